This design comes from an exercise in tuning for a short achievable clock period and few clock cycles on the open sky130 flow, not from production work.
Where RTL was checked, it was by simulation tests only, not by an equivalence proof against the original.
Runs are listed by start time; runs that overlapped did not see each other's results, and the first one shown may already differ from the original design.
Some runs may be left out. An edit can pass the tests and still lose a function that they never use.
Only the layout flow was run in run 1; the RTL was not checked for function there.
Power is estimated from default activity; no workload was simulated.

## config.mk

```make
export PLATFORM = sky130hd
export DESIGN_NAME = core_model
export DESIGN_NICKNAME = core_model
export VERILOG_FILES = /design/flow/design.v
export SDC_FILE = /design/flow/constraint.sdc
export NUM_CORES = 4
export LEC_CHECK = 0
export ABC_CLOCK_PERIOD_IN_PS = 4000
export CAP_MARGIN = 20
export CORE_MARGIN = 2
export CORE_UTILIZATION = 40
export SLEW_MARGIN = 20
```

## constraint.sdc

```tcl
create_clock -name core_clock -period 25.0 [get_ports {clk_i}]
set_input_delay 5.0000 -clock core_clock [delete_from_list [all_inputs] [get_ports {clk_i}]]
set_output_delay 5.0000 -clock core_clock [all_outputs]
set_load 0.01 [all_outputs]
```

## design.v

```verilog
`timescale 1ns / 1ps
module core_model (
    input  logic        clk_i,         
    input  logic        rstn_i,        
    output logic [31:0] imem_addr_o,   
    input  logic [31:0] imem_rdata_i,  
    output logic [31:0] dmem_addr_o,   
    output logic [3:0]  dmem_wmask_o,  
    output logic [31:0] dmem_wdata_o,  
    input  logic [31:0] dmem_rdata_i,  
    output logic        wb_valid_o,    
    output logic [4:0]  wb_rd_o,       
    output logic [31:0] wb_data_o      
);
  localparam int R_ADD = 0, R_SLT = 1, R_SLTU = 2, R_XOR = 3, R_OR = 4, R_AND = 5,
                 R_SLL = 6, R_SRL = 7, R_CLZ = 8, R_CTZ = 9, R_CPOP = 10, R_EARLY = 11;
  localparam int NR = 12;
  logic [31:0] pc_f;
  logic        v_d;
  logic [31:0] instr_d, pc_d;
  logic        wen_e, ld_e, st_e, early_e, sub_e, sra_e, bimm_e;
  logic [4:0]  rd_e;
  logic [2:0]  f3_e;
  logic [NR-1:0] rsel_e;
  logic [31:0] a_e, b_e, imm_e, early_val_e;
  logic        fa_m_e, fa_w_e, fb_m_e, fb_w_e;
  logic        wen_m, ld_m;
  logic [4:0]  rd_m;
  logic [2:0]  f3_m;
  logic [1:0]  off_m;
  logic [31:0] res_m, wdata_m;
  logic [3:0]  wmask_m;
  logic        wen_w;
  logic [4:0]  rd_w;
  logic [31:0] res_w;
  logic [31:0] rf [1:31];
  logic [31:1] rf_v;           
  logic [4:0] op_d, rs1_d, rs2_d, rd_d;
  logic [2:0] f3_d;
  logic is_lui, is_auipc, is_jal, is_jalr, is_br, is_ld, is_st, is_opi, is_op;
  assign op_d  = instr_d[6:2];
  assign rs1_d = instr_d[19:15];
  assign rs2_d = instr_d[24:20];
  assign rd_d  = instr_d[11:7];
  assign f3_d  = instr_d[14:12];
  assign is_lui   = (op_d == 5'b01101);
  assign is_auipc = (op_d == 5'b00101);
  assign is_jal   = (op_d == 5'b11011);
  assign is_jalr  = (op_d == 5'b11001);
  assign is_br    = (op_d == 5'b11000);
  assign is_ld    = (op_d == 5'b00000);
  assign is_st    = (op_d == 5'b01000);
  assign is_opi   = (op_d == 5'b00100);
  assign is_op    = (op_d == 5'b01100);
  logic use1_d, use2_d, wen_d, early_d;
  assign use1_d  = is_jalr | is_br | is_ld | is_st | is_opi | is_op;
  assign use2_d  = is_br | is_st | is_op;
  assign wen_d   = (is_lui | is_auipc | is_jal | is_jalr | is_ld | is_opi | is_op) &
                   (rd_d != 5'd0);
  assign early_d = is_lui | is_auipc | is_jal | is_jalr;
  logic [31:0] imm_i, imm_s, imm_b, imm_u, imm_j;
  assign imm_i = {{20{instr_d[31]}}, instr_d[31:20]};
  assign imm_s = {{20{instr_d[31]}}, instr_d[31:25], instr_d[11:7]};
  assign imm_b = {{19{instr_d[31]}}, instr_d[31], instr_d[7], instr_d[30:25], instr_d[11:8], 1'b0};
  assign imm_u = {instr_d[31:12], 12'b0};
  assign imm_j = {{11{instr_d[31]}}, instr_d[31], instr_d[19:12], instr_d[20], instr_d[30:21], 1'b0};
  logic [31:0] early_val_d;
  always_comb begin
    if (is_lui)        early_val_d = imm_u;
    else if (is_auipc) early_val_d = pc_d + imm_u;
    else               early_val_d = pc_d + 32'd4;
  end
  logic [31:0] rf1, rf2;
  assign rf1 = (rs1_d != 5'd0 && rf_v[rs1_d]) ? rf[rs1_d] : 32'd0;
  assign rf2 = (rs2_d != 5'd0 && rf_v[rs2_d]) ? rf[rs2_d] : 32'd0;
  logic fe1, fm1, fw1, fe2, fm2, fw2;
  assign fe1 = wen_e & (rd_e == rs1_d);
  assign fm1 = wen_m & (rd_m == rs1_d);
  assign fw1 = wen_w & (rd_w == rs1_d);
  assign fe2 = wen_e & (rd_e == rs2_d);
  assign fm2 = wen_m & (rd_m == rs2_d);
  assign fw2 = wen_w & (rd_w == rs2_d);
  logic [31:0] a_d, b_d;
  always_comb begin
    if (fe1)      a_d = early_val_e;
    else if (fm1) a_d = res_m;
    else if (fw1) a_d = res_w;
    else          a_d = rf1;
    if (fe2)      b_d = early_val_e;
    else if (fm2) b_d = res_m;
    else if (fw2) b_d = res_w;
    else          b_d = rf2;
  end
  logic needd1, needd2, stall_d;
  assign needd1 = is_jalr | is_br;
  assign needd2 = is_br;
  assign stall_d = v_d & (
      (use1_d & fe1 & ld_e) | (use2_d & fe2 & ld_e) |
      (needd1 & ((fe1 & ~early_e) | (~fe1 & fm1 & ld_m))) |
      (needd2 & ((fe2 & ~early_e) | (~fe2 & fm2 & ld_m))));
  logic eq_d, lt_d, ltu_d, cond_d, taken_d;
  assign eq_d  = (a_d == b_d);
  assign lt_d  = ($signed(a_d) < $signed(b_d));
  assign ltu_d = (a_d < b_d);
  always_comb begin
    case (f3_d[2:1])
      2'b00:   cond_d = eq_d;
      2'b10:   cond_d = lt_d;
      default: cond_d = ltu_d;
    endcase
    cond_d = cond_d ^ f3_d[0];
  end
  assign taken_d = v_d & ~stall_d & (is_jal | is_jalr | (is_br & cond_d));
  logic [31:0] tgt_pc_d, tgt_jalr_d, tgt_d;
  assign tgt_pc_d   = pc_d + (is_jal ? imm_j : imm_b);
  assign tgt_jalr_d = a_d + imm_i;
  assign tgt_d      = is_jalr ? {tgt_jalr_d[31:1], 1'b0} : tgt_pc_d;
  logic [NR-1:0] rsel_d;
  logic sub_d, sra_d, bimm_d;
  always_comb begin
    rsel_d = '0;
    sub_d  = 1'b0;
    sra_d  = instr_d[30];
    bimm_d = ~is_op;
    if (early_d) rsel_d[R_EARLY] = 1'b1;
    else if (is_ld | is_st) rsel_d[R_ADD] = 1'b1;
    else begin
      case (f3_d)
        3'b000: begin rsel_d[R_ADD] = 1'b1; sub_d = is_op & instr_d[30]; end
        3'b001: begin
          if (is_opi & instr_d[29]) begin
            case (instr_d[21:20])
              2'b00:   rsel_d[R_CLZ]  = 1'b1;
              2'b01:   rsel_d[R_CTZ]  = 1'b1;
              default: rsel_d[R_CPOP] = 1'b1;
            endcase
          end else rsel_d[R_SLL] = 1'b1;
        end
        3'b010: begin rsel_d[R_SLT]  = 1'b1; sub_d = 1'b1; end
        3'b011: begin rsel_d[R_SLTU] = 1'b1; sub_d = 1'b1; end
        3'b100: rsel_d[R_XOR] = 1'b1;
        3'b101: rsel_d[R_SRL] = 1'b1;
        3'b110: rsel_d[R_OR]  = 1'b1;
        default: rsel_d[R_AND] = 1'b1;
      endcase
    end
  end
  logic [31:0] pc_next;
  always_comb begin
    if (taken_d)      pc_next = tgt_d;
    else if (stall_d) pc_next = pc_f;
    else              pc_next = pc_f + 32'd4;
  end
  always_ff @(posedge clk_i or negedge rstn_i) begin
    if (!rstn_i) begin
      pc_f <= 32'h8000_0000;
      v_d  <= 1'b0;
    end else begin
      pc_f <= pc_next;
      if (!stall_d) v_d <= ~taken_d;
    end
  end
  always_ff @(posedge clk_i) begin
    if (!stall_d) begin
      instr_d <= imem_rdata_i;
      pc_d    <= pc_f;
    end
  end
  logic go_d;
  assign go_d = v_d & ~stall_d;
  always_ff @(posedge clk_i or negedge rstn_i) begin
    if (!rstn_i) begin
      wen_e <= 1'b0;
      ld_e  <= 1'b0;
      st_e  <= 1'b0;
    end else begin
      wen_e <= go_d & wen_d;
      ld_e  <= go_d & is_ld;
      st_e  <= go_d & is_st;
    end
  end
  always_ff @(posedge clk_i) begin
    early_e     <= early_d;
    rd_e        <= rd_d;
    f3_e        <= f3_d;
    rsel_e      <= rsel_d;
    sub_e       <= sub_d;
    sra_e       <= sra_d;
    bimm_e      <= bimm_d;
    a_e         <= a_d;
    b_e         <= b_d;
    imm_e       <= is_st ? imm_s : imm_i;
    early_val_e <= early_val_d;
    fa_m_e      <= fe1;
    fa_w_e      <= ~fe1 & fm1;
    fb_m_e      <= fe2;
    fb_w_e      <= ~fe2 & fm2;
  end
  logic [31:0] ra, rb, opb;
  assign ra  = fa_m_e ? res_m : fa_w_e ? res_w : a_e;
  assign rb  = fb_m_e ? res_m : fb_w_e ? res_w : b_e;
  assign opb = bimm_e ? imm_e : rb;
  logic [32:0] sum;
  assign sum = {1'b0, ra} + {1'b0, opb ^ {32{sub_e}}} + {32'd0, sub_e};
  logic slt, sltu;
  assign sltu = ~sum[32];
  assign slt  = (ra[31] ^ opb[31]) ? ra[31] : sum[31];
  logic [4:0]  shamt;
  logic [31:0] sll_r, srl_r;
  assign shamt = opb[4:0];
  assign sll_r = ra << shamt;
  assign srl_r = $signed({sra_e & ra[31], ra}) >>> shamt;
  logic [5:0] clz_c, ctz_c, cpop_c;
  always_comb begin
    clz_c = 6'd32;
    for (int k = 0; k < 32; k++) if (ra[k]) clz_c = 6'(31 - k);
  end
  always_comb begin
    ctz_c = 6'd32;
    for (int k = 31; k >= 0; k--) if (ra[k]) ctz_c = 6'(k);
  end
  always_comb begin
    cpop_c = 6'd0;
    for (int k = 0; k < 32; k++) cpop_c = cpop_c + {5'd0, ra[k]};
  end
  logic [31:0] res_e;
  assign res_e = ({32{rsel_e[R_ADD]}}   & sum[31:0]) |
                 ({32{rsel_e[R_SLT]}}   & {31'd0, slt}) |
                 ({32{rsel_e[R_SLTU]}}  & {31'd0, sltu}) |
                 ({32{rsel_e[R_XOR]}}   & (ra ^ opb)) |
                 ({32{rsel_e[R_OR]}}    & (ra | opb)) |
                 ({32{rsel_e[R_AND]}}   & (ra & opb)) |
                 ({32{rsel_e[R_SLL]}}   & sll_r) |
                 ({32{rsel_e[R_SRL]}}   & srl_r) |
                 ({32{rsel_e[R_CLZ]}}   & {26'd0, clz_c}) |
                 ({32{rsel_e[R_CTZ]}}   & {26'd0, ctz_c}) |
                 ({32{rsel_e[R_CPOP]}}  & {26'd0, cpop_c}) |
                 ({32{rsel_e[R_EARLY]}} & early_val_e);
  logic [3:0]  wmask_e;
  logic [31:0] wdata_e;
  always_comb begin
    case (f3_e[1:0])
      2'b00:   begin wmask_e = 4'b0001 << sum[1:0];             wdata_e = {4{rb[7:0]}}; end
      2'b01:   begin wmask_e = sum[1] ? 4'b1100 : 4'b0011;      wdata_e = {2{rb[15:0]}}; end
      default: begin wmask_e = 4'b1111;                          wdata_e = rb; end
    endcase
  end
  always_ff @(posedge clk_i or negedge rstn_i) begin
    if (!rstn_i) begin
      wen_m   <= 1'b0;
      ld_m    <= 1'b0;
      wmask_m <= 4'b0;
    end else begin
      wen_m   <= wen_e;
      ld_m    <= ld_e;
      wmask_m <= st_e ? wmask_e : 4'b0;
    end
  end
  always_ff @(posedge clk_i) begin
    rd_m    <= rd_e;
    f3_m    <= f3_e;
    off_m   <= sum[1:0];
    res_m   <= res_e;
    wdata_m <= wdata_e;
  end
  logic [7:0]  lbyte;
  logic [15:0] lhalf;
  logic [31:0] ldata, res_mw;
  always_comb begin
    case (off_m)
      2'b00:   lbyte = dmem_rdata_i[7:0];
      2'b01:   lbyte = dmem_rdata_i[15:8];
      2'b10:   lbyte = dmem_rdata_i[23:16];
      default: lbyte = dmem_rdata_i[31:24];
    endcase
    lhalf = off_m[1] ? dmem_rdata_i[31:16] : dmem_rdata_i[15:0];
    case (f3_m[1:0])
      2'b00:   ldata = {{24{lbyte[7] & ~f3_m[2]}}, lbyte};
      2'b01:   ldata = {{16{lhalf[15] & ~f3_m[2]}}, lhalf};
      default: ldata = dmem_rdata_i;
    endcase
  end
  assign res_mw = ld_m ? ldata : res_m;
  always_ff @(posedge clk_i or negedge rstn_i) begin
    if (!rstn_i) wen_w <= 1'b0;
    else         wen_w <= wen_m;
  end
  always_ff @(posedge clk_i) begin
    rd_w  <= rd_m;
    res_w <= res_mw;
  end
  always_ff @(posedge clk_i) begin
    if (wen_w) rf[rd_w] <= res_w;
  end
  always_ff @(posedge clk_i or negedge rstn_i) begin
    if (!rstn_i) rf_v <= '0;
    else if (wen_w) rf_v[rd_w] <= 1'b1;
  end
  assign imem_addr_o  = pc_f;
  assign dmem_addr_o  = res_m;
  assign dmem_wmask_o = wmask_m;
  assign dmem_wdata_o = wdata_m;
  assign wb_valid_o   = wen_w;
  assign wb_rd_o      = rd_w;
  assign wb_data_o    = res_w;
endmodule
```

## run.sh

```bash
#!/bin/bash
# synth_recipe.tcl (not shown) runs the flow's synth.tcl, then flattens the netlist and writes it again
# the make line also repeats each setting of config.mk as NAME=value (left out here)
make -C /OpenROAD-flow-scripts/flow DESIGN_CONFIG=/design/flow/config.mk WORK_HOME=/design/flow/orfs CLKGATE_MAP_FILE= SYNTH_SCRIPT=/design/flow/synth_recipe.tcl finish
```

==> summary.md, run 1 <==
| Metric | Value |
|---|---|
| Met1 Use GR | `38.1%` |
| Num CTS Buffers | `148` |
| CP Max Fanout | `64` |
| Mean number of vias per cell | `6.37` |
| CTS tree | `built` |
| Fin crit share | `39.1%` |
| Post-Synthesis Cells | `5930` |
| Crit path arrival time | `roughly 10 ns` |
| Commonest non-fill, non-tap cells in the layout | `edfxtp_1, mux4_2, nand2_1` |
| Multi-input gate area | `about 37000 sq um` |
| DR pass1 iterations | `6` |
| Synth Warn # | `1` |
| Buffers added on ports | `roughly 200` |
| Outcome | `timing/DRC/antenna clean` |
| Min Clock Period, post-route | `a little under 10 ns` |
| Post-CTS Setup Repair Bufs | `0` |
| Root buf cell | `clkbuf_16` |
| Largest delay contributor family on the critical path | `buffers and inverters` |
| Initial antenna violation count | `17` |
| Worst setup SP type | `flip-flop` |
| CTS Buffer Depth | `3` |
| Die width | `444 um` |
| Per-cell routed wire length | `32.7 um` |
| Worst slack at placement | `15.29 ns` |
| Final Max Tran Viols | `0` |
| Clock sink total | `approximately 1400` |
| GRT Util Overall | `roughly 28%` |
| Routed WL | `284000 um` |
| Die ar. | `197000 sq um` |
| Maxcap violations | `0` |
| Reg clk slew, reported paths | `roughly 0.06 ns` |
| Largest net degree at the start of global routing | `between 100 and 150` |
| First-pass GRT wire length | `about 400000 um` |
| Hold Vio Cnt, Final | `0` |
| Antenna Violating Nets Remaining | `0` |
| FMAX | `roughly 100 MHz` |
| Layout cells sized above 1 | `18.9%` |
| Post-route DRC violation count | `0` |
| Cells along the critical path | `buf_4 > buf_4 > buf_4 > mux4_2 > mux4_2 > mux2i_1 > o311ai_0 > o21ai_0 > o21ai_0 > ha_1 > nand3_1 > nor2_1 > nand4_1 > or4_1 > nor2b_1 > and3_1 > o21ai_0 > and3b_4 > buf_4 > nand2_2 > inv_1 > a311oi_1` |
| Slack of the critical path | `15.23 ns` |
| Core Util, Final | `roughly 46%` |
| # rows | `161` |
| EDFF count, synth | `between 1000 and 1500` |
| Crit path kind | `flip-flop to flip-flop` |
| Grt met2 use | `between 40% and 50%` |
| Sequential cell area | `38700 sq um` |
| Post_cts resized | `0` |
| RSZ-0062 raised after global routing | `false` |
| Layout overhead on the synthesized area | `13.1%` |
| Number of hold buffers added after CTS | `0` |
| Synthesized cell area | `between 70000 and 80000 sq um` |
| Worst EP required | `25.63 ns` |
| CP peak stage delay | `0.90 ns` |
| Core area | `193000 sq um` |
| Worst-margin pin slew | `1.36 ns` |
| Max VDD drop | `between 0.05 and 0.06 mV` |
| H-tree levels | `4` |
| P_leak | `30.9 nW` |
| Final RePlAce weighted congestion | `0.982` |
| CP Capture Type | `flip-flop` |
| Slowest-stage cell, CP | `mux2i_1` |
| Yosys cell types | `91` |
| DP HPWL | `between 150000 and 200000 um` |
| Vias in the first global route | `53800` |
| Hold Crit Class | `flip-flop to flip-flop` |
| Fillers | `17100` |
| Setup Viol. Count Final | `0` |
| NumNets Final | `6363` |
| Setup_tns | `0 ns` |
| DR iter-0 viols | `6777` |
| Met3 usage | `5.20%` |
| Hold slack | `0.339 ns` |
| I/O pin count | `~200` |
| Starting Density | `40.2%` |
| Crit path buf inv count | `5` |
| Tot Pwr | `~0.0073 W` |
| Routed vias | `55400` |
| Number of synthesized register bits | `1383` |
| Synthesized area per cell | `13.1 sq um` |
| Post-synth ARST share | `5.35%` |
| Worst skew pair latency | `0.83 ns` |
| P per Cell Area | `83.2 nW/um^2` |
| Height of the die | `444 um` |
| Post-synthesis sequential area ratio | `49.8%` |
| Global routing's busiest layer | `met2` |
| Critical Path Most Common Cell | `buf_4` |
| Dominant synthesized flop cell | `edfxtp_1` |
| Slew HR | `8.15%` |
| Most common cell after layout, fill and taps aside | `edfxtp_1` |
| Grt total ovfl | `0` |
| Skew final | `0.0709 ns` |
sequential cells by signal (all words and copies together) (netlist names), 12 cells and up, named ones only:
name         flops
pc_f            32
early_val_e     32
rf             992
a_e             32
res_w           32
wdata_m         32
pc_d            32
rf_v            31
res_m           32
rsel_e          12
b_e             32
imm_e           12
instr_d         30
cells in the mapped netlist, drive strengths merged (59+ instances only):
master  instances  area share, %
buf           157           0.98
clkbuf        250            1.2
mux4          591             17
inv           162           0.78
edfxtp       1054             41
xor2           65           0.73
a21o           81           0.78
dfrtp          73            2.4
ha            233            3.8
a21oi         379            2.5
o21ai         280            1.8
xnor2         113            1.3
mux2           59           0.87
o211ai         90           0.87
dfxtp         255            6.6
nand3          98           0.63
nor3           67           0.45
o21a           99           0.96
nor2          384            1.9
mux2i         354            4.6
nand2         425            2.1
report_power, final:
part / total, W / switching (W) / internal, W / leakage, nW
Sequential: 0.00304 / 0.000313 / 0.00272 / 12.7
Combinational: 0.00197 / 0.00120 / 0.000769 / 15.7
Clock: 0.00228 / 0.000985 / 0.00129 / 2.45
Total: 0.00729 / 0.00250 / 0.00479 / 30.9
cell families (layout without fill, tap and decap cells):
logic type | Yosys count | in the layout | share of synthesized area [%]
adder cells (fa/ha/maj) | 261 | 261 | 4.48
AO/OA/AOI/OAI | 1309 | 1309 | 10.9
XOR/XNOR | 178 | 178 | 2.01
other | 0 | 7 | 0
buffers and inverters | 575 | 808 | 3.01
multiplexers | 1004 | 1004 | 22.6
AND/OR/NAND/NOR | 1220 | 1220 | 7.15
flip-flops | 1383 | 1383 | 49.8
per-layer routing:
layer | vias to the layer above | wire (um)
met2 | 3023 | 132000
met4 | 6 | 15100
met5 | - | 48
met3 | 575 | 25200
met1 | 28300 | 113000
li1 | 23500 | -
metrics by stage:
step                      cell area [sq um]  std cells
after floorplan                       77500       5930
after global routing                  87600       8691
after global placement                82500       8411
after CTS                             87600       8688
final                                 87600       8696
after detailed placement              82600       8411
layout make-up:
class                           count  share of cell area [%]
Sequential cell                  1383                    44.1
Multi-Input combinational cell   3972                    42.0
Clock buffer                      172                    4.42
Timing Repair Buffer              363                    3.79
Tap cell                         2526                    3.61
Clock inverter                    105                    1.32
Inverter                          168                   0.722
Antenna cell                        7                  0.0200
final timing paths:
check                           slack (ns)  depth (start not counted)       from  endpoint
worst min-delay path                  0.34                          0    f3_e[2]   f3_m[2]
min in group asynchronous             4.22                          1     rstn_i  pc_f[19]
worst max-delay path                 15.23                         22  flip-flop  pc_f[20]
worst max register to register       15.23                         22  flip-flop  pc_f[20]
worst min register to register        0.34                          0    f3_e[2]   f3_m[2]
max in group asynchronous            19.67                          2     rstn_i      ld_m
==> run 2: changes to the inputs <==
--- a/design.v
+++ b/design.v
@@ -17,6 +17,20 @@
   localparam int NR = 12;
-  logic [31:0] pc_f;
+  localparam logic [31:0] RESET_PC = 32'h8000_0000;
+  logic [31:0] pc_f, pcn_f;     
+  logic [31:0] pco_f;
   logic        v_d;
   logic [31:0] instr_d, pc_d;
-  logic        wen_e, ld_e, st_e, early_e, sub_e, sra_e, bimm_e;
+  logic [31:1] s1_d, s2_d;      
+  logic [31:1] s1n_d, s2n_d;    
+  logic        pb_d;            
+  logic        pr_d;            
+  logic        pj_d;            
+  logic [31:0] ras;             
+  logic        ras_ok;          
+  logic is_lui, is_auipc, is_jal, is_jalr, is_br, is_ld, is_st, is_opi, is_op;
+  logic use1_d, use2_d, wen_d, early_d;
+  logic fe1, fm1, fw1, fe2, fm2, fw2;
+  logic        wen_e, ld_e, st_e, early_e, sub_e, sra_e, bimm_e, add_e;
+  logic        br_e, pred_e;     
+  logic [31:0] alt_e;            
   logic [4:0]  rd_e;
@@ -30,13 +44,12 @@
   logic [1:0]  off_m;
-  logic [31:0] res_m, wdata_m;
+  logic [31:0] res_m, resn_m, wdata_m, dao_m;    
   logic [3:0]  wmask_m;
-  logic        wen_w;
-  logic [4:0]  rd_w;
-  logic [31:0] res_w;
+  logic        wen_w, wenn_w, wbv_w;             
+  logic [4:0]  rd_w, rdn_w, wbr_w;               
+  logic [31:0] res_w, resn_w, wbd_w;
   logic [31:0] rf [1:31];
-  logic [31:1] rf_v;           
-  logic [4:0] op_d, rs1_d, rs2_d, rd_d;
+  logic [31:0] ra, rb, opb;    
+  logic        mis_e;          
+  logic [4:0] rs1_d, rs2_d, rd_d;
   logic [2:0] f3_d;
-  logic is_lui, is_auipc, is_jal, is_jalr, is_br, is_ld, is_st, is_opi, is_op;
-  assign op_d  = instr_d[6:2];
   assign rs1_d = instr_d[19:15];
@@ -45,17 +58,2 @@
   assign f3_d  = instr_d[14:12];
-  assign is_lui   = (op_d == 5'b01101);
-  assign is_auipc = (op_d == 5'b00101);
-  assign is_jal   = (op_d == 5'b11011);
-  assign is_jalr  = (op_d == 5'b11001);
-  assign is_br    = (op_d == 5'b11000);
-  assign is_ld    = (op_d == 5'b00000);
-  assign is_st    = (op_d == 5'b01000);
-  assign is_opi   = (op_d == 5'b00100);
-  assign is_op    = (op_d == 5'b01100);
-  logic use1_d, use2_d, wen_d, early_d;
-  assign use1_d  = is_jalr | is_br | is_ld | is_st | is_opi | is_op;
-  assign use2_d  = is_br | is_st | is_op;
-  assign wen_d   = (is_lui | is_auipc | is_jal | is_jalr | is_ld | is_opi | is_op) &
-                   (rd_d != 5'd0);
-  assign early_d = is_lui | is_auipc | is_jal | is_jalr;
   logic [31:0] imm_i, imm_s, imm_b, imm_u, imm_j;
@@ -66,2 +64,5 @@
   assign imm_j = {{11{instr_d[31]}}, instr_d[31], instr_d[19:12], instr_d[20], instr_d[30:21], 1'b0};
+  logic [31:0] p4_d, tgt_pc_d;
+  assign p4_d     = pc_d + 32'd4;
+  assign tgt_pc_d = pc_d + (is_jal ? imm_j : imm_b);
   logic [31:0] early_val_d;
@@ -70,14 +71,13 @@
     else if (is_auipc) early_val_d = pc_d + imm_u;
-    else               early_val_d = pc_d + 32'd4;
+    else               early_val_d = p4_d;
   end
   logic [31:0] rf1, rf2;
-  assign rf1 = (rs1_d != 5'd0 && rf_v[rs1_d]) ? rf[rs1_d] : 32'd0;
-  assign rf2 = (rs2_d != 5'd0 && rf_v[rs2_d]) ? rf[rs2_d] : 32'd0;
-  logic fe1, fm1, fw1, fe2, fm2, fw2;
-  assign fe1 = wen_e & (rd_e == rs1_d);
-  assign fm1 = wen_m & (rd_m == rs1_d);
-  assign fw1 = wen_w & (rd_w == rs1_d);
-  assign fe2 = wen_e & (rd_e == rs2_d);
-  assign fm2 = wen_m & (rd_m == rs2_d);
-  assign fw2 = wen_w & (rd_w == rs2_d);
+  always_comb begin
+    rf1 = 32'd0;
+    rf2 = 32'd0;
+    for (int k = 1; k < 32; k++) begin
+      rf1 = rf1 | ({{16{~s1n_d[k]}}, {16{s1_d[k]}}} & rf[k]);
+      rf2 = rf2 | ({{16{~s2n_d[k]}}, {16{s2_d[k]}}} & rf[k]);
+    end
+  end
   logic [31:0] a_d, b_d;
@@ -93,26 +93,37 @@
   end
-  logic needd1, needd2, stall_d;
-  assign needd1 = is_jalr | is_br;
-  assign needd2 = is_br;
+  logic late1, late2, late_br, stall_d;
+  logic ope1, ope2, lm1, lm2, fast_br, eq_fast;
+  assign ope1    = fe1 & ~early_e;
+  assign ope2    = fe2 & ~early_e;
+  assign lm1     = ~fe1 & fm1 & ld_m;
+  assign lm2     = ~fe2 & fm2 & ld_m;
+  assign late1   = ope1 | lm1;
+  assign late2   = ope2 | lm2;
+  assign fast_br = ~f3_d[2] & add_e &
+                   ((ope1 & ope2) | (ope1 & ~lm2) | (ope2 & ~lm1));
+  assign late_br = is_br & (late1 | late2) & ~fast_br;
   assign stall_d = v_d & (
-      (use1_d & fe1 & ld_e) | (use2_d & fe2 & ld_e) |
-      (needd1 & ((fe1 & ~early_e) | (~fe1 & fm1 & ld_m))) |
-      (needd2 & ((fe2 & ~early_e) | (~fe2 & fm2 & ld_m))));
-  logic eq_d, lt_d, ltu_d, cond_d, taken_d;
-  assign eq_d  = (a_d == b_d);
-  assign lt_d  = ($signed(a_d) < $signed(b_d));
-  assign ltu_d = (a_d < b_d);
-  always_comb begin
-    case (f3_d[2:1])
-      2'b00:   cond_d = eq_d;
-      2'b10:   cond_d = lt_d;
-      default: cond_d = ltu_d;
-    endcase
-    cond_d = cond_d ^ f3_d[0];
-  end
-  assign taken_d = v_d & ~stall_d & (is_jal | is_jalr | (is_br & cond_d));
-  logic [31:0] tgt_pc_d, tgt_jalr_d, tgt_d;
-  assign tgt_pc_d   = pc_d + (is_jal ? imm_j : imm_b);
-  assign tgt_jalr_d = a_d + imm_i;
-  assign tgt_d      = is_jalr ? {tgt_jalr_d[31:1], 1'b0} : tgt_pc_d;
+      (use1_d & fe1 & ld_e) | (use2_d & fe2 & ld_e) | (is_jalr & late1));
+  logic [31:0] fx_a, fx_b, fx_c, fx_carry;
+  assign fx_a     = ra;
+  assign fx_b     = opb ^ {32{sub_e}};
+  assign fx_c     = ope1 ? b_d : a_d;
+  assign fx_carry = {(fx_a[30:0] & fx_b[30:0]) | ((fx_a[30:0] | fx_b[30:0]) & ~fx_c[30:0]), sub_e};
+  assign eq_fast  = (ope1 & ope2) | ((fx_a ^ fx_b ^ fx_c) == fx_carry);
+  logic cond_d, cond_n;
+  br_cond u_cond_d (.a(a_d), .b(b_d), .f3(f3_d), .cond(cond_n));
+  assign cond_d = (ope1 | ope2) ? (eq_fast ^ f3_d[0]) : cond_n;
+  logic ret_ok, redir_d, k_br, k_jr, k_other;
+  assign ret_ok  = pr_d;
+  assign k_br    = is_br & ~late_br;
+  assign k_jr    = is_jalr & ~pj_d;
+  assign k_other = (is_jal & ~pb_d) | (~is_br & ~is_jal & ~is_jalr & pb_d);
+  assign redir_d = (k_br & (cond_d ^ pb_d)) | (k_jr & ~ret_ok) | k_other;
+  logic [31:0] tgt_jalr_d, tgt_pb_d;
+  ks_add #(.W(32)) u_add_jalr (.a(a_d), .b(imm_i), .cin(1'b0), .s(tgt_jalr_d), .cout());
+  assign tgt_pb_d = (pb_d & ~is_jal) ? p4_d : tgt_pc_d;
+  logic sel_de, taken_d, act_d;
+  assign sel_de  = mis_e | stall_d | (v_d & redir_d);
+  assign act_d   = v_d & ~stall_d & ~mis_e;
+  assign taken_d = act_d & redir_d;
   logic [NR-1:0] rsel_d;
@@ -147,15 +158,111 @@
   end
-  logic [31:0] pc_next;
-  always_comb begin
-    if (taken_d)      pc_next = tgt_d;
-    else if (stall_d) pc_next = pc_f;
-    else              pc_next = pc_f + 32'd4;
+  logic [31:0] w;
+  assign w = imem_rdata_i;
+  logic        add_d, zvalid_d, z_d, brz_f, ntz_f;
+  logic [31:0] zb_d;
+  assign add_d    = rsel_d[R_ADD] & ~is_ld & ~is_st;
+  assign zvalid_d = v_d & add_d & wen_d & ~late1 & ~(is_op & late2);
+  assign zb_d     = (is_op ? b_d : imm_i) ^ {32{sub_d}};
+  assign z_d      = ((a_d ^ zb_d) == {(a_d[30:0] | zb_d[30:0]), sub_d});
+  assign brz_f    = (w[6:0] == 7'b1100011) & (w[14:13] == 2'b00) &
+                    (((w[19:15] == rd_d) & (w[24:20] == 5'd0)) |
+                     ((w[24:20] == rd_d) & (w[19:15] == 5'd0)));
+  assign ntz_f    = zvalid_d & brz_f & (w[12] ? z_d : ~z_d);
+  logic ret_f, jal_f, bwd_f, jalr_f, pb_f, pj_f, pr_f, p4_f;
+  assign jal_f  = (w[6:0] == 7'b1101111);
+  assign bwd_f  = (w[6:0] == 7'b1100011) & w[31];
+  assign jalr_f = (w[6:0] == 7'b1100111);
+  assign ret_f  = jalr_f & (w[19:15] == 5'd1) & (w[31:20] == 12'd0);
+  assign pj_f   = jalr_f & v_d & early_d & wen_d & (rd_d == w[19:15]);
+  assign pb_f   = jal_f | (bwd_f & ~ntz_f);
+  assign pr_f   = ret_f & ~pj_f & ras_ok & ~(v_d & wen_d & (rd_d == 5'd1));
+  assign p4_f   = ~(pb_f | pj_f | pr_f);
+  logic [31:0] imm_j_f, imm_b_f;
+  assign imm_j_f = {{11{w[31]}}, w[31], w[19:12], w[20], w[30:21], 1'b0};
+  assign imm_b_f = {{19{w[31]}}, w[31], w[7], w[30:25], w[11:8], 1'b0};
+  logic [20:0] lo_j;
+  logic [12:0] lo_b;
+  logic [11:0] lo_r;
+  logic        cj, cb, cr;
+  ks_add #(.W(21)) u_add_j (.a(pc_f[20:0]), .b(imm_j_f[20:0]), .cin(1'b0), .s(lo_j), .cout(cj));
+  ks_add #(.W(13)) u_add_b (.a(pc_f[12:0]), .b(imm_b_f[12:0]), .cin(1'b0), .s(lo_b), .cout(cb));
+  ks_add #(.W(12)) u_add_r (.a(early_val_d[11:0]), .b(w[31:20]), .cin(1'b0), .s(lo_r), .cout(cr));
+  logic [10:0] hj_p, hj_m;
+  logic [18:0] hb_m;
+  logic [19:0] hr_p, hr_m;
+  assign hj_p = pc_f[31:21] + 11'd1;
+  assign hj_m = pc_f[31:21] - 11'd1;
+  assign hb_m = pc_f[31:13] - 19'd1;              
+  assign hr_p = early_val_d[31:12] + 20'd1;
+  assign hr_m = early_val_d[31:12] - 20'd1;
+  logic [31:0] pc4_f;
+  assign pc4_f = pc_f + 32'd4;
+  logic [31:0] pc_next, pco_next;
+  npc_sel u_npc (
+    .rstn(rstn_i), .sel_de(sel_de), .mis_e(mis_e), .stall_d(stall_d), .jr_d(is_jalr),
+    .alt_e(alt_e), .pc_f(pc_f), .tgt_pb_d(tgt_pb_d), .tgt_jalr_d(tgt_jalr_d),
+    .jal_f(jal_f), .pb_f(pb_f), .pj_f(pj_f), .pr_f(pr_f), .p4_f(p4_f),
+    .sgn(w[31]),
+    .lo_j(lo_j), .cj(cj), .hj(pc_f[31:21]), .hj_p(hj_p), .hj_m(hj_m),
+    .lo_b(lo_b), .cb(cb), .hb(pc_f[31:13]), .hb_m(hb_m),
+    .lo_r(lo_r), .cr(cr), .hr(early_val_d[31:12]), .hr_p(hr_p), .hr_m(hr_m),
+    .ras(ras), .pc4_f(pc4_f),
+    .pc_next(pc_next), .pco_next(pco_next)
+  );
+  always_ff @(posedge clk_i) begin
+    if (act_d & (is_jal | is_jalr) & (rd_d == 5'd1)) ras <= p4_d;
   end
   always_ff @(posedge clk_i or negedge rstn_i) begin
+    if (!rstn_i) ras_ok <= 1'b0;
+    else if (act_d & wen_d & (rd_d == 5'd1)) ras_ok <= is_jal | is_jalr;
+  end
+  assign pc_f = ~pcn_f;
+  always_ff @(posedge clk_i or negedge rstn_i) begin
     if (!rstn_i) begin
-      pc_f <= 32'h8000_0000;
-      v_d  <= 1'b0;
+      pcn_f <= ~RESET_PC;
+      v_d   <= 1'b0;
     end else begin
-      pc_f <= pc_next;
-      if (!stall_d) v_d <= ~taken_d;
+      pcn_f <= ~pc_next;
+      if (mis_e)         v_d <= 1'b0;
+      else if (!stall_d) v_d <= ~taken_d;
+    end
+  end
+  always_ff @(posedge clk_i) pco_f <= pco_next;
+  logic [4:0] op_f;
+  logic c_lui, c_auipc, c_jal, c_jalr, c_br, c_ld, c_st, c_opi, c_op;
+  assign op_f    = w[6:2];
+  assign c_lui   = (op_f == 5'b01101);
+  assign c_auipc = (op_f == 5'b00101);
+  assign c_jal   = (op_f == 5'b11011);
+  assign c_jalr  = (op_f == 5'b11001);
+  assign c_br    = (op_f == 5'b11000);
+  assign c_ld    = (op_f == 5'b00000);
+  assign c_st    = (op_f == 5'b01000);
+  assign c_opi   = (op_f == 5'b00100);
+  assign c_op    = (op_f == 5'b01100);
+  logic [31:1] s1_f, s2_f;
+  always_comb begin
+    for (int k = 1; k < 32; k++) begin
+      s1_f[k] = (w[19:15] == 5'(k));
+      s2_f[k] = (w[24:20] == 5'(k));
+    end
+  end
+  logic [4:0] rs1_f, rs2_f;
+  assign rs1_f = w[19:15];
+  assign rs2_f = w[24:20];
+  always_ff @(posedge clk_i) begin
+    if (stall_d) begin
+      fe1 <= 1'b0;
+      fm1 <= fe1;
+      fw1 <= fm1;
+      fe2 <= 1'b0;
+      fm2 <= fe2;
+      fw2 <= fm2;
+    end else begin
+      fe1 <= v_d & wen_d & (rd_d == rs1_f);
+      fm1 <= wen_e & (rd_e == rs1_f);
+      fw1 <= wen_m & (rd_m == rs1_f);
+      fe2 <= v_d & wen_d & (rd_d == rs2_f);
+      fm2 <= wen_e & (rd_e == rs2_f);
+      fw2 <= wen_m & (rd_m == rs2_f);
     end
@@ -164,4 +271,24 @@
     if (!stall_d) begin
-      instr_d <= imem_rdata_i;
-      pc_d    <= pc_f;
+      instr_d  <= w;
+      pc_d     <= pc_f;
+      s1_d     <= s1_f;
+      s2_d     <= s2_f;
+      s1n_d    <= ~s1_f;
+      s2n_d    <= ~s2_f;
+      pb_d     <= pb_f;
+      pr_d     <= pr_f;
+      pj_d     <= pj_f;
+      is_lui   <= c_lui;
+      is_auipc <= c_auipc;
+      is_jal   <= c_jal;
+      is_jalr  <= c_jalr;
+      is_br    <= c_br;
+      is_ld    <= c_ld;
+      is_st    <= c_st;
+      is_opi   <= c_opi;
+      is_op    <= c_op;
+      use1_d   <= c_jalr | c_br | c_ld | c_st | c_opi | c_op;
+      use2_d   <= c_br | c_st | c_op;
+      wen_d    <= (c_lui | c_auipc | c_jal | c_jalr | c_ld | c_opi | c_op) & (w[11:7] != 5'd0);
+      early_d  <= c_lui | c_auipc | c_jal | c_jalr;
     end
@@ -169,3 +296,3 @@
   logic go_d;
-  assign go_d = v_d & ~stall_d;
+  assign go_d = v_d & ~stall_d & ~mis_e;
   always_ff @(posedge clk_i or negedge rstn_i) begin
@@ -175,2 +302,3 @@
       st_e  <= 1'b0;
+      br_e  <= 1'b0;
     end else begin
@@ -179,2 +307,3 @@
       st_e  <= go_d & is_st;
+      br_e  <= go_d & late_br;
     end
@@ -186,2 +315,3 @@
     rsel_e      <= rsel_d;
+    add_e       <= rsel_d[R_ADD] & ~is_ld;
     sub_e       <= sub_d;
@@ -193,2 +323,4 @@
     early_val_e <= early_val_d;
+    pred_e      <= pb_d;
+    alt_e       <= pb_d ? p4_d : tgt_pc_d;
     fa_m_e      <= fe1;
@@ -198,3 +330,2 @@
   end
-  logic [31:0] ra, rb, opb;
   assign ra  = fa_m_e ? res_m : fa_w_e ? res_w : a_e;
@@ -203,3 +334,3 @@
   logic [32:0] sum;
-  assign sum = {1'b0, ra} + {1'b0, opb ^ {32{sub_e}}} + {32'd0, sub_e};
+  ks_add #(.W(32)) u_add_e (.a(ra), .b(opb ^ {32{sub_e}}), .cin(sub_e), .s(sum[31:0]), .cout(sum[32]));
   logic slt, sltu;
@@ -213,14 +344,10 @@
   logic [5:0] clz_c, ctz_c, cpop_c;
-  always_comb begin
-    clz_c = 6'd32;
-    for (int k = 0; k < 32; k++) if (ra[k]) clz_c = 6'(31 - k);
-  end
-  always_comb begin
-    ctz_c = 6'd32;
-    for (int k = 31; k >= 0; k--) if (ra[k]) ctz_c = 6'(k);
-  end
-  always_comb begin
-    cpop_c = 6'd0;
-    for (int k = 0; k < 32; k++) cpop_c = cpop_c + {5'd0, ra[k]};
-  end
+  logic [31:0] ra_rev;
+  always_comb for (int k = 0; k < 32; k++) ra_rev[k] = ra[31 - k];
+  lzc32 u_clz (.x(ra),     .n(clz_c));
+  lzc32 u_ctz (.x(ra_rev), .n(ctz_c));
+  popc32 u_cpop (.x(ra), .n(cpop_c));
+  logic cond_e;
+  br_cond u_cond_e (.a(ra), .b(rb), .f3(f3_e), .cond(cond_e));
+  assign mis_e = br_e & (cond_e ^ pred_e);
   logic [31:0] res_e;
@@ -262,5 +389,7 @@
     off_m   <= sum[1:0];
-    res_m   <= res_e;
+    resn_m  <= ~res_e;
+    dao_m   <= res_e;
     wdata_m <= wdata_e;
   end
+  assign res_m = ~resn_m;
   logic [7:0]  lbyte;
@@ -284,23 +413,151 @@
   always_ff @(posedge clk_i or negedge rstn_i) begin
-    if (!rstn_i) wen_w <= 1'b0;
-    else         wen_w <= wen_m;
+    if (!rstn_i) begin
+      wenn_w <= 1'b1;
+      wbv_w  <= 1'b0;
+    end else begin
+      wenn_w <= ~wen_m;
+      wbv_w  <= wen_m;
+    end
   end
   always_ff @(posedge clk_i) begin
-    rd_w  <= rd_m;
-    res_w <= res_mw;
-  end
+    rdn_w  <= ~rd_m;
+    resn_w <= ~res_mw;
+    wbr_w  <= rd_m;
+    wbd_w  <= res_mw;
+  end
+  assign wen_w = ~wenn_w;
+  assign rd_w  = ~rdn_w;
+  assign res_w = ~resn_w;
   always_ff @(posedge clk_i) begin
-    if (wen_w) rf[rd_w] <= res_w;
-  end
-  always_ff @(posedge clk_i or negedge rstn_i) begin
-    if (!rstn_i) rf_v <= '0;
-    else if (wen_w) rf_v[rd_w] <= 1'b1;
+    for (int k = 1; k < 32; k++)
+      if (!rstn_i || (wen_w && rd_w == 5'(k))) rf[k] <= rstn_i ? res_w : 32'd0;
   end
-  assign imem_addr_o  = pc_f;
-  assign dmem_addr_o  = res_m;
+  assign imem_addr_o  = pco_f;
+  assign dmem_addr_o  = dao_m;
   assign dmem_wmask_o = wmask_m;
   assign dmem_wdata_o = wdata_m;
-  assign wb_valid_o   = wen_w;
-  assign wb_rd_o      = rd_w;
-  assign wb_data_o    = res_w;
+  assign wb_valid_o   = wbv_w;
+  assign wb_rd_o      = wbr_w;
+  assign wb_data_o    = wbd_w;
+endmodule
+module npc_sel (
+    input  logic        rstn,
+    input  logic        sel_de, mis_e, stall_d, jr_d,
+    input  logic [31:0] alt_e, pc_f, tgt_pb_d, tgt_jalr_d,
+    input  logic        jal_f, pb_f, pj_f, pr_f, p4_f,
+    input  logic        sgn,               
+    input  logic [20:0] lo_j,
+    input  logic        cj,
+    input  logic [10:0] hj, hj_p, hj_m,
+    input  logic [12:0] lo_b,
+    input  logic        cb,
+    input  logic [18:0] hb, hb_m,
+    input  logic [11:0] lo_r,
+    input  logic        cr,
+    input  logic [19:0] hr, hr_p, hr_m,
+    input  logic [31:0] ras, pc4_f,
+    output logic [31:0] pc_next,
+    output logic [31:0] pco_next
+);
+  logic [31:0] pc_de, pc_fp, tj, tb, tr;
+  assign pc_de = mis_e ? alt_e : stall_d ? pc_f : jr_d ? {tgt_jalr_d[31:1], 1'b0} : tgt_pb_d;
+  assign tj    = {(cj ? (sgn ? hj : hj_p) : (sgn ? hj_m : hj)), lo_j};
+  assign tb    = {(cb ? hb : hb_m), lo_b};      
+  assign tr    = {(cr ? (sgn ? hr : hr_p) : (sgn ? hr_m : hr)), lo_r[11:1], 1'b0};
+  assign pc_fp = ({32{pb_f & jal_f}}  & tj) | ({32{pb_f & ~jal_f}} & tb) |
+                 ({32{pj_f}} & tr) | ({32{pr_f}} & ras) | ({32{p4_f}} & pc4_f);
+  assign pc_next  = sel_de ? pc_de : pc_fp;
+  assign pco_next = rstn ? pc_next : 32'h8000_0000;
+endmodule
+module br_cond (
+    input  logic [31:0] a,
+    input  logic [31:0] b,
+    input  logic [2:0]  f3,
+    output logic        cond
+);
+  logic eq, lt, ltu, c;
+  assign eq  = (a == b);
+  assign lt  = ($signed(a) < $signed(b));
+  assign ltu = (a < b);
+  always_comb begin
+    case (f3[2:1])
+      2'b00:   c = eq;
+      2'b10:   c = lt;
+      default: c = ltu;
+    endcase
+  end
+  assign cond = c ^ f3[0];
+endmodule
+module ks_add #(
+    parameter int W = 32
+) (
+    input  logic [W-1:0] a,
+    input  logic [W-1:0] b,
+    input  logic         cin,
+    output logic [W-1:0] s,
+    output logic         cout
+);
+  logic [W-1:0] p, g, gg, pp;
+  always_comb begin
+    p  = a ^ b;
+    g  = a & b;
+    gg = g;
+    pp = p;
+    gg[0] = g[0] | (p[0] & cin);
+    for (int d = 1; d < W; d = d * 2) begin
+      for (int i = W - 1; i >= d; i--) begin
+        gg[i] = gg[i] | (pp[i] & gg[i - d]);
+        pp[i] = pp[i] & pp[i - d];
+      end
+    end
+  end
+  assign s    = p ^ {gg[W-2:0], cin};
+  assign cout = gg[W-1];
+endmodule
+module lzc32 (
+    input  logic [31:0] x,
+    output logic [5:0]  n
+);
+  logic [15:0] v1; logic [15:0][0:0] c1;
+  logic [7:0]  v2; logic [7:0][1:0]  c2;
+  logic [3:0]  v3; logic [3:0][2:0]  c3;
+  logic [1:0]  v4; logic [1:0][3:0]  c4;
+  logic        v5; logic [4:0]       c5;
+  always_comb begin
+    for (int i = 0; i < 16; i++) begin
+      v1[i] = x[2*i+1] | x[2*i];
+      c1[i] = ~x[2*i+1];
+    end
+    for (int i = 0; i < 8; i++) begin
+      v2[i] = v1[2*i+1] | v1[2*i];
+      c2[i] = v1[2*i+1] ? {1'b0, c1[2*i+1]} : {1'b1, c1[2*i]};
+    end
+    for (int i = 0; i < 4; i++) begin
+      v3[i] = v2[2*i+1] | v2[2*i];
+      c3[i] = v2[2*i+1] ? {1'b0, c2[2*i+1]} : {1'b1, c2[2*i]};
+    end
+    for (int i = 0; i < 2; i++) begin
+      v4[i] = v3[2*i+1] | v3[2*i];
+      c4[i] = v3[2*i+1] ? {1'b0, c3[2*i+1]} : {1'b1, c3[2*i]};
+    end
+    v5 = v4[1] | v4[0];
+    c5 = v4[1] ? {1'b0, c4[1]} : {1'b1, c4[0]};
+    n  = v5 ? {1'b0, c5} : 6'd32;
+  end
+endmodule
+module popc32 (
+    input  logic [31:0] x,
+    output logic [5:0]  n
+);
+  logic [15:0][1:0] s1;
+  logic [7:0][2:0]  s2;
+  logic [3:0][3:0]  s3;
+  logic [1:0][4:0]  s4;
+  always_comb begin
+    for (int i = 0; i < 16; i++) s1[i] = {1'b0, x[2*i]} + {1'b0, x[2*i+1]};
+    for (int i = 0; i < 8; i++)  s2[i] = {1'b0, s1[2*i]} + {1'b0, s1[2*i+1]};
+    for (int i = 0; i < 4; i++)  s3[i] = {1'b0, s2[2*i]} + {1'b0, s2[2*i+1]};
+    for (int i = 0; i < 2; i++)  s4[i] = {1'b0, s3[2*i]} + {1'b0, s3[2*i+1]};
+    n = {1'b0, s4[0]} + {1'b0, s4[1]};
+  end
 endmodule
==> flow/run.sh (new file) <==
#!/bin/bash
# The standard ORFS layout (standard.sh), tuned for speed:
#  - gates may be resized to any footprint,
#  - no full-adder cell extraction in synthesis (abc maps all logic).
# The registers are those of the standard synthesis.
set -euo pipefail
bash standard.sh SETUP_SLACK_MARGIN=19 MATCH_CELL_FOOTPRINT=0 ADDER_MAP_FILE= finish > standard_flow.log 2>&1
==> standard.sh (new file) <==
#!/bin/bash
# synth_recipe.tcl (not shown) runs the flow's synth.tcl, then flattens the netlist and writes it again
# the make line also repeats each setting of config.mk as NAME=value (left out here)
make -C /OpenROAD-flow-scripts/flow DESIGN_CONFIG=/design/flow/config.mk WORK_HOME=/design/flow/orfs CLKGATE_MAP_FILE= SYNTH_SCRIPT=/design/flow/synth_recipe.tcl "${@:-finish}"
--- a/config.mk
+++ b/config.mk
@@ -7,6 +7,6 @@
 export LEC_CHECK = 0
-export ABC_CLOCK_PERIOD_IN_PS = 4000
 export CAP_MARGIN = 20
 export CORE_MARGIN = 2
-export CORE_UTILIZATION = 40
+export CORE_UTILIZATION = 50
 export SLEW_MARGIN = 20
+export SYNTH_HIERARCHICAL = 1
removed: run.sh
==> summary.md, run 2 <==
| Metric | Value |
|---|---|
| Layout overhead on the synthesized area | `17.2%` |
| Core area | `187000 sq um (-2.8%)` |
| Skew final | `0.0401 ns (-0.0308 ns)` |
| CP Capture Type | `flip-flop` |
| Clk pwr share | `24.0% (-7.3 points)` |
| Worst setup SP type | `input port` |
| DP HPWL | `299000 um (+59%)` |
| Register with the most flip-flops | `rf` |
| CP Max Fanout | `7 (-89%)` |
| Post-route DRC violation count | `0 (unchanged)` |
| Vias in the first global route | `79800 (+48%)` |
| Routed WL | `480000 um (+69%)` |
| Layout cells sized above 1 | `16.6% (-2.3 points)` |
| Antenna Violating Nets Remaining | `0 (unchanged)` |
| RSZ-0062 raised after global routing | `true` |
| Met1 Use GR | `64.1% (+26 points)` |
| Global routing's busiest layer | `met2` |
| Sw Share | `39.8% (+5.5 points)` |
| Comb power frac | `40.7% (+14 points)` |
| Synthesized area per cell | `10.2 sq um (-22%)` |
| P_leak | `40.7 nW (+32%)` |
| Hold Vio Cnt, Final | `0 (unchanged)` |
| H-tree levels | `4 (unchanged)` |
| Synthesized cell area | `93900 sq um (+21%)` |
| Setup_tns | `0 ns (unchanged)` |
| I/O pin count | `204 (unchanged)` |
| Per-cell routed wire length | `39.3 um (+20%)` |
| Num CTS Buffers | `179 (+21%)` |
| Commonest non-fill, non-tap cells in the layout | `edfxtp_1, nor2b_1, nand2_1` |
| Int Power | `0.00701 W (+46%)` |
| Grt total ovfl | `0 (unchanged)` |
| Setup Viol. Count Final | `0 (unchanged)` |
| Reg clk slew, reported paths | `0.06 ns (about the same)` |
| Die ar. | `191000 sq um (-3.0%)` |
| P per Cell Area | `106 nW/um^2 (+27%)` |
| Met3 usage | `19.2% (+14 points)` |
| Psw | `0.00463 W (+85%)` |
| Largest net degree at the start of global routing | `87 (-22%)` |
| Fin crit share | `29.7% (-9.4 points)` |
| DR pass1 iterations | `13 (+7)` |
| Synth Warn # | `15 (+14)` |
| Routed vias | `87400 (+58%)` |
| Clock sink total | `1653 (+20%)` |
| Finished Layout Cells | `12200 (+40%)` |
| GRT Util Overall | `48.4% (+20 points)` |
| Tot Pwr | `0.0116 W (+60%)` |
| Slew HR | `10.1% (+1.9 points)` |
| Post-Synthesis Cells | `9181 (+55%)` |
| Starting Density | `50.2% (+9.9 points)` |
| Hold slack | `0.399 ns (+0.0592 ns)` |
| Hold Crit Class | `flip-flop to flip-flop` |
| Root buf cell | `clkbuf_16` |
| Reg power frac | `35.3% (-6.4 points)` |
| Grt met2 use | `65.7% (+21 points)` |
| NumNets Final | `9603 (+51%)` |
| Mean number of vias per cell | `7.15 (+12%)` |
| Crit path kind | `input port to flip-flop` |
| Worst skew pair latency | `0.87 ns (+0.04 ns)` |
| Most common cell after layout, fill and taps aside | `edfxtp_1` |
| Crit path arrival time | `8.12 ns (-2.28 ns)` |
| Worst-margin pin slew | `1.35 ns (-0.0143 ns)` |
| Max VDD drop | `0.213 mV (+310%)` |
| CTS tree | `built` |
| Outcome | `timing/DRC/antenna clean` |
| CTS Buffer Depth | `3 (unchanged)` |
| Maxcap violations | `0 (unchanged)` |
| Max reg flops | `992 (unchanged)` |
| Height of the die | `437 um (-1.5%)` |
| First-pass GRT wire length | `647000 um (+61%)` |
| Buffers added on ports | `203 (+1.0%)` |
| DP Cell Count | `11700 (+39%)` |
| Final Max Tran Viols | `0 (unchanged)` |
| Worst EP required | `25.69 ns (+0.06 ns)` |
| Die width | `437 um (-1.5%)` |
| FMAX | `135 MHz (+32%)` |
| DR iter-0 viols | `16100 (+140%)` |
| Final RePlAce weighted congestion | `1.02 (+4.3%)` |
| Min Clock Period, post-route | `7.43 ns (-2.35 ns)` |
| # rows | `159 (-1.2%)` |
| Initial antenna violation count | `44 (+27)` |
## run 2: power by group through the flow
stage	clock network, W	registers (W)	logic, W
floorplan	0	0.00375	0.00290
global placement	0	0.00409	0.00407
detailed placement	0	0.00409	0.00413
CTS	0.00278	0.00405	0.00449
global route	0.00289	0.00411	0.00499
finish	0.00279	0.00411	0.00474
## run 2: repair_timing
item / CTS / global route
pin swaps: 67 / 38
endpoints found under the setup margin: 1834 / 408
hold buffers: 0 / 0
hold endpoints to repair: 0 / 0
gates resized for setup: 929 / 157
setup buffers: 112 / 27
gates cloned: 19 / 6
## run 2: worst max-delay path, cell delays in order
cell,delay [ns]
buf_6,0.10
buf_12,0.12
maj3_2,0.31
maj3_2,0.32
maj3_2,0.32
a221o_1,0.37
a211o_1,0.30
maj3_4,0.45
buf_12,0.19
mux2i_1,0.19
o22ai_2,0.12
nor4b_2,0.23
a41oi_1,0.08
## run 2: final timing paths
path                              to  slack [ns]  depth (start not counted)        startpoint
max                        pco_f[31]       17.57                         13  imem_rdata_i[20]
min                          rd_m[2]        0.40                          0           rd_e[2]
max reg2reg                pco_f[22]       17.67                         25         s2n_d[18]
min reg2reg                  rd_m[2]        0.40                          0           rd_e[2]
max in group asynchronous  pcn_f[14]       19.75                          4            rstn_i
min in group asynchronous       st_e        4.03                          1            rstn_i
## run 2: routing by layer
metal,share of wire [%],vias up
met5,0.034,-
met4,8.1,26
met3,16,2036
met2,39,8161
met1,37,42400
li1,-,34800
## run 2: stage by stage
stage          utilization [%]  area, sq um  worst slack (ns)
2_1_floorplan                -        94900             17.35
3_3_place_gp              53.7       101000             15.88
3_5_place_dp              53.7       101000             15.81
4_1_cts                   58.3       109000             17.67
5_1_grt                   58.7       110000             17.48
6_report                  58.8       110000             17.57
## run 2: layout make-up
class / instances / area [sq um]
clock inverter: 98 / 1220
multi-input combinational: 6452 / 45900
clock buffer: 233 / 4880
tap: 2495 / 3120
timing repair inverter: 1 / 5.00
inverter: 525 / 2040
sequential: 1653 / 45800
timing repair buffer: 725 / 7010
fill: 15900 / 77200
antenna: 35 / 87.6
Testbench counts for the RTL of run 2, summed over its fixed seeds: cycles 80,748.
==> run 3: changes to the inputs <==
--- a/design.v
+++ b/design.v
@@ -49,3 +49,3 @@
   logic [31:0] res_w, resn_w, wbd_w;
-  logic [31:0] rf [1:31];
+  logic [31:1][31:0] rf;
   logic [31:0] ra, rb, opb;    
@@ -74,21 +74,9 @@
   logic [31:0] rf1, rf2;
-  always_comb begin
-    rf1 = 32'd0;
-    rf2 = 32'd0;
-    for (int k = 1; k < 32; k++) begin
-      rf1 = rf1 | ({{16{~s1n_d[k]}}, {16{s1_d[k]}}} & rf[k]);
-      rf2 = rf2 | ({{16{~s2n_d[k]}}, {16{s2_d[k]}}} & rf[k]);
-    end
-  end
+  rf_read u_rd1 (.rf(rf), .s_lo(s1_d), .sn_hi(s1n_d), .q(rf1));
+  rf_read u_rd2 (.rf(rf), .s_lo(s2_d), .sn_hi(s2n_d), .q(rf2));
   logic [31:0] a_d, b_d;
-  always_comb begin
-    if (fe1)      a_d = early_val_e;
-    else if (fm1) a_d = res_m;
-    else if (fw1) a_d = res_w;
-    else          a_d = rf1;
-    if (fe2)      b_d = early_val_e;
-    else if (fm2) b_d = res_m;
-    else if (fw2) b_d = res_w;
-    else          b_d = rf2;
-  end
+  fwd_mux u_fwd1 (.fe(fe1), .fm(fm1), .fw(fw1), .ve(early_val_e), .vm(res_m), .vw(res_w),
+                  .vr(rf1), .q(a_d));
+  fwd_mux u_fwd2 (.fe(fe2), .fm(fm2), .fw(fw2), .ve(early_val_e), .vm(res_m), .vw(res_w),
+                  .vr(rf2), .q(b_d));
   logic late1, late2, late_br, stall_d;
@@ -106,8 +94,5 @@
       (use1_d & fe1 & ld_e) | (use2_d & fe2 & ld_e) | (is_jalr & late1));
-  logic [31:0] fx_a, fx_b, fx_c, fx_carry;
-  assign fx_a     = ra;
-  assign fx_b     = opb ^ {32{sub_e}};
-  assign fx_c     = ope1 ? b_d : a_d;
-  assign fx_carry = {(fx_a[30:0] & fx_b[30:0]) | ((fx_a[30:0] | fx_b[30:0]) & ~fx_c[30:0]), sub_e};
-  assign eq_fast  = (ope1 & ope2) | ((fx_a ^ fx_b ^ fx_c) == fx_carry);
+  logic fx_eq;
+  sum_eq u_fx (.a(ra), .b(opb ^ {32{sub_e}}), .cin(sub_e), .c(ope1 ? b_d : a_d), .eq(fx_eq));
+  assign eq_fast  = (ope1 & ope2) | fx_eq;
   logic cond_d, cond_n;
@@ -120,3 +105,2 @@
   assign k_other = (is_jal & ~pb_d) | (~is_br & ~is_jal & ~is_jalr & pb_d);
-  assign redir_d = (k_br & (cond_d ^ pb_d)) | (k_jr & ~ret_ok) | k_other;
   logic [31:0] tgt_jalr_d, tgt_pb_d;
@@ -125,3 +109,5 @@
   logic sel_de, taken_d, act_d;
-  assign sel_de  = mis_e | stall_d | (v_d & redir_d);
+  d_sel u_dsel (.k_br(k_br), .cond_d(cond_d), .pb_d(pb_d), .k_jr(k_jr), .ret_ok(ret_ok),
+                .k_other(k_other), .v_d(v_d), .mis_e(mis_e), .stall_d(stall_d),
+                .redir_d(redir_d), .sel_de(sel_de));
   assign act_d   = v_d & ~stall_d & ~mis_e;
@@ -160,21 +146,11 @@
   assign w = imem_rdata_i;
-  logic        add_d, zvalid_d, z_d, brz_f, ntz_f;
-  logic [31:0] zb_d;
-  assign add_d    = rsel_d[R_ADD] & ~is_ld & ~is_st;
-  assign zvalid_d = v_d & add_d & wen_d & ~late1 & ~(is_op & late2);
-  assign zb_d     = (is_op ? b_d : imm_i) ^ {32{sub_d}};
-  assign z_d      = ((a_d ^ zb_d) == {(a_d[30:0] | zb_d[30:0]), sub_d});
-  assign brz_f    = (w[6:0] == 7'b1100011) & (w[14:13] == 2'b00) &
-                    (((w[19:15] == rd_d) & (w[24:20] == 5'd0)) |
-                     ((w[24:20] == rd_d) & (w[19:15] == 5'd0)));
-  assign ntz_f    = zvalid_d & brz_f & (w[12] ? z_d : ~z_d);
-  logic ret_f, jal_f, bwd_f, jalr_f, pb_f, pj_f, pr_f, p4_f;
-  assign jal_f  = (w[6:0] == 7'b1101111);
-  assign bwd_f  = (w[6:0] == 7'b1100011) & w[31];
-  assign jalr_f = (w[6:0] == 7'b1100111);
-  assign ret_f  = jalr_f & (w[19:15] == 5'd1) & (w[31:20] == 12'd0);
-  assign pj_f   = jalr_f & v_d & early_d & wen_d & (rd_d == w[19:15]);
+  logic        addi_d, zvalid_d, z_d, brz_f, ntz_f;
+  assign addi_d   = is_opi & (f3_d == 3'b000);
+  assign zvalid_d = v_d & addi_d & wen_d & ~late1;
+  sum_zero u_z (.a(a_d), .b(imm_i), .z(z_d));
+  logic jal_f, bwd_f, pb_f, pj_f, pr_f;
+  f_dec u_fdec (.w(w), .rd_d(rd_d), .v_d(v_d), .early_d(early_d), .wen_d(wen_d),
+                .zvalid_d(zvalid_d), .z_d(z_d), .ras_ok(ras_ok),
+                .jal_f(jal_f), .bwd_f(bwd_f), .ntz_f(ntz_f), .pj_f(pj_f), .pr_f(pr_f));
   assign pb_f   = jal_f | (bwd_f & ~ntz_f);
-  assign pr_f   = ret_f & ~pj_f & ras_ok & ~(v_d & wen_d & (rd_d == 5'd1));
-  assign p4_f   = ~(pb_f | pj_f | pr_f);
   logic [31:0] imm_j_f, imm_b_f;
@@ -186,3 +162,3 @@
   logic        cj, cb, cr;
-  ks_add #(.W(21)) u_add_j (.a(pc_f[20:0]), .b(imm_j_f[20:0]), .cin(1'b0), .s(lo_j), .cout(cj));
+  csel_add21 u_add_j (.a(pc_f[20:0]), .b(imm_j_f[20:0]), .s(lo_j), .cout(cj));
   ks_add #(.W(13)) u_add_b (.a(pc_f[12:0]), .b(imm_b_f[12:0]), .cin(1'b0), .s(lo_b), .cout(cb));
@@ -203,3 +179,3 @@
     .alt_e(alt_e), .pc_f(pc_f), .tgt_pb_d(tgt_pb_d), .tgt_jalr_d(tgt_jalr_d),
-    .jal_f(jal_f), .pb_f(pb_f), .pj_f(pj_f), .pr_f(pr_f), .p4_f(p4_f),
+    .jal_f(jal_f), .bwd_f(bwd_f), .ntz_f(ntz_f), .pj_f(pj_f), .pr_f(pr_f),
     .sgn(w[31]),
@@ -446,3 +422,3 @@
     input  logic [31:0] alt_e, pc_f, tgt_pb_d, tgt_jalr_d,
-    input  logic        jal_f, pb_f, pj_f, pr_f, p4_f,
+    input  logic        jal_f, bwd_f, ntz_f, pj_f, pr_f,
     input  logic        sgn,               
@@ -461,11 +437,16 @@
 );
-  logic [31:0] pc_de, pc_fp, tj, tb, tr;
+  logic [31:0] pc_de, pc_fo, tb, tr;
+  logic [10:0] hj0, hj1;
+  logic        sj;
   assign pc_de = mis_e ? alt_e : stall_d ? pc_f : jr_d ? {tgt_jalr_d[31:1], 1'b0} : tgt_pb_d;
-  assign tj    = {(cj ? (sgn ? hj : hj_p) : (sgn ? hj_m : hj)), lo_j};
+  assign hj0   = sgn ? hj_m : hj;
+  assign hj1   = sgn ? hj : hj_p;
   assign tb    = {(cb ? hb : hb_m), lo_b};      
   assign tr    = {(cr ? (sgn ? hr : hr_p) : (sgn ? hr_m : hr)), lo_r[11:1], 1'b0};
-  assign pc_fp = ({32{pb_f & jal_f}}  & tj) | ({32{pb_f & ~jal_f}} & tb) |
-                 ({32{pj_f}} & tr) | ({32{pr_f}} & ras) | ({32{p4_f}} & pc4_f);
-  assign pc_next  = sel_de ? pc_de : pc_fp;
-  assign pco_next = rstn ? pc_next : 32'h8000_0000;
+  logic [31:0] base;
+  assign base  = pj_f ? tr : pr_f ? ras : pc4_f;
+  assign pc_fo = (bwd_f & ~ntz_f) ? tb : base;
+  assign sj    = jal_f;
+  npc_last u_last (.rstn(rstn), .sel_de(sel_de), .pc_de(pc_de), .sj(sj), .cj(cj), .hj0(hj0),
+                   .hj1(hj1), .lo_j(lo_j), .pc_fo(pc_fo), .pc_next(pc_next), .pco_next(pco_next));
 endmodule
@@ -499,18 +480,31 @@
 );
-  logic [W-1:0] p, g, gg, pp;
+  localparam int L = (W > 16) ? 5 : (W > 8) ? 4 : (W > 4) ? 3 : (W > 2) ? 2 : 1;
+  logic [W-1:0] p;
+  logic [L:0][W-1:0] gg, pp;
+  assign p     = a ^ b;
+  assign gg[0] = {(a[W-1:1] & b[W-1:1]), (a[0] & b[0]) | (p[0] & cin)};
+  assign pp[0] = p;
+  for (genvar l = 0; l < L; l++) begin : g_lvl
+    ks_level #(.W(W), .D(1 << l)) u_lvl (.gi(gg[l]), .pi(pp[l]), .go(gg[l+1]), .po(pp[l+1]));
+  end
+  assign s    = p ^ {gg[L][W-2:0], cin};
+  assign cout = gg[L][W-1];
+endmodule
+module ks_level #(
+    parameter int W = 32,
+    parameter int D = 1
+) (
+    input  logic [W-1:0] gi,
+    input  logic [W-1:0] pi,
+    output logic [W-1:0] go,
+    output logic [W-1:0] po
+);
   always_comb begin
-    p  = a ^ b;
-    g  = a & b;
-    gg = g;
-    pp = p;
-    gg[0] = g[0] | (p[0] & cin);
-    for (int d = 1; d < W; d = d * 2) begin
-      for (int i = W - 1; i >= d; i--) begin
-        gg[i] = gg[i] | (pp[i] & gg[i - d]);
-        pp[i] = pp[i] & pp[i - d];
-      end
+    go = gi;
+    po = pi;
+    for (int i = D; i < W; i++) begin
+      go[i] = gi[i] | (pi[i] & gi[i - D]);
+      po[i] = pi[i] & pi[i - D];
     end
   end
-  assign s    = p ^ {gg[W-2:0], cin};
-  assign cout = gg[W-1];
 endmodule
@@ -563 +557,93 @@
 endmodule
+module rf_read (
+    input  logic [31:1][31:0] rf,
+    input  logic [31:1]       s_lo,
+    input  logic [31:1]       sn_hi,
+    output logic [31:0]       q
+);
+  always_comb begin
+    q = 32'd0;
+    for (int k = 1; k < 32; k++) q = q | ({{16{~sn_hi[k]}}, {16{s_lo[k]}}} & rf[k]);
+  end
+endmodule
+module fwd_mux (
+    input  logic        fe, fm, fw,
+    input  logic [31:0] ve, vm, vw, vr,
+    output logic [31:0] q
+);
+  assign q = fe ? ve : fm ? vm : fw ? vw : vr;
+endmodule
+module sum_eq (
+    input  logic [31:0] a,
+    input  logic [31:0] b,
+    input  logic        cin,
+    input  logic [31:0] c,
+    output logic        eq
+);
+  logic [31:0] carry;
+  assign carry = {(a[30:0] & b[30:0]) | ((a[30:0] | b[30:0]) & ~c[30:0]), cin};
+  assign eq    = ((a ^ b ^ c) == carry);
+endmodule
+module npc_last (
+    input  logic        rstn,
+    input  logic        sel_de,
+    input  logic [31:0] pc_de,
+    input  logic        sj, cj,
+    input  logic [10:0] hj0, hj1,
+    input  logic [20:0] lo_j,
+    input  logic [31:0] pc_fo,
+    output logic [31:0] pc_next,
+    output logic [31:0] pco_next
+);
+  logic [31:0] pc_fp;
+  assign pc_fp    = sj ? {(cj ? hj1 : hj0), lo_j} : pc_fo;
+  assign pc_next  = sel_de ? pc_de : pc_fp;
+  assign pco_next = rstn ? pc_next : 32'h8000_0000;
+endmodule
+module csel_add21 (
+    input  logic [20:0] a,
+    input  logic [20:0] b,
+    output logic [20:0] s,
+    output logic        cout
+);
+  logic [10:0] sl;
+  logic [9:0]  s0, s1;
+  logic        cl, c0, c1;
+  ks_add #(.W(11)) u_l  (.a(a[10:0]),  .b(b[10:0]),  .cin(1'b0), .s(sl), .cout(cl));
+  ks_add #(.W(10)) u_h0 (.a(a[20:11]), .b(b[20:11]), .cin(1'b0), .s(s0), .cout(c0));
+  ks_add #(.W(10)) u_h1 (.a(a[20:11]), .b(b[20:11]), .cin(1'b1), .s(s1), .cout(c1));
+  assign s    = {(cl ? s1 : s0), sl};
+  assign cout = cl ? c1 : c0;
+endmodule
+module sum_zero (
+    input  logic [31:0] a,
+    input  logic [31:0] b,
+    output logic        z
+);
+  assign z = ((a ^ b) == {(a[30:0] | b[30:0]), 1'b0});
+endmodule
+module d_sel (
+    input  logic k_br, cond_d, pb_d, k_jr, ret_ok, k_other, v_d, mis_e, stall_d,
+    output logic redir_d,
+    output logic sel_de
+);
+  assign redir_d = (k_br & (cond_d ^ pb_d)) | (k_jr & ~ret_ok) | k_other;
+  assign sel_de  = mis_e | stall_d | (v_d & redir_d);
+endmodule
+module f_dec (
+    input  logic [31:0] w,
+    input  logic [4:0]  rd_d,
+    input  logic        v_d, early_d, wen_d, zvalid_d, z_d, ras_ok,
+    output logic        jal_f, bwd_f, ntz_f, pj_f, pr_f
+);
+  logic jalr_f, ret_f, brz_f;
+  assign jal_f  = (w[6:0] == 7'b1101111);
+  assign bwd_f  = (w[6:0] == 7'b1100011) & w[31];
+  assign jalr_f = (w[6:0] == 7'b1100111);
+  assign ret_f  = jalr_f & (w[19:15] == 5'd1) & (w[31:20] == 12'd0);
+  assign pj_f   = jalr_f & v_d & early_d & wen_d & (rd_d == w[19:15]);
+  assign pr_f   = ret_f & ~pj_f & ras_ok & ~(v_d & wen_d & (rd_d == 5'd1));
+  assign brz_f  = (w[6:0] == 7'b1100011) & (w[14:13] == 2'b00) &
+                  (w[19:15] == rd_d) & (w[24:20] == 5'd0);
+  assign ntz_f  = zvalid_d & brz_f & (w[12] ? z_d : ~z_d);
+endmodule
==> summary.md, run 3 <==
| Metric | Value |
|---|---|
| Maxcap violations | `0 (unchanged)` |
| Worst skew pair latency | `0.88 ns (about the same)` |
| Die ar. | `206000 sq um (+7.7%)` |
| Outcome | `timing/DRC/antenna clean` |
| Max reg flops | `992 (unchanged)` |
| Crit path arrival time | `7.67 ns (-0.45 ns)` |
| RSZ-0062 raised after global routing | `true` |
| DR pass1 iterations | `10 (-3)` |
| Reg2Reg Depth | `22 (-12%)` |
| DP Area | `106000 sq um (+5.8%)` |
| Clock sink total | `1653 (unchanged)` |
| CP peak stage delay | `0.92 ns (+0.47 ns)` |
| Hold Crit Class | `flip-flop to flip-flop` |
| Hold Vio Cnt, Final | `0 (unchanged)` |
| P per Cell Area | `108 nW/um^2 (+2.0%)` |
| Initial antenna violation count | `28 (-36%)` |
| Antenna Violating Nets Remaining | `0 (unchanged)` |
| Core area | `202000 sq um (+7.7%)` |
| Worst EP required | `25.72 ns (+0.03 ns)` |
| Fin crit share | `27.8% (-1.9 points)` |
| Crit path to | `pco_f[28]` |
| Synthesized cell area | `101000 sq um (+7.8%)` |
| Post-Synthesis Cells | `10100 (+10%)` |
| Post-route DRC violation count | `0 (unchanged)` |
| CP Max Fanout | `10 (+3)` |
| Non-Filler Cell Area, Final | `118000 sq um (+6.8%)` |
| Min Clock Period, post-route | `6.95 ns (-0.481 ns)` |
| Die width | `454 um (+3.8%)` |
| Core Util, Final | `58.3% (-0.49 points)` |
| # rows | `165 (+3.8%)` |
| First-pass GRT wire length | `598000 um (-7.5%)` |
| Layout overhead on the synthesized area | `16.1%` |
| GRT Util Overall | `40.7% (-7.7 points)` |
| CP Capture Type | `flip-flop` |
| Final Max Tran Viols | `0 (unchanged)` |
| Routed vias | `86100 (-1.4%)` |
| Layout cells sized above 1 | `17.8% (+1.2 points)` |
| Buffers added on ports | `203 (unchanged)` |
| FMAX | `144 MHz (+6.9%)` |
| Vias in the first global route | `79200 (-0.76%)` |
| Skew final | `0.0628 ns (+0.0227 ns)` |
| Slew HR | `18.4% (+8.3 points)` |
| NumNets Final | `10400 (+8.6%)` |
| Height of the die | `454 um (+3.8%)` |
| Hold wc startpoint | `wen_m` |
| Grt total ovfl | `0 (unchanged)` |
| Most common cell after layout, fill and taps aside | `inv_1` |
| Largest net degree at the start of global routing | `130 (+49%)` |
| Routed WL | `432000 um (-9.9%)` |
| CTS tree | `built` |
| Slowest-stage cell, CP | `nor4_1` |
| Worst-margin pin slew | `1.22 ns (-0.124 ns)` |
| Final RePlAce weighted congestion | `1.05 (+2.6%)` |
| Crit path from | `s1n_d[1]` |
| FF-to-FF Start | `s1n_d[1]` |
| Root buf cell | `clkbuf_16` |
| Worst setup SP type | `flip-flop` |
| Register with the most flip-flops | `rf` |
| RR Endpoint | `pco_f[28]` |
| H-tree levels | `4 (unchanged)` |
| Setup Viol. Count Final | `0 (unchanged)` |
| Num CTS Buffers | `178 (-0.56%)` |
| DP HPWL | `296000 um (-0.96%)` |
| Cells along the critical path | `buf_4 > o22ai_1 > nor4_1 > nand4_1 > mux2i_1 > a211oi_2 > buf_4 > nor2b_4 > or4_1 > or3_1 > or2_0 > nor4_1 > o31ai_1 > xor2_1 > o22a_1 > xor2_2 > a311oi_2 > nand2_2 > buf_4 > and2_1 > a221o_1 > and2_1` |
| DR iter-0 viols | `13700 (-15%)` |
| Crit path kind | `flip-flop to flip-flop` |
| CTS Buffer Depth | `3 (unchanged)` |
| Hold slack | `0.385 ns (-0.0138 ns)` |
| Starting Density | `50.2% (about the same)` |
| Critical Path Most Common Cell | `buf_4` |
| Synth Warn # | `32 (+17)` |
| Worst reg2reg setup slack | `18.05 ns (+0.38 ns)` |
| I/O pin count | `204 (unchanged)` |
| Mean number of vias per cell | `6.52 (-8.9%)` |
| Setup_tns | `0 ns (unchanged)` |
| Reg clk slew, reported paths | `0.07 ns (about the same)` |
| Max VDD drop | `0.307 mV (+44%)` |
| Synthesized area per cell | `10.0 sq um (-2.0%)` |
| P_leak | `49.3 nW (+21%)` |
| Commonest non-fill, non-tap cells in the layout | `inv_1, edfxtp_1, buf_4` |
| Per-cell routed wire length | `32.7 um (-17%)` |
==> run 3: layout make-up <==
type	instances	area [sq um]
Fill cell	16900	84200
Timing Repair Buffer	799	7680
Antenna cell	26	65.1
Multi-Input combinational cell	6477	49800
Sequential cell	1653	45800
Tap cell	2672	3340
Timing Repair inverter	1	7.51
Clock buffer	231	4850
Clock inverter	103	1370
Inverter	1253	4730
==> run 3: per-layer routing <==
| layer | up-vias | routed length [um] | global-route usage [%] |
|---|---|---|---|
| met4 | 20 | 28200 | 22.4 |
| li1 | 36800 | - | - |
| met1 | 42300 | 172000 | 57.0 |
| met3 | 1016 | 54400 | 10.4 |
| met5 | - | 137 | 0 |
| met2 | 6004 | 177000 | 57.3 |
==> run 3: critical path: cells and delay by family, from the launching register on <==
kind,cells,cell delay [ns]
multiplexers,1,0.28
XOR/XNOR,2,0.36
AO/OA/AOI/OAI,6,1.28
AND/OR/NAND/NOR,10,3.60
buffers and inverters,3,0.72
flip-flops,1,0.54
==> run 3: worst min path at each step <==
stage,to,slack [ns],cells past startpoint
detailed placement,wbv_w,0.37,0
floorplan,f3_m[2],0.35,0
global route,wbv_w,0.39,0
finish,wbv_w,0.38,0
global placement,wbv_w,0.36,0
CTS,rd_m[1],0.38,0
==> run 3: what timing repair did <==
action                                   CTS  global route
setup buffers                            241            26
pin swaps                                 62            54
cloned                                    27             1
gates resized for setup                  904           190
hold buffers                               0             0
endpoints found under the setup margin  1509           301
==> run 3: stage by stage <==
stage               setup WS, ns  std cells  total power [W]
global placement           16.04      12600          0.00914
global route               18.10      13200           0.0131
CTS                        18.25      13200           0.0123
detailed placement         15.98      12600          0.00921
finish                     18.05      13200           0.0127
floorplan                  17.71      10100          0.00750
==> run 3: power breakdown <==
part | total [W] | leakage [nW] | switching [W] | internal, W
clock | 0.00283 | 3.00 | 0.00119 | 0.00164
sequential | 0.00405 | 16.3 | 0.000515 | 0.00353
combinational | 0.00581 | 30.0 | 0.00342 | 0.00238
total | 0.0127 | 49.3 | 0.00513 | 0.00756
Testbench counts for the RTL of run 3, summed over its fixed seeds: cycles 80,748.
==> run 4: changes to the inputs <==
--- a/design.v
+++ b/design.v
@@ -33,2 +33,3 @@
   logic        wen_e, ld_e, st_e, early_e, sub_e, sra_e, bimm_e, add_e;
+  logic        eld_e;            
   logic        br_e, pred_e;     
@@ -42,4 +43,4 @@
   logic [4:0]  rd_m;
-  logic [2:0]  f3_m;
-  logic [1:0]  off_m;
+  logic [2:0]  f3_a;            
+  logic [1:0]  off_a;
   logic [31:0] res_m, resn_m, wdata_m, dao_m;    
@@ -51,2 +52,3 @@
   logic [31:0] ra, rb, opb;    
+  logic [31:0] ldata;          
   logic        mis_e;          
@@ -107,2 +109,4 @@
   ks_add #(.W(32)) u_add_jalr (.a(a_d), .b(imm_i), .cin(1'b0), .s(tgt_jalr_d), .cout());
+  logic eld_d;
+  assign eld_d = is_ld & ~late1 & ~ld_e & ~st_e;
   assign tgt_pb_d = (pb_d & ~is_jal) ? p4_d : tgt_pc_d;
@@ -277,2 +281,3 @@
       ld_e  <= 1'b0;
+      eld_e <= 1'b0;
       st_e  <= 1'b0;
@@ -281,3 +286,4 @@
       wen_e <= go_d & wen_d;
-      ld_e  <= go_d & is_ld;
+      ld_e  <= go_d & is_ld & ~eld_d;
+      eld_e <= go_d & eld_d;
       st_e  <= go_d & is_st;
@@ -363,6 +369,6 @@
     rd_m    <= rd_e;
-    f3_m    <= f3_e;
-    off_m   <= sum[1:0];
-    resn_m  <= ~res_e;
-    dao_m   <= res_e;
+    f3_a    <= eld_d ? f3_d : f3_e;
+    off_a   <= eld_d ? tgt_jalr_d[1:0] : sum[1:0];
+    dao_m   <= eld_d ? tgt_jalr_d : res_e;
+    resn_m  <= ~(eld_e ? ldata : res_e);
     wdata_m <= wdata_e;
@@ -372,5 +378,5 @@
   logic [15:0] lhalf;
-  logic [31:0] ldata, res_mw;
+  logic [31:0] res_mw;
   always_comb begin
-    case (off_m)
+    case (off_a)
       2'b00:   lbyte = dmem_rdata_i[7:0];
@@ -380,6 +386,6 @@
     endcase
-    lhalf = off_m[1] ? dmem_rdata_i[31:16] : dmem_rdata_i[15:0];
-    case (f3_m[1:0])
-      2'b00:   ldata = {{24{lbyte[7] & ~f3_m[2]}}, lbyte};
-      2'b01:   ldata = {{16{lhalf[15] & ~f3_m[2]}}, lhalf};
+    lhalf = off_a[1] ? dmem_rdata_i[31:16] : dmem_rdata_i[15:0];
+    case (f3_a[1:0])
+      2'b00:   ldata = {{24{lbyte[7] & ~f3_a[2]}}, lbyte};
+      2'b01:   ldata = {{16{lhalf[15] & ~f3_a[2]}}, lhalf};
       default: ldata = dmem_rdata_i;
@@ -597,6 +603,17 @@
 );
-  logic [31:0] pc_fp;
-  assign pc_fp    = sj ? {(cj ? hj1 : hj0), lo_j} : pc_fo;
-  assign pc_next  = sel_de ? pc_de : pc_fp;
-  assign pco_next = rstn ? pc_next : 32'h8000_0000;
+  localparam logic [31:0] RESET_PC = 32'h8000_0000;
+  logic [31:0] e;
+  logic [10:0] e0, e1, r0, r1;
+  logic [20:0] er;
+  logic        use_lo, use_lo_r;
+  assign e        = sel_de ? pc_de : pc_fo;
+  assign use_lo   = ~sel_de & sj;
+  assign use_lo_r = rstn & use_lo;
+  assign e0 = use_lo ? hj0 : e[31:21];
+  assign e1 = use_lo ? hj1 : e[31:21];
+  assign r0 = rstn ? e0 : RESET_PC[31:21];
+  assign r1 = rstn ? e1 : RESET_PC[31:21];
+  assign er = rstn ? e[20:0] : RESET_PC[20:0];
+  assign pc_next  = {(cj ? e1 : e0), (use_lo ? lo_j : e[20:0])};
+  assign pco_next = {(cj ? r1 : r0), (use_lo_r ? lo_j : er)};
 endmodule
==> summary.md, run 4 <==
| Metric | Value |
|---|---|
| Tot Pwr | `0.0129 W (+1.8%)` |
| Clk pwr share | `21.0% (-1.3 points)` |
| Setup Viol. Count Final | `0 (unchanged)` |
| CP peak stage delay | `0.41 ns (-0.51 ns)` |
| GRT Util Overall | `41.3% (+0.53 points)` |
| H-tree levels | `4 (unchanged)` |
| Layout overhead on the synthesized area | `16.6%` |
| Root buf cell | `clkbuf_16` |
| Mean number of vias per cell | `6.57 (+0.82%)` |
| Clock sink total | `1654 (+0.060%)` |
| Most common cell after layout, fill and taps aside | `inv_1` |
| Per-cell routed wire length | `33.6 um (+2.7%)` |
| CTS tree | `built` |
| Height of the die | `457 um (+0.75%)` |
| CP Capture Type | `flip-flop` |
| DP Cell Count | `12600 (+0.30%)` |
| FMAX | `146 MHz (+1.3%)` |
| P_leak | `50.1 nW (+1.7%)` |
| Die width | `457 um (+0.75%)` |
| Synthesized cell area | `103000 sq um (+1.5%)` |
| Non-Filler Cell Area, Final | `120000 sq um (+2.0%)` |
| Worst skew pair latency | `0.88 ns (about the same)` |
| Outcome | `timing/DRC/antenna clean` |
| Worst setup SP type | `input port` |
| Worst-margin pin slew | `1.33 ns (+0.101 ns)` |
| CP Max Fanout | `8 (-2)` |
| I/O pin count | `204 (unchanged)` |
| Fin crit share | `27.4% (-0.35 points)` |
| Slowest-stage cell, CP | `or3b_4` |
| Setup_tns | `0 ns (unchanged)` |
| P per Cell Area | `108 nW/um^2 (-0.16%)` |
| Synthesized area per cell | `10.1 sq um (+0.87%)` |
| DR pass1 iterations | `9 (-1)` |
| Num CTS Buffers | `176 (-1.1%)` |
| DR iter-0 viols | `13500 (-1.1%)` |
| # rows | `166 (+0.61%)` |
| Worst EP required | `25.74 ns (+0.02 ns)` |
| Synth Warn # | `32 (unchanged)` |
| Crit path kind | `input port to flip-flop` |
| Worst slack at placement | `16.16 ns (+0.180 ns)` |
| NumNets Final | `10500 (+1.1%)` |
| Min Clock Period, post-route | `6.86 ns (-0.0883 ns)` |
| Register with the most flip-flops | `rf` |
| Reg power frac | `31.4% (-0.5 points)` |
| Initial antenna violation count | `51 (+82%)` |
| Layout cells sized above 1 | `19.2% (+1.4 points)` |
| Fillers | `17200 (+1.7%)` |
| Critical Path Most Common Cell | `a21o_1` |
| Max VDD drop | `0.241 mV (-21%)` |
| Die ar. | `209000 sq um (+1.5%)` |
| Hold Crit Class | `flip-flop to flip-flop` |
| RSZ-0062 raised after global routing | `true` |
| Max reg flops | `992 (unchanged)` |
| Int Power | `0.00769 W (+1.7%)` |
| Maxcap violations | `0 (unchanged)` |
| Psw | `0.00523 W (+1.9%)` |
| Core area | `204000 sq um (+1.3%)` |
| Skew final | `0.0646 ns (+0.00181 ns)` |
| Antenna Violating Nets Remaining | `0 (unchanged)` |
| Comb power frac | `47.5% (+1.7 points)` |
| Post-route DRC violation count | `0 (unchanged)` |
| Vias in the first global route | `80900 (+2.2%)` |
| Final RePlAce weighted congestion | `1.04 (-0.75%)` |
| DP HPWL | `306000 um (+3.1%)` |
| Starting Density | `50.3% (+0.10 points)` |
| Sw Share | `40.5% (+0.041 points)` |
| First-pass GRT wire length | `616000 um (+3.0%)` |
| Slew HR | `11.0% (-7.4 points)` |
| Routed vias | `87600 (+1.7%)` |
| CTS Buffer Depth | `3 (unchanged)` |
| Crit path arrival time | `7.60 ns (-0.07 ns)` |
| Cells along the critical path | `buf_6 > buf_12 > xor2_4 > a21o_1 > a21o_1 > a21o_1 > a21o_4 > buf_12 > mux2i_2 > mux2_4 > a221oi_2 > or3b_4 > o211ai_1 > inv_1` |
| Reg clk slew, reported paths | `0.07 ns (about the same)` |
| Largest net degree at the start of global routing | `140 (+7.7%)` |
| Commonest non-fill, non-tap cells in the layout | `inv_1, edfxtp_1, buf_4` |
| Routed WL | `448000 um (+3.6%)` |
| DP Area | `107000 sq um (+0.95%)` |
| Finished Layout Cells | `13300 (+0.90%)` |
| Buffers added on ports | `203 (unchanged)` |
| Hold Vio Cnt, Final | `0 (unchanged)` |
| Slack of the critical path | `18.14 ns (+0.0883 ns)` |
| Grt total ovfl | `0 (unchanged)` |
| Post-Synthesis Cells | `10200 (+0.65%)` |
| Final Max Tran Viols | `0 (unchanged)` |
-- run 4: what timing repair did --
action / CTS / global route
endpoints found under the setup margin: 1656 / 380
gates cloned: 25 / 4
setup buffers: 269 / 90
resized for setup: 1024 / 248
hold buffers: 0 / 0
pin swaps: 81 / 81
-- run 4: layout make-up --
| type | instances | area, sq um | share of cell area (%) |
|---|---|---|---|
| repair buffers | 863 | 8650 | 7.21 |
| inverters | 1255 | 4770 | 3.98 |
| clock buffers | 235 | 4870 | 4.07 |
| flip-flops and latches | 1654 | 45800 | 38.2 |
| multi-input cells | 6525 | 51300 | 42.8 |
| well taps | 2688 | 3360 | 2.81 |
| repair inverters | 1 | 5.00 | 0.00418 |
| diodes | 20 | 50.0 | 0.0418 |
| clock inverters | 93 | 1060 | 0.882 |
-- run 4: power groups by stage --
stage / combinational (W) / clock [W] / sequential [W]
final: 0.00614 / 0.00272 / 0.00406
after global routing: 0.00642 / 0.00283 / 0.00408
after CTS: 0.00562 / 0.00273 / 0.00402
after detailed placement: 0.00502 / 0 / 0.00406
after global placement: 0.00498 / 0 / 0.00405
after floorplan: 0.00367 / 0 / 0.00376
-- run 4: per-stage QoR --
stage | utilization [%] | hold slack, ns
after detailed placement | 52.5 | 0.366
after global placement | 52.5 | 0.361
final | 58.6 | 0.369
after global routing | 58.6 | 0.387
after CTS | 57.7 | 0.372
after floorplan | - | 0.354
-- run 4: per-layer routing --
| metal | up-vias | wire, um | global-route usage (%) |
|---|---|---|---|
| met3 | 1234 | 57200 | 11.4 |
| met4 | 48 | 32400 | 24.9 |
| met2 | 5960 | 183000 | 58.3 |
| met1 | 43200 | 175000 | 56.1 |
| li1 | 37200 | - | - |
| met5 | - | 288 | 0 |
-- run 4: critical path: cells and delay by family --
kind                   cells  cell delay [ns]
multiplexers               2             0.44
buffers and inverters      4             0.46
AO/OA/AOI/OAI              6             1.10
AND/OR/NAND/NOR            1             0.41
XOR/XNOR                   1             0.18
-- run 4: path summary, 6_finish.rpt --
| kind | from | endpoint | slack (ns) | depth (start not counted) |
|---|---|---|---|---|
| setup reg to reg | s1n_d[5] | pcn_f[27] | 18.26 | 21 |
| hold / removal | wen_m | wbv_w | 0.37 | 0 |
| min in group asynchronous | rstn_i | wmask_m[1] | 4.01 | 1 |
| setup / recovery | imem_rdata_i[25] | pcn_f[31] | 18.14 | 14 |
| hold reg to reg | wen_m | wbv_w | 0.37 | 0 |
| max in group asynchronous | rstn_i | pcn_f[15] | 19.97 | 2 |
Testbench counts for the RTL of run 4, summed over its fixed seeds: cycles 79,146.
==> run 5: changes to the inputs <==
--- a/design.v
+++ b/design.v
@@ -443,5 +443,4 @@
 );
-  logic [31:0] pc_de, pc_fo, tb, tr;
+  logic [31:0] pc_de, tr;
   logic [10:0] hj0, hj1;
-  logic        sj;
   assign pc_de = mis_e ? alt_e : stall_d ? pc_f : jr_d ? {tgt_jalr_d[31:1], 1'b0} : tgt_pb_d;
@@ -449,3 +448,2 @@
   assign hj1   = sgn ? hj : hj_p;
-  assign tb    = {(cb ? hb : hb_m), lo_b};      
   assign tr    = {(cr ? (sgn ? hr : hr_p) : (sgn ? hr_m : hr)), lo_r[11:1], 1'b0};
@@ -453,6 +451,6 @@
   assign base  = pj_f ? tr : pr_f ? ras : pc4_f;
-  assign pc_fo = (bwd_f & ~ntz_f) ? tb : base;
-  assign sj    = jal_f;
-  npc_last u_last (.rstn(rstn), .sel_de(sel_de), .pc_de(pc_de), .sj(sj), .cj(cj), .hj0(hj0),
-                   .hj1(hj1), .lo_j(lo_j), .pc_fo(pc_fo), .pc_next(pc_next), .pco_next(pco_next));
+  npc_last u_last (.rstn(rstn), .sel_de(sel_de), .pc_de(pc_de), .base(base),
+                   .sj(jal_f), .cj(cj), .hj0(hj0), .hj1(hj1), .lo_j(lo_j),
+                   .sb(bwd_f & ~ntz_f), .cb(cb), .hb0(hb_m), .hb1(hb), .lo_b(lo_b),
+                   .pc_next(pc_next), .pco_next(pco_next));
 endmodule
@@ -595,3 +593,3 @@
     input  logic        sel_de,
-    input  logic [31:0] pc_de,
+    input  logic [31:0] pc_de, base,
     input  logic        sj, cj,
@@ -599,3 +597,5 @@
     input  logic [20:0] lo_j,
-    input  logic [31:0] pc_fo,
+    input  logic        sb, cb,
+    input  logic [18:0] hb0, hb1,
+    input  logic [12:0] lo_b,
     output logic [31:0] pc_next,
@@ -604,16 +604,14 @@
   localparam logic [31:0] RESET_PC = 32'h8000_0000;
-  logic [31:0] e;
-  logic [10:0] e0, e1, r0, r1;
-  logic [20:0] er;
-  logic        use_lo, use_lo_r;
-  assign e        = sel_de ? pc_de : pc_fo;
-  assign use_lo   = ~sel_de & sj;
-  assign use_lo_r = rstn & use_lo;
-  assign e0 = use_lo ? hj0 : e[31:21];
-  assign e1 = use_lo ? hj1 : e[31:21];
-  assign r0 = rstn ? e0 : RESET_PC[31:21];
-  assign r1 = rstn ? e1 : RESET_PC[31:21];
-  assign er = rstn ? e[20:0] : RESET_PC[20:0];
-  assign pc_next  = {(cj ? e1 : e0), (use_lo ? lo_j : e[20:0])};
-  assign pco_next = {(cj ? r1 : r0), (use_lo_r ? lo_j : er)};
+  logic [31:0] e, x0, x1, y0, y1, n;
+  logic        uj, ub;
+  assign e  = sel_de ? pc_de : base;
+  assign uj = ~sel_de & sj;
+  assign ub = ~sel_de & ~sj & sb;
+  assign x0 = {hj0, lo_j};
+  assign x1 = {hj1, lo_j};
+  assign y0 = {hb0, lo_b};
+  assign y1 = {hb1, lo_b};
+  assign n  = uj ? (cj ? x1 : x0) : ub ? (cb ? y1 : y0) : e;
+  assign pc_next  = n;
+  assign pco_next = rstn ? n : RESET_PC;
 endmodule
==> summary.md, run 5 <==
| Metric | Value |
|---|---|
| Outcome | `timing/DRC/antenna clean` |
| Setup Viol. Count Final | `0 (unchanged)` |
| Crit path arrival time | `7.48 ns (-0.12 ns)` |
| Buffers added on ports | `203 (unchanged)` |
| Clock sink total | `1654 (unchanged)` |
| FMAX | `148 MHz (+1.6%)` |
| Min Clock Period, post-route | `6.75 ns (-0.107 ns)` |
| CP Capture Type | `flip-flop` |
| Worst-margin pin slew | `1.31 ns (-0.0133 ns)` |
| CP Max Fanout | `16 (+8)` |
| Comb power frac | `47.2% (-0.3 points)` |
| Layout cells sized above 1 | `20.4% (+1.2 points)` |
| DR iter-0 viols | `13400 (-0.87%)` |
| Register with the most flip-flops | `rf` |
| Int Power | `0.00774 W (+0.61%)` |
| Antenna Violating Nets Remaining | `0 (unchanged)` |
| Routed WL | `446000 um (-0.45%)` |
| Per-cell routed wire length | `33.7 um (+0.27%)` |
| Psw | `0.00522 W (-0.13%)` |
| Non-Filler Cell Area, Final | `120000 sq um (-0.23%)` |
| Synthesized area per cell | `10.1 sq um (+0.11%)` |
| Maxcap violations | `0 (unchanged)` |
| Core area | `202000 sq um (-1.1%)` |
| Die ar. | `207000 sq um (-1.0%)` |
| DP HPWL | `305000 um (-0.14%)` |
| Most common cell after layout, fill and taps aside | `edfxtp_1` |
| Met3 usage | `11.2% (-0.23 points)` |
| Worst EP required | `25.72 ns (-0.02 ns)` |
| P per Cell Area | `108 nW/um^2 (+0.54%)` |
| Fin crit share | `27.0% (-0.43 points)` |
| Tot Pwr | `0.0130 W (+0.31%)` |
| Height of the die | `455 um (-0.51%)` |
| DR pass1 iterations | `9 (unchanged)` |
| Reg clk slew, reported paths | `0.06 ns (about the same)` |
| Worst reg2reg setup slack | `18.25 ns (about the same)` |
| Vias in the first global route | `80000 (-1.1%)` |
| DP Area | `107000 sq um (-0.67%)` |
| RSZ-0062 raised after global routing | `true` |
| Worst skew pair latency | `0.88 ns (about the same)` |
| Slowest-stage cell, CP | `nor4_1` |
| Max reg flops | `992 (unchanged)` |
| I/O pin count | `204 (unchanged)` |
| Starting Density | `50.3% (about the same)` |
| Commonest non-fill, non-tap cells in the layout | `edfxtp_1, inv_1, buf_4` |
| P_leak | `49.8 nW (-0.76%)` |
| Layout overhead on the synthesized area | `17.6%` |
| Setup_tns | `0 ns (unchanged)` |
| Num CTS Buffers | `181 (+2.8%)` |
| Skew final | `0.0949 ns (+0.0303 ns)` |
| Synthesized cell area | `102000 sq um (-1.0%)` |
| Crit path buf inv count | `3 (-1)` |
| Post-Synthesis Cells | `10000 (-1.1%)` |
| Mean number of vias per cell | `6.52 (-0.72%)` |
| Slew HR | `11.6% (+0.60 points)` |
| Hold Crit Class | `flip-flop to flip-flop` |
| Core Util, Final | `59.2% (+0.52 points)` |
| Largest net degree at the start of global routing | `115 (-18%)` |
| Sw Share | `40.3% (-0.18 points)` |
| Global routing's busiest layer | `met2` |
| NumNets Final | `10500 (-0.83%)` |
| Max VDD drop | `0.213 mV (-12%)` |
| Grt total ovfl | `0 (unchanged)` |
| Hold Vio Cnt, Final | `0 (unchanged)` |
| Post-route DRC violation count | `0 (unchanged)` |
| Crit path kind | `flip-flop to flip-flop` |
| Synth Warn # | `32 (unchanged)` |
| Largest delay contributor family on the critical path | `simple AND/OR/NAND/NOR gates` |
| Routed vias | `86400 (-1.4%)` |
| Met1 Use GR | `54.9% (-1.2 points)` |
| Cells along the critical path | `buf_4 > o22ai_1 > nor4_1 > nand4_1 > mux2i_1 > a211oi_2 > buf_4 > mux2_2 > xor2_1 > xnor2_1 > xnor2_1 > nor4_1 > nand4_1 > nor3_4 > maj3_2 > a21oi_1 > o22a_1 > xor2_1 > a311oi_1 > nand2_2 > buf_12 > or3b_4 > a211oi_2 > a211oi_1` |
| Clk pwr share | `21.3% (+0.3 points)` |
| H-tree levels | `4 (unchanged)` |
| First-pass GRT wire length | `611000 um (-0.77%)` |
| CTS Buffer Depth | `3 (unchanged)` |
| Root buf cell | `clkbuf_16` |
| GRT Util Overall | `41.7% (+0.43 points)` |
| Reg power frac | `31.6% (+0.2 points)` |
| CTS tree | `built` |
| # rows | `165 (-0.60%)` |
| Final RePlAce weighted congestion | `1.05 (+0.55%)` |
| Worst setup SP type | `flip-flop` |
| Final Max Tran Viols | `0 (unchanged)` |
| Grt met2 use | `60.1% (+1.8 points)` |
| Initial antenna violation count | `44 (-14%)` |
| Die width | `455 um (-0.51%)` |
| CP peak stage delay | `0.95 ns (+0.54 ns)` |
run 5: timing repair:
item | 4_1_cts | 5_1_grt
pin swaps | 108 | 123
setup buffers | 225 | 83
endpoints found under the setup margin | 1719 | 618
gates resized for setup | 1089 | 300
hold buffers | 0 | 0
gates cloned | 36 | 6
run 5: routing by layer:
layer  part of all wire [%]  up-vias
met5                  0.045        -
met1                     38    42400
met3                     12     1352
met4                    8.2       30
met2                     42     5767
li1                       -    36900
run 5: metrics by stage:
step | setup WS (ns) | cells | hold WS, ns
finish | 18.25 | 13200 | 0.397
global route | 18.24 | 13200 | 0.403
CTS | 18.39 | 13100 | 0.395
detailed placement | 16.27 | 12500 | 0.384
global placement | 16.31 | 12500 | 0.384
floorplan | 17.89 | 10100 | 0.354
run 5: layout make-up:
cell class | instances | area (sq um)
sequential | 1654 | 45800
antenna | 26 | 65.1
clock buffer | 232 | 4850
tap | 2672 | 3340
timing repair buffer | 852 | 8610
multi-input combinational | 6455 | 50900
fill | 16800 | 82500
timing repair inverter | 1 | 5.00
inverter | 1243 | 4700
clock inverter | 103 | 1240
run 5: power groups by stage:
stage / logic (W) / registers (W) / clock network [W]
floorplan: 0.00363 / 0.00380 / 0
global placement: 0.00498 / 0.00406 / 0
detailed placement: 0.00503 / 0.00408 / 0
CTS: 0.00559 / 0.00405 / 0.00276
global route: 0.00639 / 0.00412 / 0.00287
finish: 0.00611 / 0.00409 / 0.00276
run 5: worst paths after layout:
| check | to | from | depth (start not counted) |
|---|---|---|---|
| worst max-delay path | pco_f[14] | s1n_d[4] | 24 |
| worst min-delay path | rd_m[3] | rd_e[3] | 0 |
| worst max register to register | pco_f[14] | s1n_d[4] | 24 |
| worst min register to register | rd_m[3] | rd_e[3] | 0 |
| max in group asynchronous | v_d | rstn_i | 3 |
| min in group asynchronous | wmask_m[1] | rstn_i | 1 |
Testbench counts for the RTL of run 5, summed over its fixed seeds: cycles 79,146.
==> run 6: changes to the inputs <==
--- a/design.v
+++ b/design.v
@@ -116,2 +116,6 @@
                 .redir_d(redir_d), .sel_de(sel_de));
+  logic sel_de2;
+  d_sel u_dsel2 (.k_br(k_br), .cond_d(cond_d), .pb_d(pb_d), .k_jr(k_jr), .ret_ok(ret_ok),
+                 .k_other(k_other), .v_d(v_d), .mis_e(mis_e), .stall_d(stall_d),
+                 .redir_d(), .sel_de(sel_de2));
   assign act_d   = v_d & ~stall_d & ~mis_e;
@@ -181,3 +185,3 @@
   npc_sel u_npc (
-    .rstn(rstn_i), .sel_de(sel_de), .mis_e(mis_e), .stall_d(stall_d), .jr_d(is_jalr),
+    .rstn(rstn_i), .sel_de(sel_de), .sel_de2(sel_de2), .mis_e(mis_e), .stall_d(stall_d), .jr_d(is_jalr),
     .alt_e(alt_e), .pc_f(pc_f), .tgt_pb_d(tgt_pb_d), .tgt_jalr_d(tgt_jalr_d),
@@ -426,3 +430,3 @@
     input  logic        rstn,
-    input  logic        sel_de, mis_e, stall_d, jr_d,
+    input  logic        sel_de, sel_de2, mis_e, stall_d, jr_d,
     input  logic [31:0] alt_e, pc_f, tgt_pb_d, tgt_jalr_d,
@@ -451,6 +455,10 @@
   assign base  = pj_f ? tr : pr_f ? ras : pc4_f;
-  npc_last u_last (.rstn(rstn), .sel_de(sel_de), .pc_de(pc_de), .base(base),
+  npc_last #(.RST(0)) u_last (.rstn(rstn), .sel_de(sel_de), .pc_de(pc_de), .base(base),
                    .sj(jal_f), .cj(cj), .hj0(hj0), .hj1(hj1), .lo_j(lo_j),
                    .sb(bwd_f & ~ntz_f), .cb(cb), .hb0(hb_m), .hb1(hb), .lo_b(lo_b),
-                   .pc_next(pc_next), .pco_next(pco_next));
+                   .q(pc_next));
+  npc_last #(.RST(1)) u_last_o (.rstn(rstn), .sel_de(sel_de2), .pc_de(pc_de), .base(base),
+                   .sj(jal_f), .cj(cj), .hj0(hj0), .hj1(hj1), .lo_j(lo_j),
+                   .sb(bwd_f & ~ntz_f), .cb(cb), .hb0(hb_m), .hb1(hb), .lo_b(lo_b),
+                   .q(pco_next));
 endmodule
@@ -590,3 +598,5 @@
 endmodule
-module npc_last (
+module npc_last #(
+    parameter bit RST = 1'b0
+) (
     input  logic        rstn,
@@ -600,4 +610,3 @@
     input  logic [12:0] lo_b,
-    output logic [31:0] pc_next,
-    output logic [31:0] pco_next
+    output logic [31:0] q
 );
@@ -614,4 +623,3 @@
   assign n  = uj ? (cj ? x1 : x0) : ub ? (cb ? y1 : y0) : e;
-  assign pc_next  = n;
-  assign pco_next = rstn ? n : RESET_PC;
+  assign q  = (RST && !rstn) ? RESET_PC : n;
 endmodule
==> summary.md, run 6 <==
| Metric | Value |
|---|---|
| Outcome | `timing/DRC/antenna clean` |
| Number of hold buffers added after CTS | `0 (unchanged)` |
| Mean number of vias per cell | `6.58 (+0.82%)` |
| Buffers added on ports | `203 (unchanged)` |
| Num CTS Buffers | `179 (-1.1%)` |
| Worst EP required | `25.81 ns (+0.09 ns)` |
| Die ar. | `209000 sq um (+1.2%)` |
| Min Clock Period, post-route | `6.65 ns (-0.105 ns)` |
| H-tree levels | `4 (unchanged)` |
| CP Max Fanout | `6 (-10)` |
| First-pass GRT wire length | `630000 um (+3.0%)` |
| Initial antenna violation count | `44 (unchanged)` |
| Synthesized cell area | `103000 sq um (+1.2%)` |
| DP HPWL | `313000 um (+2.5%)` |
| Reg clk slew, reported paths | `0.06 ns (about the same)` |
| Hold Crit Class | `flip-flop to flip-flop` |
| P per Cell Area | `106 nW/um^2 (-1.9%)` |
| Cells along the critical path | `buf_12 > buf_12 > xor2_2 > and2_4 > and2_4 > and2_4 > a21o_4 > clkbuf_16 > mux2i_1 > a221oi_2 > nor2_1 > a2bb2oi_2 > o21ai_1 > inv_1` |
| Worst setup SP type | `input port` |
| Commonest non-fill, non-tap cells in the layout | `edfxtp_1, inv_1, buf_4` |
| Worst-margin pin slew | `1.32 ns (+0.00687 ns)` |
| Vias in the first global route | `82600 (+3.2%)` |
| Worst slack at placement | `15.73 ns (-0.540 ns)` |
| Slew HR | `11.6% (-0.013 points)` |
| Final Max Tran Viols | `0 (unchanged)` |
| Die width | `458 um (+0.58%)` |
| Max VDD drop | `0.225 mV (+5.8%)` |
| GRT Util Overall | `42.2% (+0.50 points)` |
| Register with the most flip-flops | `rf` |
| Layout cells sized above 1 | `21.6% (+1.1 points)` |
| Crit path arrival time | `7.45 ns (-0.03 ns)` |
| Routed vias | `88900 (+3.0%)` |
| Max reg flops | `992 (unchanged)` |
| Height of the die | `458 um (+0.58%)` |
| NumNets Final | `10700 (+2.6%)` |
| Starting Density | `50.3% (about the same)` |
| Most common cell after layout, fill and taps aside | `edfxtp_1` |
| Root buf cell | `clkbuf_16` |
| Setup_tns | `0 ns (unchanged)` |
| CTS Buffer Depth | `3 (unchanged)` |
| Synth Warn # | `32 (unchanged)` |
| I/O pin count | `204 (unchanged)` |
| Maxcap violations | `0 (unchanged)` |
| DR iter-0 viols | `13600 (+1.6%)` |
| Critical Path Most Common Cell | `and2_4` |
| Crit path kind | `input port to flip-flop` |
| Fin crit share | `26.6% (-0.42 points)` |
| Routed WL | `460000 um (+3.2%)` |
| Largest delay contributor family on the critical path | `compound AO/OA/AOI/OAI gates` |
| Post-Synthesis Cells | `10300 (+2.0%)` |
| DP Cell Count | `12700 (+1.4%)` |
| CP Capture Type | `flip-flop` |
| CTS tree | `built` |
| Per-cell routed wire length | `34.0 um (+1.1%)` |
| Core area | `205000 sq um (+1.2%)` |
| DR pass1 iterations | `10 (+1)` |
| Clock sink total | `1654 (unchanged)` |
| WHS Path Cells | `0 (unchanged)` |
| Reg2Reg Depth | `25 (+4.2%)` |
| Crit path depth | `14 (-42%)` |
| RSZ-0062 raised after global routing | `true` |
| FMAX | `150 MHz (+1.6%)` |
| Post-route DRC violation count | `0 (unchanged)` |
| Layout overhead on the synthesized area | `18.5%` |
| Hold Vio Cnt, Final | `0 (unchanged)` |
| CP peak stage delay | `0.43 ns (-0.52 ns)` |
| Slowest-stage cell, CP | `a221oi_2` |
| Antenna Violating Nets Remaining | `0 (unchanged)` |
| P_leak | `50.9 nW (+2.4%)` |
| Grt total ovfl | `0 (unchanged)` |
| Setup Viol. Count Final | `0 (unchanged)` |
| Final RePlAce weighted congestion | `1.04 (-0.51%)` |
| Largest net degree at the start of global routing | `145 (+26%)` |
| Crit path buf inv count | `4 (+1)` |
| Worst skew pair latency | `0.89 ns (about the same)` |
| Finished Layout Cells | `13500 (+2.1%)` |
| Worst reg2reg setup slack | `18.35 ns (+0.10 ns)` |
| Skew final | `0.0787 ns (-0.0162 ns)` |
| Synthesized area per cell | `10.0 sq um (-0.85%)` |
| # rows | `166 (+0.61%)` |
| Slack of the critical path | `18.35 ns (+0.105 ns)` |
run 6: area by class of cell:
cell class | instances | area [sq um]
inverter | 1242 | 4730
timing repair buffer | 933 | 9300
antenna | 23 | 57.6
clock inverter | 94 | 1080
multi-input combinational | 6649 | 52600
sequential | 1654 | 45800
tap | 2688 | 3360
clock buffer | 238 | 5010
fill | 17000 | 82700
run 6: per-stage QoR:
step                      cell area (sq um)  power [W]  utilization (%)  hold WS (ns)
after detailed placement             108000    0.00913             52.6         0.365
after CTS                            120000     0.0125             58.4         0.375
final                                122000     0.0130             59.6         0.377
after global placement               108000    0.00907             52.6         0.362
after global routing                 122000     0.0134             59.6         0.397
after floorplan                      104000    0.00742                -         0.354
run 6: power breakdown:
group	total, W	internal [W]	switching, W	leakage [nW]
sequential	0.00404	0.00351	0.000526	16.4
combinational	0.00615	0.00257	0.00358	31.6
clock	0.00277	0.00157	0.00119	2.96
total	0.0130	0.00766	0.00530	50.9
run 6: metal layers:
layer	wire, um	vias to the layer above	GRT usage (%)
met1	177000	43800	56.0
li1	-	37700	-
met5	222	-	0
met3	55200	1319	11.1
met2	194000	6063	61.5
met4	34000	26	25.9
run 6: worst reg2reg max path, stage by stage (launching register included):
cell	delay, ns
edfxtp_1	0.42
buf_4	0.17
buf_4	0.17
a22oi_1	0.16
nand4_1	0.48
or4_4	0.74
mux2i_1	0.19
a211oi_2	0.09
buf_4	0.23
mux2_2	0.36
xor2_1	0.23
xnor2_1	0.12
xnor2_1	0.17
a21oi_1	0.18
nand4_1	0.18
nor3_4	0.40
maj3_2	0.29
a21oi_2	0.05
o22a_2	0.29
xor2_1	0.18
a311oi_2	0.35
nand2_2	0.12
buf_12	0.16
or3b_4	0.50
o22a_1	0.26
o2111ai_2	0.09
run 6: worst paths after layout:
path	startpoint	end
worst max-delay path	imem_rdata_i[24]	pcn_f[19]
worst min-delay path	wen_m	wbv_w
worst max register to register	s1_d[27]	pco_f[31]
worst min register to register	wen_m	wbv_w
max in group asynchronous	rstn_i	wen_m
min in group asynchronous	rstn_i	wmask_m[1]
run 6: timing repair:
item | CTS | global route
resized for setup | 1195 | 319
buffers inserted | 327 | 74
pin swaps | 177 | 123
gates cloned | 53 | 12
setup endpoints to repair | 2426 | 1044
hold endpoints to repair | 0 | 0
Testbench counts for the RTL of run 6, summed over its fixed seeds: cycles 79,146.

[port drivers added, routing unchanged]
The flow's constraints put no driver on any port. The routed layouts listed below were extracted and timed again, unchanged, in two steps. Step 1 assumes that a clkbuf_16 drives the clock port and a buf_2 every other input. Step 2 also shifts input and output timing later by t, the mid clock arrival at the registers, as if the neighbouring blocks saw the same clock. a / b / c = ideal ports / drivers / drivers and shift; a / b = the first two.
| run | t (ns) | setup slack, ns | worst register clock-pin slew, ns | worst slew at a driven data input, ns | pins driven straight from the clock port |
|---|---|---|---|---|---|
| run 1 | 0.881 | 15.225 / 15.225 / 15.225 | 0.07 / 0.07 | 0.19 | 1 |
| run 2 | 0.940 | 17.571 / 17.629 / 16.689 | 0.08 / 0.08 | 0.37 | 1 |
| run 3 | 0.945 | 18.052 / 18.052 / 17.238 | 0.07 / 0.07 | 0.15 | 1 |
| run 4 | 0.944 | 18.140 / 18.198 / 17.254 | 0.07 / 0.07 | 0.10 | 1 |
| run 5 | 0.929 | 18.247 / 18.247 / 17.453 | 0.07 / 0.07 | 0.06 | 1 |
| run 6 | 0.938 | 18.352 / 18.316 / 17.378 | 0.07 / 0.07 | 0.27 | 1 |
After both steps setup and hold are still met in every run listed. For run 6, which loses most, drivers alone change the setup slack by -0.036 ns; drivers and shift together by -0.974 ns.
